Background: an optimization exercise with open tools, aiming at small area. Do not read the settings as production practice. Where RTL was checked, it was by simulation tests only, not by an equivalence proof against the original. The runs stand in the order in which they began. Some may have run side by side, so a run need not build on the results above it, and the first need not be the original design. Some runs may be left out. An edit can pass the tests and still lose a function that they never use. No functional check of the RTL was part of runs 1 and 9.

File: run.sh
#!/bin/bash
# synth_recipe.tcl (not shown) runs the flow's synth.tcl, then flattens the netlist and writes it again
# the make line also repeats each setting of config.mk as NAME=value (left out here)
make -C /OpenROAD-flow-scripts/flow DESIGN_CONFIG=/design/flow/config.mk WORK_HOME=/design/flow/orfs CLKGATE_MAP_FILE= SYNTH_SCRIPT=/design/flow/synth_recipe.tcl finish
File: constraint.sdc
create_clock -name core_clock -period 800.0 [get_ports {clk}]
set_input_delay 160.0000 -clock core_clock [delete_from_list [all_inputs] [get_ports {clk}]]
set_output_delay 160.0000 -clock core_clock [all_outputs]
set_load 0.01 [all_outputs]
File: config.mk
export PLATFORM = sky130hd
export DESIGN_NAME = recip_top
export DESIGN_NICKNAME = recip_top
export VERILOG_FILES = /design/flow/design.v
export SDC_FILE = /design/flow/constraint.sdc
export NUM_CORES = 8
export LEC_CHECK = 0
export ABC_AREA = 1
export CAP_MARGIN = 20
export CORE_MARGIN = 2
export CORE_UTILIZATION = 45
export SLEW_MARGIN = 20
File: design.v
module FloatingAddition #(parameter XLEN=32)
                        (input [XLEN-1:0]A,
                         input [XLEN-1:0]B,
                         input clk,
                         output reg  [XLEN-1:0] result);
reg [23:0] A_Mantissa,B_Mantissa;
reg [23:0] Temp_Mantissa;
reg [22:0] Mantissa;
reg [7:0] Exponent;
reg Sign;
wire MSB;
reg [7:0] A_Exponent,B_Exponent,Temp_Exponent,diff_Exponent;
reg A_sign,B_sign,Temp_sign;
reg [32:0] Temp;
reg carry;
reg [2:0] one_hot;
reg comp;
reg [7:0] exp_adjust;
integer i;
always @(*)
begin
comp =  (A[30:23] >= B[30:23])? 1'b1 : 1'b0;
A_Mantissa = comp ? {1'b1,A[22:0]} : {1'b1,B[22:0]};
A_Exponent = comp ? A[30:23] : B[30:23];
A_sign = comp ? A[31] : B[31];
B_Mantissa = comp ? {1'b1,B[22:0]} : {1'b1,A[22:0]};
B_Exponent = comp ? B[30:23] : A[30:23];
B_sign = comp ? B[31] : A[31];
diff_Exponent = A_Exponent-B_Exponent;
B_Mantissa = (B_Mantissa >> diff_Exponent);
{carry,Temp_Mantissa} =  (A_sign ~^ B_sign)? A_Mantissa + B_Mantissa : A_Mantissa-B_Mantissa ; 
exp_adjust = A_Exponent;
if(carry)
    begin
        Temp_Mantissa = Temp_Mantissa>>1;
        exp_adjust = exp_adjust+1'b1;
    end
else
    begin
for (i = 0; i < 256; i = i + 1) begin
    if (!Temp_Mantissa[23]) begin
        Temp_Mantissa = Temp_Mantissa << 1;
        exp_adjust = exp_adjust - 1'b1;
    end else begin
        i = 256;
    end
end
    end
Sign = A_sign;
Mantissa = Temp_Mantissa[22:0];
Exponent = exp_adjust;
result = {Sign,Exponent,Mantissa};
end
endmodule
module FloatingMultiplication #(parameter XLEN=32)
                                (input [XLEN-1:0]A,
                                 input [XLEN-1:0]B,
                                 input clk,
                                 output reg  [XLEN-1:0] result);
reg [23:0] A_Mantissa,B_Mantissa;
reg [22:0] Mantissa;
reg [47:0] Temp_Mantissa;
reg [7:0] A_Exponent,B_Exponent,Temp_Exponent,diff_Exponent,Exponent;
reg A_sign,B_sign,Sign;
reg [32:0] Temp;
reg [6:0] exp_adjust;
always@(*)
begin
A_Mantissa = {1'b1,A[22:0]};
A_Exponent = A[30:23];
A_sign = A[31];
B_Mantissa = {1'b1,B[22:0]};
B_Exponent = B[30:23];
B_sign = B[31];
Temp_Exponent = A_Exponent+B_Exponent-127;
Temp_Mantissa = A_Mantissa*B_Mantissa;
Mantissa = Temp_Mantissa[47] ? Temp_Mantissa[46:24] : Temp_Mantissa[45:23];
Exponent = Temp_Mantissa[47] ? Temp_Exponent+1'b1 : Temp_Exponent;
Sign = A_sign^B_sign;
result = {Sign,Exponent,Mantissa};
end
endmodule
module FloatingReciprocal#(parameter XLEN=32)
                        (
                         input [XLEN-1:0]B,
                         input clk,
                          output [XLEN-1:0] reciprocal);
reg [23:0] A_Mantissa,B_Mantissa;
reg [22:0] Mantissa;
wire [7:0] exp;
reg [23:0] Temp_Mantissa;
reg [7:0] A_Exponent,B_Exponent,Temp_Exponent,diff_Exponent;
wire [7:0] Exponent;
reg [7:0] A_adjust,B_adjust;
reg A_sign,B_sign,Sign;
reg [32:0] Temp;
wire [31:0] temp1,temp2,temp3,temp4,temp5,temp6,temp7,debug;
wire [31:0] x0,x1,x2,x3;
reg [6:0] exp_adjust;
reg [XLEN-1:0] B_scaled; 
reg en1,en2,en3,en4,en5;
reg dummy;
FloatingMultiplication M1(.A({{1'b0,8'd126,B[22:0]}}),.B(32'h3ff0f0f1),.clk(clk),.result(temp1));  
assign debug = {1'b1,temp1[30:0]};
  FloatingAddition A1(.A(32'h4034b4b5),.B({1'b1,temp1[30:0]}),.result(x0),.clk(clk));
FloatingMultiplication M2(.A({{1'b0,8'd126,B[22:0]}}),.B(x0),.clk(clk),.result(temp2));
  FloatingAddition A2(.A(32'h40000000),.B({!temp2[31],temp2[30:0]}),.result(temp3),.clk(clk));
FloatingMultiplication M3(.A(x0),.B(temp3),.clk(clk),.result(x1));
FloatingMultiplication M4(.A({1'b0,8'd126,B[22:0]}),.B(x1),.clk(clk),.result(temp4));
  FloatingAddition A3(.A(32'h40000000),.B({!temp4[31],temp4[30:0]}),.result(temp5),.clk(clk));
FloatingMultiplication M5(.A(x1),.B(temp5),.clk(clk),.result(x2));
FloatingMultiplication M6(.A({1'b0,8'd126,B[22:0]}),.B(x2),.clk(clk),.result(temp6));
  FloatingAddition A4(.A(32'h40000000),.B({!temp6[31],temp6[30:0]}),.result(temp7),.clk(clk));
FloatingMultiplication M7(.A(x2),.B(temp7),.clk(clk),.result(x3));
assign Exponent = x3[30:23]+8'd126-B[30:23];
  assign reciprocal = (B==32'b0)?32'b0:{B[31],Exponent,x3[22:0]};
endmodule
module recip_top(
  input clk,
  input [31:0] b,
  output reg [31:0] r
);
  reg [31:0] b_q;
  wire [31:0] rw;
  FloatingReciprocal u_recip(.B(b_q), .clk(clk), .reciprocal(rw));
  always @(posedge clk) begin
    b_q <= b;
    r <= rw;
  end
endmodule
==> notes.md, run 1 <==
Route
The detailed-route wire length is 1040000 µm. In this run the remaining antenna-violating nets after routing total 0. After detailed routing, the number of vias per cell comes to 5.20. The first-iteration detailed-routing DRC count is 20600. In the final routed layout, each cell accounts on average for 17.1 µm. The DRC violations left is 0. The via count is 315000.

The first-pass detailed-route iteration total is 8.

Clock tree
The number of H-tree levels is 3. The CTS tree is yes. The maximum number of buffers from clock root to sink is 2. Clock-pin slew was measured on the worst setup and hold paths at approximately 100 ps. CTS saw 64 sinks. After clock tree synthesis, the setup repair step added 0 buffers. The root buffer selected by CTS is sky130_fd_sc_hd__clkbuf_16.

The number of buffers inserted during clock tree synthesis is 9. Buffers inserted to repair hold after CTS numbered 0. For the worst-skew pair, the clock arrives at the later sink with an insertion delay of 470 ps. The number of gates resized after cts is 0.

Worst hold path
The class of the most critical hold timing path is reg2reg. The beginning of the worst hold path is b_q[31]. The worst hold endpoint is r[31]. The number of cells on the worst hold path is 0.

STA
The count of final setup violators is 0. The clock arrives with 53.6 ps of skew. The number of max-slew violations in the final report is 0.

The tightest slew margin relative to the limit is 19.1%. In the finished design, the share of the clock period the worst path needs comes to 53.2%. Setup repair after global routing left no endpoint under its margin.

The clock period could shrink to about 430000 ps. Based on the critical path, the design can be clocked at up to 2.35 MHz. Summed over all failing endpoints, the final setup total negative slack is 0 ps. The post-layout worst setup margin is 374460 ps. The number of hold violations in the final report was 0.

Global routing
The pin count of the biggest net entering global routing is roughly 100. Global routing finished with a remaining overflow of 0. The number of global-route vias before repair was between 300k and 400k.

The first global-routing pass estimated 1660000 µm of wire. The total routing resource utilization after global routing is 27.6%. The initial antenna violation count is 34.

Synthesis
The fraction of the yosys area taken by sequential cells is 0.390%. The dominant register cell in the synthesized netlist is sky130_fd_sc_hd__dfxtp_1. The number of synthesized register bits is between 60 and 70. The count of cell types in the netlist is around 130. Synthesis produced 51700 cells. The cell area after technology mapping is approximately 330000 µm². In this run, synthesis inferred 0 flip-flops with an integrated enable. The post-synthesis average cell area is 6.36 µm². Yosys printed 3 warnings. After synthesis, the share of flip-flops with an asynchronous set or reset is 0%.

Die
The number of placement rows is 314. During I/O placement, the number of pins put on the boundary was 65. The floorplan step set the die width to 859 µm.

The area of the core is 730000 µm². The die area is 738000 µm². The chip height is roughly 860 µm.

The initial core utilization is 45.1%.

Setup path
Among cell families on the critical path, the largest total delay comes from adder cells. The launch point of the worst path is b_q[20]. The slowest cell on the critical path is sky130_fd_sc_hd__a21oi_4. The worst setup path is launched from a flop. The number of buffers and inverters on the critical path is about 170. The most numerous cell type found on the critical path is sky130_fd_sc_hd__ha_1. For this run, the slowest stage of the critical path takes around 800 ps. The path length in cells of the critical path is between 700 and 800.

Following the worst setup path forward leads to its endpoint at r[30]. The worst setup path is captured at a flop. The arrival time of the worst setup path is 425920 ps.

The critical path class is reg2reg. STA puts the critical path data required time at around 800000 ps. In this run the worst path has a maximum fanout of 32.

Layout
The number of non-filler instances in the completed layout is 60500. The area added between synthesis and finish is 1.85%. The post-route standard cell area excluding fillers is 335000 µm².

The most frequent standard cell in the layout excluding fill and tap cells is sky130_fd_sc_hd__nand2_1. At the end of the flow, the number of nets in the layout was 56100. In the final layout, the share of cells above drive strength 1 is between 10% and 20%. Leaving out fill and tap cells, the most frequent cells in the layout are 11000 x sky130_fd_sc_hd__nand2_1, 9890 x sky130_fd_sc_hd__inv_1, 5687 x sky130_fd_sc_hd__nor2_1.

Flow run
The max-capacitance violation count is 0.

Place
The number of cells after detailed placement is 60500. The quantity of I/O buffers inserted on ports is 64. The worst-case setup slack after placement is approximately 380000 ps. The wire-length estimate of the detail-placed layout is 834000 µm.

The last weighted congestion value of the routability-driven placer is approximately 0.95. The post-placement cell area is around 330000 µm².

Outcome
The run finished with no timing, DRC or antenna violations.
==> state kept, by name, summed over array words and instances (netlist names) <==
| name | count |
|---|---|
| b_q | 32 |
| r | 32 |
==> layer usage <==
layer	vias up	global-route usage (%)	share of wire [%]
met1	148000	36.8	45
met5	-	0	0.0026
met3	1582	2.80	5.6
li1	158000	-	-
met4	4	8.63	3.8
met2	7614	46.8	46
==> area by class of cell <==
type | instances | area [µm²]
clock inverter | 6 | 95.1
inverter | 10500 | 40500
antenna | 14 | 35.0
tap | 9638 | 12100
timing repair buffer | 519 | 4230
sequential | 64 | 1340
clock buffer | 10 | 250
fill | 77000 | 395000
multi-input combinational | 39800 | 276000
==> logic make-up (layout without fill, tap and decap cells) <==
logic type | count (synthesis) | after routing | synth area share (%)
muxes | 11 | 11 | 0.0346
buffers and inverters | 11900 | 11000 | 15.7
other | 2 | 18 | 0.00228
DFF | 64 | 64 | 0.390
AOI/OAI and AO/OA | 2123 | 2123 | 3.75
adders and majority gates | 5253 | 5253 | 27.0
xor gates and xnor gates | 449 | 449 | 1.28
and+or+nand+nor | 31900 | 31900 | 51.8
==> per-stage QoR <==
stage	util, %	hold slack, ps
after detailed placement	45.9	371
after global placement	45.8	368
after floorplan	-	407
final	45.9	379
after global routing	45.9	388
after CTS	45.9	380
==> synthesized netlist by cell type (529+ instances only) <==
| master | count | area, µm² |
|---|---|---|
| sky130_fd_sc_hd__inv_1 | 9905 | 37200 |
| sky130_fd_sc_hd__nand2_1 | 11000 | 41300 |
| sky130_fd_sc_hd__nand3_1 | 4947 | 24800 |
| sky130_fd_sc_hd__nand2_4 | 1044 | 11800 |
| sky130_fd_sc_hd__ha_1 | 2166 | 27100 |
| sky130_fd_sc_hd__nand3b_1 | 548 | 4110 |
| sky130_fd_sc_hd__nor2_1 | 5694 | 21400 |
| sky130_fd_sc_hd__nand2_2 | 3961 | 24800 |
| sky130_fd_sc_hd__a21oi_1 | 966 | 4830 |
| sky130_fd_sc_hd__fa_1 | 3087 | 61800 |
| sky130_fd_sc_hd__clkbuf_1 | 767 | 2880 |
| sky130_fd_sc_hd__nand3_2 | 2086 | 20900 |
| sky130_fd_sc_hd__o21ai_0 | 529 | 2650 |
| sky130_fd_sc_hd__nand4_1 | 838 | 5240 |
Power of run 1 is not shown: the default activity estimate is doubtful for this run.
## Run 2: large edit since run 1, in outline
design.v: 130 -> 7773 lines; modules unchanged: 0
  fa: new, 4 lines
  ha: new, 4 lines
  recip_core: new, 7750 lines, shown in part
  recip_top: edited, 13 -> 15 lines
  removed: FloatingAddition, FloatingMultiplication, FloatingReciprocal
==> module fa as of run 2 <==
module fa(input a, input b, input c, output s, output co);
  assign s = a ^ b ^ c;
  assign co = (a & b) | (a & c) | (b & c);
endmodule
==> module ha as of run 2 <==
module ha(input a, input b, output s, output co);
  assign s = a ^ b;
  assign co = a & b;
endmodule
==> module recip_core as of run 2, first 58 of 7750 lines <==
module recip_core(input [22:0] f, output [22:0] mant);
  wire nf1 = ~f[0];
  wire nf2 = ~f[1];
  wire nf3 = ~f[2];
  wire nf4 = ~f[3];
  wire nf5 = ~f[4];
  wire nf6 = ~f[5];
  wire nf7 = ~f[6];
  wire nf8 = ~f[7];
  wire nf9 = ~f[8];
  wire nf10 = ~f[9];
  wire nf11 = ~f[10];
  wire nf12 = ~f[11];
  wire nf13 = ~f[12];
  wire nf14 = ~f[13];
  wire nf15 = ~f[14];
  wire nf16 = ~f[15];
  wire nf17 = ~f[16];
  wire nf18 = ~f[17];
  wire nf19 = ~f[18];
  wire nf20 = ~f[19];
  wire nf21 = ~f[20];
  wire nf22 = ~f[21];
  wire nf23 = ~f[22];
  wire s24, c25;
  ha u25(.a(f[0]), .b(~f[4]), .s(s24), .co(c25));
  wire s26, c27;
  fa u27(.a(f[1]), .b(~f[5]), .c(c25), .s(s26), .co(c27));
  wire s28, c29;
  fa u29(.a(f[2]), .b(~f[6]), .c(c27), .s(s28), .co(c29));
  wire s30, c31;
  fa u31(.a(f[3]), .b(~f[7]), .c(c29), .s(s30), .co(c31));
  wire s32, c33;
  fa u33(.a(~f[0]), .b(f[4]), .c(~f[8]), .s(s32), .co(c33));
  wire s34 = ~(s32 ^ c31);
  wire c35 = s32 | c31;
  wire s36, c37;
  fa u37(.a(~f[1]), .b(f[5]), .c(~f[9]), .s(s36), .co(c37));
  wire s38, c39;
  fa u39(.a(c33), .b(s36), .c(c35), .s(s38), .co(c39));
  wire s40, c41;
  fa u41(.a(~f[2]), .b(f[6]), .c(~f[10]), .s(s40), .co(c41));
  wire s42, c43;
  fa u43(.a(c37), .b(s40), .c(c39), .s(s42), .co(c43));
  wire s44, c45;
  fa u45(.a(~f[3]), .b(f[7]), .c(~f[11]), .s(s44), .co(c45));
  wire s46, c47;
  fa u47(.a(c41), .b(s44), .c(c43), .s(s46), .co(c47));
  wire s48, c49;
  fa u49(.a(f[0]), .b(~f[4]), .c(f[8]), .s(s48), .co(c49));
  wire s50, c51;
  fa u51(.a(~f[12]), .b(c45), .c(s48), .s(s50), .co(c51));
  wire s52, c53;
  ha u53(.a(s50), .b(c47), .s(s52), .co(c53));
  wire s54, c55;
  fa u55(.a(f[1]), .b(~f[5]), .c(f[9]), .s(s54), .co(c55));
  wire s56, c57;
  fa u57(.a(~f[13]), .b(c49), .c(s54), .s(s56), .co(c57));
==> module recip_top as of run 2 <==
module recip_top(
  input clk,
  input [31:0] b,
  output reg [31:0] r
);
  reg [31:0] b_q;
  wire [22:0] mant;
  recip_core u_core(.f(b_q[22:0]), .mant(mant));
  wire [7:0] e = 8'd253 - b_q[30:23];
  wire zero = (b_q == 32'd0);
  always @(posedge clk) begin
    b_q <= b;
    r <= zero ? 32'd0 : {b_q[31], e, mant};
  end
endmodule
--- a/config.mk
+++ b/config.mk
@@ -11,2 +11,4 @@
 export CORE_UTILIZATION = 45
 export SLEW_MARGIN = 20
+export SYNTH_HIERARCHICAL = 1
+export SYNTH_MINIMUM_KEEP_SIZE = 0
==> notes.md, run 2 <==
Setup path
The end of the worst register-to-register path is r[22]. The cell family with the largest share of critical-path delay is buffers and inverters. The critical path class is reg2out.

The highest fanout seen on the critical path is 1. The largest single stage delay on the critical path is 520 ps. In this run the critical register-to-register path is launched from b_q[4]. The worst setup path is launched from a flop. The arrival time of the worst setup path is 1220 ps.

The number of cells on the worst reg-to-reg path is 318. The slowest cell on the critical path is sky130_fd_sc_hd__clkdlybuf4s50_1. The critical path goes through clkdlybuf4s50_1. The slack of the worst reg-to-reg path is 695610 ps. The number of buffers and inverters on the critical path is 1.

The data required time at the worst endpoint is between 600000 and 700000 ps. STA classifies the critical path endpoint as an output pin.

Clock tree
The number of buffers inserted during clock tree synthesis is 9. The post-CTS clock slew at the launch and capture registers of the worst setup and hold paths is around 90 ps. The clock tree synthesis step divided the H-tree into 3 levels. Buffers inserted to repair hold after CTS numbered 0. Clock tree synthesis selected as its root buffer the cell sky130_fd_sc_hd__clkbuf_16.

TritonCTS built the clock tree. The count of clock tree sinks is 64. The number of buffers added for setup after CTS is 0. The maximum number of buffers from clock root to sink is 2. Post-CTS repair changed the size of 0 cells. Clock latency on the worst-skew pair, taken at its later pin, is between 400 and 500 ps.

STA
After routing, the total negative slack on setup checks comes to 0 ps. The post-route worst hold slack is between 400 and 500 ps. The final critical path takes up 20.2% of the cycle. Setup violations remaining at the end of the flow were counted as 0. The number of hold violations in the final report is 0. Across all setup checks in the final design, the least slack found is roughly 640000 ps. The maximum clock frequency is 6.20 MHz. The number of max-slew violations in the final report is 0.

The worst path needs ~160000 ps of the cycle, external delays included. Setup repair after global routing left no endpoint under its margin. The clock arrives with roughly 37 ps of skew. The worst pin sits at a relative slew slack of a little over a third. For the pin with the worst max-slew slack, the measured transition is 976 ps.

Global routing
The residual overflow from global routing is 0. The met2 track demand over resource is 48.6%. The fraction of met1 tracks used by global routing is 39.8%. Entering global routing, the biggest net connects 64 pins.

The number of global-route vias before repair came to 52900. The total routing resource utilization after global routing is 30.3%. The first global-routing pass estimated 327000 µm of wire. The initial antenna violation count is 4. Global routing consumed, on the met3 layer, 7.56% of the routing resources.

The layer with the highest usage after global routing is met2.

Synthesis
The fraction of synthesized cell area taken by the top area cell type is 75.1%. The area share of xor/xnor cells in the synthesized design is 0.469%. The area share of fa/ha/maj cells after synthesis is around 77%.

The dominant register cell in the synthesized netlist is sky130_fd_sc_hd__dfxtp_1. Ranked by total cell area, the synthesized netlist is headed by sky130_fd_sc_hd__fa_1 75%, sky130_fd_sc_hd__nand2_1 15%, sky130_fd_sc_hd__clkbuf_1 2.4%. The most frequent cell after synthesis is sky130_fd_sc_hd__nand2_1. The post-synthesis average cell area is 10.6 µm². The number of synthesized register bits is 64. After synthesis the cells add up to between 60000 and 70000 µm². Sorting the synthesized cells by how often they occur yields 2471 x sky130_fd_sc_hd__nand2_1, 2383 x sky130_fd_sc_hd__fa_1, 408 x sky130_fd_sc_hd__clkbuf_1. After synthesis, the largest family of logic cells by area is adder cells. The compound-gate portion of the synthesized area is 0.0276%. The fraction of the yosys area taken by sequential cells is about 2%.

The number of different library cells used by synthesis comes to 32. The biggest area consumer among synthesized cells is sky130_fd_sc_hd__fa_1. The post-synthesis instance total is 5964. The warning count from the yosys run is 7. The post-synthesis mux area share is 0%. Yosys mapped a number of flops with a built-in enable equal to 0. Of the total synthesized cell area, the portion taken by AND, OR, NAND and NOR gates is 16.3%.

The fraction of synthesis flops using an asynchronous set or reset pin is 0%.

Outcome
The run finished with no timing, DRC or antenna violations.

Route
The first TritonRoute pass finished after 5 iterations. Once detail routing completed, the nets flagged for antenna violations numbered 0. The post-detailed-route via-to-cell ratio is roughly 6. After detailed routing, the average wire length per cell comes to 28.1 µm. The via count is roughly 45000.

Summed over all layers, the routed wires come to 213000 µm. The DRC violations left is 0. The first-iteration detailed-routing DRC count is roughly 4200.

Worst hold path
The number of cells on the worst hold path is 0. The worst hold endpoint is r[31]. The class of the most critical hold timing path is reg2reg. The beginning of the worst hold path is b_q[31].

Layout
The top cell types in the final layout, fill and taps aside, are 2471 x sky130_fd_sc_hd__nand2_1, 2376 x sky130_fd_sc_hd__fa_1, 174 x sky130_fd_sc_hd__buf_4. The filler cells instantiated in the layout total 12900. The sequential cell area is about 1400 µm². In the final layout, the share of cells above drive strength 1 is under 10%.

The final net count is 8182. In the final layout, the registers with the most flip-flops are b_q x32, r x32. Relative to the synthesized area, the layout overhead comes to 4.09%. The number of non-filler instances in the completed layout is 7569. Leaving out fill and tap cells, the most frequent cell in the layout is sky130_fd_sc_hd__nand2_1. The area of the multi-input gates is around 59000 µm².

Die
The die is 380 µm tall. The core region is approximately 140000 µm². The number of placement rows is 137. The initial core utilization is 45.4%. The die area is 144000 µm².

The floorplan step set the die width to roughly 380 µm. The number of top-level pins is 65.

Place
During placement, the flow inserted port buffers numbering 64. At the placement stage, the worst setup path has a slack of 639170 ps. The congestion estimate from routability-driven global placement came to 0.893. The placed wire-length estimate is around 150000 µm. In this run, placement finished with an instance count of 7550.

Flow run
The max-capacitance violation count is 0.
[run 2: changes by cell type after synthesis, sizes merged, moves of 358 or more]
| cell | previous run | this run |
|---|---|---|
| nand2 | 16039 | 2489 |
| nand3 | 7314 | 57 |
| nand3b | 599 | 3 |
| inv | 10255 | 182 |
| a21oi | 1015 | 0 |
| nor3 | 366 | 8 |
| clkbuf | 1104 | 408 |
| fa | 3087 | 2383 |
| o21ai | 699 | 2 |
| nor2 | 6297 | 87 |
| ha | 2166 | 81 |
| nand4 | 883 | 7 |
[run 2: how the worst max path moves through the flow]
stage,from,endpoint,slack [ps],cells after the start
6_report,r[6],r[6],638780,1
5_1_grt,r[29],r[29],638710,1
4_1_cts,r[6],r[6],638740,1
3_5_place_dp,r[1],r[1],639170,1
3_3_place_gp,r[9],r[9],639170,1
2_1_floorplan,r[0],r[0],639670,0
[run 2: layout make-up]
type,instances,share of cell area [%]
Clock buffer,13,0.411
Timing Repair Buffer,241,3.04
Multi-Input combinational cell,5183,89.8
Sequential cell,64,2.06
Inverter,186,1.06
Clock inverter,3,0.0360
Antenna cell,3,0.0114
Tap cell,1876,3.55
[run 2: kinds of logic after synthesis]
kind of cell | count (synthesis)
AO/OA/AOI/OAI | 3
XOR/XNOR | 34
adder cells (fa/ha/maj) | 2464
buffers and inverters | 717
flip-flops | 64
AND/OR/NAND/NOR | 2682
[run 2: per-stage QoR]
stage	area (µm²)	util (%)
6_report	66100	47.3
5_1_grt	66100	47.3
4_1_cts	66100	47.3
3_5_place_dp	65800	47.0
3_3_place_gp	65800	47.0
2_1_floorplan	63500	-
[run 2: per-layer routing]
metal / up-vias / wire [µm]
met5: - / 27
met4: 4 / 10400
met3: 654 / 24000
met2: 3156 / 100000
met1: 24700 / 78100
li1: 16800 / -
[run 2: per-module statistics from Yosys (local to each module, per instance)]
module | times used | cells | flip-flops and latches
fa | 2383 | 1 | 0
ha | 44 | 1 | 0
recip_core | 1 | 3364 | 0
recip_top | 1 | 173 | 64
Power of run 2 is not shown: default switching activity piles up to over one toggle a cycle in this logic, so the estimate is an artifact.
--- run 3: outline of the changes from run 2 ---
design.v: 7773 -> 4599 lines; modules unchanged: 3
  recip_core: edited, 7750 -> 4576 lines, shown in part
==> module recip_core as of run 3, first 48 of 4576 lines <==
module recip_core(input [22:0] f, output [22:0] mant);
  wire s1, c2;
  ha u2(.a(f[0]), .b(~f[4]), .s(s1), .co(c2));
  wire s3, c4;
  fa u4(.a(f[1]), .b(~f[5]), .c(c2), .s(s3), .co(c4));
  wire s5, c6;
  fa u6(.a(f[2]), .b(~f[6]), .c(c4), .s(s5), .co(c6));
  wire s7, c8;
  fa u8(.a(f[3]), .b(~f[7]), .c(c6), .s(s7), .co(c8));
  wire s9, c10;
  fa u10(.a(~f[0]), .b(f[4]), .c(~f[8]), .s(s9), .co(c10));
  wire s11 = ~(s9 ^ c8);
  wire c12 = s9 | c8;
  wire s13, c14;
  fa u14(.a(~f[1]), .b(f[5]), .c(~f[9]), .s(s13), .co(c14));
  wire s15, c16;
  fa u16(.a(c10), .b(s13), .c(c12), .s(s15), .co(c16));
  wire s17, c18;
  fa u18(.a(~f[2]), .b(f[6]), .c(~f[10]), .s(s17), .co(c18));
  wire s19, c20;
  fa u20(.a(c14), .b(s17), .c(c16), .s(s19), .co(c20));
  wire s21, c22;
  fa u22(.a(~f[3]), .b(f[7]), .c(~f[11]), .s(s21), .co(c22));
  wire s23, c24;
  fa u24(.a(c18), .b(s21), .c(c20), .s(s23), .co(c24));
  wire s25, c26;
  fa u26(.a(f[0]), .b(~f[4]), .c(f[8]), .s(s25), .co(c26));
  wire s27, c28;
  fa u28(.a(~f[12]), .b(c22), .c(s25), .s(s27), .co(c28));
  wire s29, c30;
  ha u30(.a(s27), .b(c24), .s(s29), .co(c30));
  wire s31, c32;
  fa u32(.a(f[1]), .b(~f[5]), .c(f[9]), .s(s31), .co(c32));
  wire s33, c34;
  fa u34(.a(~f[13]), .b(c26), .c(s31), .s(s33), .co(c34));
  wire s35, c36;
  fa u36(.a(c28), .b(s33), .c(c30), .s(s35), .co(c36));
  wire s37, c38;
  fa u38(.a(f[2]), .b(~f[6]), .c(f[10]), .s(s37), .co(c38));
  wire s39, c40;
  fa u40(.a(~f[14]), .b(c32), .c(s37), .s(s39), .co(c40));
  wire s41, c42;
  fa u42(.a(c34), .b(s39), .c(c36), .s(s41), .co(c42));
  wire s43, c44;
  fa u44(.a(f[3]), .b(~f[7]), .c(f[11]), .s(s43), .co(c44));
  wire s45, c46;
  fa u46(.a(~f[15]), .b(c38), .c(s43), .s(s45), .co(c46));
  wire s47, c48;
==> notes.md, run 3 <==
Layout
The count of cells in the finished layout, fillers not included, comes to 6809. After routing the design area is between 50000 and 60000 µm². Leaving out fill and tap cells, the most frequent cell in the layout is sky130_fd_sc_hd__fa_1. The total of fill cells in the finished design is 10600. At the end of the flow, the number of nets in the layout was 6824. The largest registers in the layout are b_q x32, r x32. The fraction of final layout cells sized beyond drive strength 1 is 7.68%. In the layout the commonest cells are 1402 x sky130_fd_sc_hd__fa_1, 1061 x sky130_fd_sc_hd__o22ai_1, 1032 x sky130_fd_sc_hd__a21oi_1.

The area growth from synthesis to layout is 5.09%.

Synthesis
By instance count, the leading cell after synthesis is sky130_fd_sc_hd__fa_1. The fraction of synthesized cell area taken by the top area cell type is between 50% and 60%. In this run, synthesis produced a sequential element count of 64. The cell area after technology mapping is 50400 µm². The post-synthesis average cell area is 9.01 µm². Of the synthesized area, sequential elements account for 2.54%. For this run, the number of Yosys warnings is 7. The commonest cells after synthesis are 1402 x sky130_fd_sc_hd__fa_1, 1061 x sky130_fd_sc_hd__o22ai_1, 1032 x sky130_fd_sc_hd__a21oi_1.

The dominant register cell in the synthesized netlist is sky130_fd_sc_hd__dfxtp_1. In this run, distinct cell masters in the synthesized netlist total 36. Yosys attributes the largest share of cell area to sky130_fd_sc_hd__fa_1 56%, sky130_fd_sc_hd__o22ai_1 13%, sky130_fd_sc_hd__a21oi_1 10%. Synthesis handed over a netlist of 5595 instances. The biggest area consumer among synthesized cells is sky130_fd_sc_hd__fa_1. Yosys mapped a number of flops with a built-in enable equal to 0. The fraction of synthesis flops using an asynchronous set or reset pin is 0%.

Global routing
The initial antenna violation count was 5. Global routing used 41.2% of the available tracks. Entering global routing, the biggest net connects 62 pins. The first-pass GRT wire length is ~350000 µm. The residual overflow from global routing is 0. The number of global-route vias before repair came to 52600.

Route
The number of routed nets with antenna violations is 0. Using the TritonRoute via totals, the vias-per-cell ratio works out to around 7.5. The first routing iteration left about 11000 violations. The DRC violations left is 0. After detailed routing, the average wire length per cell comes to around 35 µm.

The first-pass detailed-route iteration total is 9. For this block, the routed nets add up to 241000 µm of wire. The routed layout has 51300 vias.

Place
The quantity of I/O buffers inserted on ports is 64. The number of cells after detailed placement is 6784. The placed wire-length estimate is 159000 µm. At the end of routability-driven placement, the weighted congestion stood at around 1.0. Summing all placed instances gives a cell area of between 50000 and 60000 µm².

Setup path
The critical path class is reg2out. The category of the worst setup path launch point is a flop. The launch point of the worst path is r[22]. The number of buffers and inverters on the critical path is 1.

On the worst path, the slowest cell contributes a delay of roughly 560 ps. The launch instance of the worst register-to-register path is b_q[4]. STA classifies the critical path endpoint as an output pin. The highest fanout seen on the critical path is 1. The data required time at the worst endpoint is 640000 ps.

At the worst endpoint, the arrival time is between 1000 and 1500 ps. The slowest cell on the critical path is sky130_fd_sc_hd__clkdlybuf4s50_1. Traced cell by cell, the critical path runs through clkdlybuf4s50_1. The cell family with the largest share of critical-path delay is buffers and inverters.

STA
The sum of negative setup slack is 0 ps. The transition at the pin with the smallest max-transition slack is 1150 ps. The fraction of the cycle the final worst path needs is roughly 20%. The worst clock skew is 7.32 ps. The count of final setup violators is 0.

The post-route worst hold slack is roughly 360 ps. Timing would allow up to around 6.2 MHz. The routed design could run at a clock period as short as 161190 ps. The tightest slew margin relative to the limit is a little under a quarter. Setup repair after global routing left no endpoint under its margin. The number of max-slew violations in the final report is 0.

The number of hold violations in the final report is 0.

Outcome
The flow ran to the end and the layout has no timing, DRC or antenna violations.

Clock tree
For this design, the sink count on the clock tree is 64. After clock tree synthesis, the clock-pin slew on the worst setup and hold paths is 50 ps. TritonCTS created 9 clock buffers. The CTS tree is yes. In this run the post-CTS setup repair buffer count came out at 0. After clock tree synthesis, the repair step resized 0 gates. The maximum number of buffers from clock root to sink is 2. The cell sitting at the root of the clock tree is a sky130_fd_sc_hd__clkbuf_16.

CTS built an H-tree with a depth of 3. Clock latency on the worst-skew pair, taken at its later pin, is 320 ps. The hold-fix buffer count after cts is 0.

Die
The die covers 115000 µm². For this design the top-level I/O count stands at between 60 and 70. After floorplanning, the core was sized to cover approximately 110000 µm². The initial core utilization is 45.4%. The chip height is 339 µm.

The die outline width is ~340 µm. The number of placement rows is about 120.

Worst hold path
The class of the most critical hold timing path is reg2reg. In this run the most critical hold path is launched from b_q[31].

Flow run
The tool flagged a number of max-cap violations equal to 0.
run 3: cell count changes in the layout (fill, tap and decap cells not counted), moves of 38 or more:
cell                       delta
sky130_fd_sc_hd__inv_1      +214
sky130_fd_sc_hd__nand2_1   -2110
sky130_fd_sc_hd__nand3_1     +78
sky130_fd_sc_hd__a21oi_1   +1032
sky130_fd_sc_hd__fa_1       -974
sky130_fd_sc_hd__nor2_1     +100
sky130_fd_sc_hd__o22ai_1   +1061
sky130_fd_sc_hd__or2_2       +38
sky130_fd_sc_hd__clkinv_1    +40
sky130_fd_sc_hd__o221ai_1    +51
sky130_fd_sc_hd__buf_4      +103
run 3: final timing paths:
check             endpoint  slack (ps)  cells past startpoint
hold / removal       r[31]         360                      0
hold reg to reg      r[31]         360                      0
setup reg to reg     r[22]      687560                    363
setup / recovery     r[22]      638810                      1
run 3: area by class of cell:
class                           count  area [µm²]  share of cell area, %
Multi-Input combinational cell   4443       45100                   85.1
Timing Repair Buffer              341        2720                   5.13
Tap cell                         1488        1860                   3.51
Inverter                          448        1680                   3.18
Sequential cell                    64        1280                   2.42
Clock buffer                       10         239                  0.451
Clock inverter                      6        92.6                  0.175
Antenna cell                        9        22.5                 0.0425
run 3: metal layers:
layer / vias to the layer above / routed length (µm) / global-route usage, %
li1: 18800 / - / -
met1: 24900 / 80100 / 51.1
met2: 5921 / 97200 / 57.7
met3: 1651 / 43700 / 19.5
met4: 8 / 20300 / 25.4
met5: - / 85 / 0.250
run 3: kinds of logic after synthesis:
| logic type | after synthesis | share of synthesized area, % |
|---|---|---|
| XOR/XNOR | 30 | 0.521 |
| AND/OR/NAND/NOR | 766 | 6.42 |
| adder cells (fa/ha/maj) | 1484 | 57.7 |
| buffers and inverters | 1088 | 8.27 |
| AO/OA/AOI/OAI | 2163 | 24.5 |
| flip-flops | 64 | 2.54 |
run 3: per-stage QoR:
step           utilization [%]  setup slack (ps)
6_report                  47.7            638810
5_1_grt                   47.7            638780
4_1_cts                   47.7            638800
3_5_place_dp              47.4            639160
3_3_place_gp              47.4            639160
2_1_floorplan                -            639670
run 3: Yosys stat by module (local to each module, per instance):
module      cell area (µm²)  cells  times used  flip-flops and latches
fa                     20.0      1        1402                       0
ha                     12.5      1          31                       0
recip_core            20200   3989           1                       0
recip_top              1770    173           1                      64
Power of run 3 is left out for the same reason.
--- run 4: outline of the changes from run 3 ---
design.v: 4599 -> 4271 lines; modules unchanged: 2
  mj: new, 3 lines
  pp3: new, 3 lines
  recip_core: edited, 4576 -> 4242 lines, shown in part
  recip_top: edited, 15 -> 15 lines
==> module mj as of run 4 <==
module mj(input a, input b, input c, output co);
  assign co = (a & b) | (a & c) | (b & c);
endmodule
==> module pp3 as of run 4 <==
module pp3(input a1, input a2, input b1, input b2, input c1, input c2, output y);
  assign y = ~((a1 & a2) | (b1 & b2) | (c1 & c2));
endmodule
==> module recip_core as of run 4, first 49 of 4242 lines <==
module recip_core(input [22:0] f, output [22:0] nmant);
  wire s1 = ~f[0];
  wire s2 = ~(f[1] ^ f[0]);
  wire c3 = f[1] | f[0];
  wire s4 = ~(f[2] ^ c3);
  wire c5 = f[2] | c3;
  wire s6 = ~(f[3] ^ c5);
  wire c7 = f[3] | c5;
  wire s8, c9;
  fa u9(.a(~f[0]), .b(f[4]), .c(c7), .s(s8), .co(c9));
  wire s10, c11;
  fa u11(.a(~f[1]), .b(f[5]), .c(c9), .s(s10), .co(c11));
  wire s12, c13;
  fa u13(.a(~f[2]), .b(f[6]), .c(c11), .s(s12), .co(c13));
  wire s14, c15;
  fa u15(.a(~f[3]), .b(f[7]), .c(c13), .s(s14), .co(c15));
  wire s16, c17;
  fa u17(.a(~f[4]), .b(f[8]), .c(c15), .s(s16), .co(c17));
  wire s18, c19;
  fa u19(.a(~f[5]), .b(f[9]), .c(c17), .s(s18), .co(c19));
  wire s20, c21;
  fa u21(.a(~f[6]), .b(f[10]), .c(c19), .s(s20), .co(c21));
  wire s22, c23;
  fa u23(.a(~f[7]), .b(f[11]), .c(c21), .s(s22), .co(c23));
  wire s24, c25;
  fa u25(.a(~f[8]), .b(f[12]), .c(c23), .s(s24), .co(c25));
  wire s26, c27;
  fa u27(.a(~f[9]), .b(f[13]), .c(c25), .s(s26), .co(c27));
  wire s28, c29;
  fa u29(.a(~f[10]), .b(f[14]), .c(c27), .s(s28), .co(c29));
  wire s30, c31;
  fa u31(.a(~f[11]), .b(f[15]), .c(c29), .s(s30), .co(c31));
  wire s32, c33;
  fa u33(.a(~f[12]), .b(f[16]), .c(c31), .s(s32), .co(c33));
  wire s34, c35;
  fa u35(.a(~f[13]), .b(f[17]), .c(c33), .s(s34), .co(c35));
  wire s36, c37;
  fa u37(.a(~f[14]), .b(f[18]), .c(c35), .s(s36), .co(c37));
  wire s38, c39;
  fa u39(.a(~f[15]), .b(f[19]), .c(c37), .s(s38), .co(c39));
  wire s40, c41;
  fa u41(.a(~f[16]), .b(f[20]), .c(c39), .s(s40), .co(c41));
  wire s42, c43;
  fa u43(.a(~f[17]), .b(f[21]), .c(c41), .s(s42), .co(c43));
  wire s44, c45;
  fa u45(.a(~f[18]), .b(f[22]), .c(c43), .s(s44), .co(c45));
  wire s46 = ~(~f[19] ^ c45);
  wire c47 = ~f[19] | c45;
  wire s48, c49;
==> module recip_top as of run 4 <==
module recip_top(
  input clk,
  input [31:0] b,
  output reg [31:0] r
);
  reg [31:0] b_q;
  wire [22:0] nmant;    
  recip_core u_core(.f(b_q[22:0]), .nmant(nmant));
  wire [7:0] e = 8'd253 - b_q[30:23];
  wire zero = (b_q == 32'd0);
  always @(posedge clk) begin
    b_q <= b;
    r <= zero ? 32'd0 : {b_q[31], e, ~nmant};
  end
endmodule
removed: run.sh
==> flow/run.sh (new file) <==
#!/bin/bash
# Layout flow: the standard flow (its own synthesis, unchanged), with two
# changes to the layout that keep the netlist's logic as synthesized:
#  - the port buffers are the smallest buffer, sky130_fd_sc_hd__buf_1;
#  - after repair_design (3_4_place_resized), cells that have drive to spare
#    are downsized to the smallest drive strength of the same function that
#    adds no max-slew or max-capacitance violation (flow/downsize.tcl).
set -euo pipefail
W=$(pwd)
F=$W/flow
EXTRA="POST_RESIZE_TCL=$F/downsize.tcl \"BUFFER_PORTS_ARGS=-buffer_cell sky130_fd_sc_hd__buf_1\""
sed "s#\"\${@:-finish}\"#$EXTRA \"\${@:-finish}\"#" standard.sh > lay_standard.sh
if ! grep -q POST_RESIZE_TCL lay_standard.sh; then
  echo "could not add our settings: using the standard flow unchanged"
  cp standard.sh lay_standard.sh
fi
bash lay_standard.sh > layout.log 2>&1
==> flow/downsize.tcl (new file) <==
# Downsize cells that have drive to spare (the buffers repair_design inserted
# and the gates it upsized): try the smaller drive strengths of the same
# function, smallest first, and keep the first that adds no max-slew or
# max-capacitance violation, with the slew limit tightened to 80% of the
# library's for margin.
if { [catch {
  estimate_parasitics -placement
  set s0 [sta::max_slew_violation_count]
  set c0 [sta::max_capacitance_violation_count]
  puts "downsize: before, slew violations $s0, cap violations $c0"
  set_max_transition 1.2 [current_design]
  set s0 [sta::max_slew_violation_count]
  set db [ord::get_db]
  set n 0
  set tried 0
  set dont_use {}
  if { [info exists ::env(DONT_USE_CELLS)] } { set dont_use $::env(DONT_USE_CELLS) }
  foreach inst [get_cells *] {
    set m [get_property $inst ref_name]
    if { ![regexp {^(sky130_fd_sc_hd__[a-z0-9]+)_([0-9]+)$} $m -> base s] } { continue }
    if { [regexp {__(df|sdf|edf|dl|sdl|clk|tap|fill|decap|conb|dly|lpflow|probe)} $m] } { continue }
    set a0 [[$db findMaster $m] getArea]
    set cands {}
    foreach lc [get_lib_cells ${base}_*] {
      set nm [get_name $lc]
      if { ![regexp "^${base}_\[0-9\]+\$" $nm] || $nm == $m } { continue }
      if { [lsearch -exact $dont_use $nm] >= 0 } { continue }
      set mm [$db findMaster $nm]
      if { $mm == "NULL" } { continue }
      set a [$mm getArea]
      if { $a < $a0 } { lappend cands [list $a $nm] }
    }
    if { [llength $cands] == 0 } { continue }
    incr tried
    foreach c [lsort -real -index 0 $cands] {
      set nm [lindex $c 1]
      replace_cell $inst $nm
      if { [sta::max_slew_violation_count] <= $s0 && [sta::max_capacitance_violation_count] <= $c0 } {
        incr n
        break
      } else {
        replace_cell $inst $m
      }
    }
  }
  set_max_transition 1.5 [current_design]
  puts "downsize: downsized $n of $tried"
  puts "downsize: after, slew violations [sta::max_slew_violation_count], cap violations [sta::max_capacitance_violation_count]"
} err] } {
  puts "downsize: skipped ($err)"
}
==> standard.sh (new file) <==
#!/bin/bash
# synth_recipe.tcl (not shown) runs the flow's synth.tcl, then flattens the netlist and writes it again
# the make line also repeats each setting of config.mk as NAME=value (left out here)
make -C /OpenROAD-flow-scripts/flow DESIGN_CONFIG=/design/flow/config.mk WORK_HOME=/design/flow/orfs CLKGATE_MAP_FILE= SYNTH_SCRIPT=/design/flow/synth_recipe.tcl "${@:-finish}"
--- a/config.mk
+++ b/config.mk
@@ -7,8 +7,8 @@
 export LEC_CHECK = 0
 export ABC_AREA = 1
-export CAP_MARGIN = 20
+export CAP_MARGIN = 0
 export CORE_MARGIN = 2
-export CORE_UTILIZATION = 45
-export SLEW_MARGIN = 20
+export CORE_UTILIZATION = 40
+export SLEW_MARGIN = 0
 export SYNTH_HIERARCHICAL = 1
 export SYNTH_MINIMUM_KEEP_SIZE = 0
==> notes.md, run 4 <==
Outcome
The flow ran to the end, but the layout failed its checks. The layout checks failed on max-capacitance violations, max-slew violations.

STA
The sum of negative setup slack is 0 ps. The number of hold violations in the final report was 0. Setup repair after global routing left no endpoint under its margin.

The number of max-slew violations in the final report is 23. The count of final setup violators is 0. The worst path in the final design needs a cycle of 160920 ps, including I/O delays and setup. The transition at the pin with the smallest max-transition slack is 1730 ps. The maximum clock frequency is between 6 and 7 MHz. The tightest slew margin relative to the limit is -15.5%. The worst clock skew is 32.2 ps. Of the available clock period, the critical path in the final layout requires 20.1%.

Synthesis
The fraction of the yosys area taken by sequential cells is 2.70%. The largest total area in the synthesized netlist belongs to sky130_fd_sc_hd__fa_1. For this run, asynchronously set or reset flops after synthesis account for 0%.

The dominant register cell in the synthesized netlist is sky130_fd_sc_hd__dfxtp_1. The synthesized design devotes to its leading area cell type 50.9% of total area. Among all cell types in the netlist, the one instantiated most often is sky130_fd_sc_hd__fa_1. The count of flip-flops with a built-in enable after synthesis is 0. A synthesized cell averages 8.59 µm².

By area the synthesized netlist is led by sky130_fd_sc_hd__fa_1 51%, sky130_fd_sc_hd__o22ai_1 15%, sky130_fd_sc_hd__a21oi_1 12%. The number of synthesized register bits is 64. The count of cell types in the netlist is 32. The Yosys step of the flow raised 7 warnings. Counting every instance in the synthesized netlist gives 5523. Counting instances in the post-synthesis netlist gives the leading cell types as 1207 x sky130_fd_sc_hd__fa_1, 1132 x sky130_fd_sc_hd__a21oi_1, 1112 x sky130_fd_sc_hd__o22ai_1. The cell area after technology mapping is around 47000 µm².

Setup path
The category of the worst setup path launch point is a flop. The critical path endpoint category is an output pin. Broken down by cell family, the worst path's largest delay share belongs to flip-flops.

Setup slack on the worst reg-to-reg path comes out at 692710 ps. Walking the worst path, the cells encountered are buf_1. The highest fanout seen on the critical path is 1. The critical path class is reg2out. Data on the critical path is required at its endpoint by 640000 ps.

The arrival time of the worst setup path is roughly 920 ps. For this run, the slowest stage of the critical path takes between 300 and 400 ps. The path depth of the worst reg2reg path is 370.

The end of the worst register-to-register path is r[22]. For this design, the slowest cell found on the critical path is sky130_fd_sc_hd__dfxtp_1. The worst register-to-register path begins at b_q[2]. The number of buffers and inverters on the critical path is 1.

Die
For this configuration, the core starts out at a cell density of 40.2%. The die area is 121000 µm². The floorplan has 126 rows.

In this run the count of I/O pins placed on the die edge is 65. The die is 348 µm wide. The area of the core is 118000 µm². The chip height is around 350 µm.

Global routing
Entering global routing, the biggest net connects between 70 and 80 pins. Global routing consumed, over all layers together, 38.5% of the routing resources. The residual overflow from global routing is 0.

The initial antenna violation count was 13. The number of global-route vias before repair is 52100. The first-pass GRT wire length is 347000 µm.

Clock tree
The clock reaches the later pin of the worst-skew pair after 440 ps. CTS saw 64 sinks. TritonCTS built the clock tree. The number of setup buffers added after CTS is 0. The number of H-tree levels is 3. The number of buffers inserted during clock tree synthesis is 9. In this run the clock root is driven by a sky130_fd_sc_hd__clkbuf_16. The maximum number of buffers from clock root to sink is 2. After clock tree synthesis, the repair step resized 0 gates. The hold-fix buffer count after cts is 0. The post-CTS clock slew at the launch and capture registers of the worst setup and hold paths is 90 ps.

Route
The DRC violations left is 0. The via count is 51300. The first TritonRoute pass finished after 12 iterations.

The post-detailed-route wirelength per cell is 35.4 µm. The post-detailed-route via-to-cell ratio is about 7.6. The first-iteration detailed-routing DRC count is 10800.

For this block, the routed nets add up to 239000 µm of wire. The number of routed nets with antenna violations is 0.

Worst hold path
The worst hold endpoint is r[31]. The worst hold path was traced through 0 stages. The worst hold path belongs to the class reg2reg. The startpoint identified for the worst hold timing path is b_q[31].

Place
The quantity of I/O buffers inserted on ports is 64. Once detailed placement completed, the half-perimeter wirelength came to 151000 µm. The last weighted congestion value of the routability-driven placer is 1.00.

Flow run
The max-capacitance violation count is 2.

Layout
The final net count is 6525. The fraction of final layout cells sized beyond drive strength 1 is 4.66%. Leaving out fill and tap cells, the most frequent cell in the layout is sky130_fd_sc_hd__fa_1. In the layout the commonest cells are 1207 x sky130_fd_sc_hd__fa_1, 1132 x sky130_fd_sc_hd__a21oi_1, 1112 x sky130_fd_sc_hd__o22ai_1.

The area added between synthesis and finish is 2.30%. In the final layout, the registers with the most flip-flops are b_q x32, r x32.
run 4: cell count changes in the layout (fill, tap and decap cells not counted), moves of 42 or more:
cell                              previous run  this run
sky130_fd_sc_hd__nand3_1                   133        18
sky130_fd_sc_hd__buf_1                       0       136
sky130_fd_sc_hd__buf_4                     277        19
sky130_fd_sc_hd__buf_2                       0       154
sky130_fd_sc_hd__a21oi_1                  1032      1132
sky130_fd_sc_hd__o22ai_1                  1061      1112
sky130_fd_sc_hd__clkdlybuf4s50_1            64         0
sky130_fd_sc_hd__fa_1                     1402      1207
sky130_fd_sc_hd__o21ai_0                     7        77
sky130_fd_sc_hd__nor2_1                    183       141
run 4: per-stage QoR:
step,setup slack (ps),hold slack [ps],std cells,utilization [%],cell area (µm²)
after floorplan,639670,392,5523,-,47500
after global placement,639560,359,6717,41.5,49000
after detailed placement,639540,363,6717,40.9,48200
after CTS,639050,367,6733,41.1,48500
after global routing,639020,379,6733,41.1,48500
final,639080,363,6744,41.2,48500
run 4: layout make-up:
cell class	count	area (µm²)
clock inverters	7	80.1
clock buffers	9	225
repair buffers	309	1420
flip-flops and latches	64	1280
multi-input cells	4328	41800
diodes	11	27.5
fillers	11800	69400
inverters	480	1800
well taps	1536	1920
run 4: Yosys stat by module, one instance, submodules excluded:
module | cell area (µm²) | cells inside
recip_core | 21200 | 4132
ha | 12.5 | 1
fa | 20.0 | 1
recip_top | 1680 | 150
run 4: how the worst max path moves through the flow:
stage	endpoint	startpoint	cells past startpoint	slack [ps]
6_report	r[20]	r[20]	1	639080
2_1_floorplan	r[0]	r[0]	0	639670
3_3_place_gp	r[30]	r[30]	1	639560
5_1_grt	r[20]	r[20]	1	639020
4_1_cts	r[20]	r[20]	1	639050
3_5_place_dp	r[23]	r[23]	1	639540
run 4: kinds of logic after synthesis:
kind of cell,after synthesis,share of synthesized area (%)
AND/OR/NAND/NOR,561,4.71
AO/OA/AOI/OAI,2427,29.3
XOR/XNOR,40,0.738
buffers and inverters,1131,9.24
flip-flops,64,2.70
adder cells (fa/ha/maj),1300,53.4
run 4: layer usage:
layer  GRT usage (%)  share of wire (%)  vias to the layer above
met5            3.12               0.22                        -
met1            46.7                 33                    24700
met3            20.1                 19                     1836
li1                -                  -                    18800
met4            24.7                8.8                       18
met2            52.9                 39                     5940
Power of run 4 is left out for the same reason.
==> run 5: changes to the inputs <==
==> run.sh (new file) <==
#!/bin/bash
# synth_recipe.tcl (not shown) runs the flow's synth.tcl, then flattens the netlist and writes it again
# the make line also repeats each setting of config.mk as NAME=value (left out here)
make -C /OpenROAD-flow-scripts/flow DESIGN_CONFIG=/design/flow/config.mk WORK_HOME=/design/flow/orfs CLKGATE_MAP_FILE= SYNTH_SCRIPT=/design/flow/synth_recipe.tcl finish
--- a/config.mk
+++ b/config.mk
@@ -7,8 +7,8 @@
 export LEC_CHECK = 0
 export ABC_AREA = 1
-export CAP_MARGIN = 0
+export CAP_MARGIN = 10
 export CORE_MARGIN = 2
 export CORE_UTILIZATION = 40
-export SLEW_MARGIN = 0
+export SLEW_MARGIN = 10
 export SYNTH_HIERARCHICAL = 1
 export SYNTH_MINIMUM_KEEP_SIZE = 0
removed: flow/run.sh
removed: flow/downsize.tcl
removed: standard.sh
==> notes.md, run 5 <==
Outcome
The run finished with no timing, DRC or antenna violations.

Layout
Of the cells placed in the final design, the portion with a size suffix greater than 1 is roughly 6.7%. The area of the multi-input gates is between 40000 and 50000 µm². The library cells used most frequently in the layout, excluding fill and tap cells, are 1206 x sky130_fd_sc_hd__fa_1, 1132 x sky130_fd_sc_hd__a21oi_1, 1112 x sky130_fd_sc_hd__o22ai_1.

The final net count is 6528. The most frequent standard cell in the layout excluding fill and tap cells is sky130_fd_sc_hd__fa_1. Fill cells in the final layout number 11600. The area added between synthesis and finish is 4.81%. The largest registers in the layout are b_q x32, r x32. The post-route standard cell area excluding fillers is slightly below 50000 µm². Across the whole layout, storage elements account for between 1000 and 1500 µm².

Synthesis
The post-synthesis average cell area is 8.59 µm². In this run, synthesis produced a sequential element count of 64. Ranked by total cell area, the synthesized netlist is headed by sky130_fd_sc_hd__fa_1 51%, sky130_fd_sc_hd__o22ai_1 15%, sky130_fd_sc_hd__a21oi_1 12%.

The cell area after technology mapping is 47500 µm². The share of synthesized area in the top cell type comes to 50.9%. The fraction of the yosys area taken by sequential cells is 2.70%.

After synthesis, the netlist uses 32 different library cells. The post-synthesis instance total is 5523. The synthesized design contains 0 enable-type register cells. The biggest area consumer among synthesized cells is sky130_fd_sc_hd__fa_1. The warning count from the yosys run is 7.

After synthesis, the most frequently instantiated cells are 1207 x sky130_fd_sc_hd__fa_1, 1132 x sky130_fd_sc_hd__a21oi_1, 1112 x sky130_fd_sc_hd__o22ai_1. The most used flip-flop cell after synthesis is sky130_fd_sc_hd__dfxtp_1. Of all flip-flops after synthesis, the portion carrying an async set or reset was 0%. The most common cell in the synthesized netlist is sky130_fd_sc_hd__fa_1.

Worst hold path
The class of the most critical hold timing path is reg2reg. The beginning of the worst hold path is b_q[31].

Clock tree
The number of buffers inserted during clock tree synthesis is 9. The number of H-tree levels is 3. Buffers inserted to repair hold after CTS numbered 0. The clock insertion delay at the later pin of the skew report is 440 ps. Clock tree synthesis found a total of 64 sinks. The longest clock path from root to sink contains 2 buffers.

The number of buffers added for setup after CTS is 0. TritonCTS built the clock tree. Clock tree synthesis selected as its root buffer the cell sky130_fd_sc_hd__clkbuf_16.

The post-CTS clock slew at the launch and capture registers of the worst setup and hold paths is 90 ps. Once the clock tree was built, the resizer swapped 0 gates to a different size.

Setup path
Grouping stages by cell kind, the critical path spends the most delay in buffers and inverters. In this run the worst path has a maximum fanout of 1. In this run the critical register-to-register path is launched from b_q[2]. The setup path with the least slack is of type reg2out. Traced cell by cell, the critical path runs through clkdlybuf4s50_1. STA classifies the critical path endpoint as an output pin. The launch point of the worst path is r[13]. The slowest cell on the critical path is sky130_fd_sc_hd__clkdlybuf4s50_1. Together, buffers and inverters on the worst path number 1. The maximum single-stage delay on the critical path is 540 ps. STA classifies the critical path startpoint as a flop.

The arrival time of the worst setup path is 1310 ps. Data on the critical path is required at its endpoint by 640000 ps.

Route
The first routing iteration left 10400 violations. In the final routed layout, each cell accounts on average for 34.7 µm. The pre-antenna-repair detailed-routing pass consisted of 14 iterations. The detailed-route wire length is roughly 230000 µm. In this run the remaining antenna-violating nets after routing total 0.

The post-detailed-route via-to-cell ratio is between 7 and 8. For this run, design rule violations remaining after detail routing come to 0. The via count is 50600.

Flow run
Max-cap violations in this run came to 0.

Global routing
After global routing the overflow that remains totals 0. The initial antenna violation count came to 6. The first-pass GRT wire length is 345000 µm.

Entering global routing, the biggest net connects 69 pins. For this run, the total global-route usage over all layers was measured as 38.1%. The number of global-route vias before repair came to 52100.

STA
After layout, the worst path uses approximately 20% of the clock period. The transition at the pin with the smallest max-transition slack is between 1000 and 1500 ps. The maximum clock frequency is just over 6 MHz. The clock period minus worst slack is 161310 ps. For the final database, setup skew stands at 37.6 ps. The worst path meets setup with ~640000 ps of slack. The number of hold violations in the final report is 0. Setup repair after global routing left no endpoint under its margin. The number of max-slew violations in the final report is 0.

Setup violations remaining at the end of the flow were counted as 0. Adding up every negative setup slack in the final design gives 0 ps. In this run the tightest slew margin relative to its limit is around 15%.

Die
Pin placement for this block handled 65 I/O pins. The die is 348 µm tall. The initial core utilization is 40.2%. The number of placement rows is 126.

In this run the horizontal extent of the chip is 348 µm. The area of the core is 118000 µm². The die area is 121000 µm².

Place
Detailed placement finished with a half-perimeter wire length of 152000 µm. At the end of routability-driven placement, the weighted congestion stood at 0.995. The quantity of I/O buffers inserted on ports is 64. The worst-case setup slack after placement is about 640000 ps. The post-placement cell area is 49400 µm².
-- run 5: cell counts after synthesis --
Identical to the previous run, type by type.
-- run 5: kinds of logic (layout without fill, tap and decap cells) --
kind of cell | count (synthesis) | after routing | share of synthesized area (%)
AOI/OAI and AO/OA | 2427 | 2427 | 29.3
adders and majority gates | 1300 | 1300 | 53.4
xor gates and xnor gates | 40 | 40 | 0.738
buffers and inverters | 1131 | 807 | 9.24
and+or+nand+nor | 561 | 561 | 4.71
DFF | 64 | 64 | 2.70
other | 0 | 10 | 0
-- run 5: Yosys stat by module (local to each module, per instance) --
module	flops+latches	area (µm²)	cells
ha	0	12.5	1
recip_core	0	21200	4132
recip_top	64	1680	150
fa	0	20.0	1
-- run 5: cell type report --
class | count | area share [%]
Multi-Input combinational cell | 4328 | 84.3
Inverter | 480 | 3.62
Antenna cell | 10 | 0.0503
Clock buffer | 11 | 0.488
Timing Repair Buffer | 312 | 5.03
Clock inverter | 4 | 0.108
Tap cell | 1536 | 3.86
Sequential cell | 64 | 2.58
-- run 5: worst reg2reg max path: cells and delay by family, from the launching register on --
kind	cells	cell delay, ps
AOI/OAI and AO/OA	23	4260
DFF	1	610
adders and majority gates	236	84730
buffers and inverters	60	7560
and+or+nand+nor	40	3970
xor gates and xnor gates	9	2340
-- run 5: path summary, 6_finish.rpt --
check,to,slack (ps),depth (start not counted)
min reg2reg,r[31],370,0
max,r[13],638690,1
max reg2reg,r[22],696280,368
min,r[31],370,0
-- run 5: stage by stage --
step / instances / util (%) / hold WS (ps)
after floorplan: 5523 / - / 392
after global placement: 6720 / 41.9 / 363
after detailed placement: 6720 / 41.9 / 363
after CTS: 6735 / 42.2 / 371
after global routing: 6735 / 42.2 / 371
final: 6745 / 42.2 / 368
-- run 5: routing by layer --
metal | global-route usage [%] | vias up | wire [µm] | share of wire [%]
met1 | 47.2 | 24500 | 79600 | 34
met2 | 52.8 | 5730 | 92900 | 40
met3 | 18.8 | 1608 | 41800 | 18
met4 | 23.3 | 8 | 19500 | 8.3
li1 | - | 18800 | - | -
met5 | 1.56 | - | 251 | 0.11
Power of run 5 is left out for the same reason.
==> run 6: too many edits to list; what changed since run 5 <==
design.v: 4271 -> 4271 lines; modules unchanged: 5
  recip_core: edited, 4242 -> 4242 lines, shown in part
==> module recip_core, changes in run 6, first 37 of 1532 lines <==
@@ -53,196 +53,196 @@
   wire s52, c53;
   ha u53(.a(~f[22]), .b(c51), .s(s52), .co(c53));
-  wire c54 = ~f[4] | s1;
-  wire c55 = (~f[5] & s2) | (~f[5] & c54) | (s2 & c54);
-  wire c56 = (~f[6] & s4) | (~f[6] & c55) | (s4 & c55);
-  wire c57 = (~f[7] & s6) | (~f[7] & c56) | (s6 & c56);
-  wire c58 = (~f[8] & s8) | (~f[8] & c57) | (s8 & c57);
-  wire c59 = (~f[9] & s10) | (~f[9] & c58) | (s10 & c58);
-  wire c60 = (~f[10] & s12) | (~f[10] & c59) | (s12 & c59);
-  wire c61 = (~f[11] & s14) | (~f[11] & c60) | (s14 & c60);
+  wire c54 = f[4] & ~s1;
+  wire c55 = (f[5] & ~s2) | (f[5] & c54) | (~s2 & c54);
+  wire c56 = (f[6] & ~s4) | (f[6] & c55) | (~s4 & c55);
+  wire c57 = (f[7] & ~s6) | (f[7] & c56) | (~s6 & c56);
+  wire c58 = (f[8] & ~s8) | (f[8] & c57) | (~s8 & c57);
+  wire c59 = (f[9] & ~s10) | (f[9] & c58) | (~s10 & c58);
+  wire c60 = (f[10] & ~s12) | (f[10] & c59) | (~s12 & c59);
+  wire c61 = (f[11] & ~s14) | (f[11] & c60) | (~s14 & c60);
   wire s62, c63;
-  fa u63(.a(~f[12]), .b(s16), .c(s1), .s(s62), .co(c63));
-  wire c64 = s62 | c61;
+  fa u63(.a(f[12]), .b(~s16), .c(~s1), .s(s62), .co(c63));
+  wire c64 = s62 & c61;
   wire s65, c66;
-  fa u66(.a(~f[13]), .b(s18), .c(s2), .s(s65), .co(c66));
+  fa u66(.a(f[13]), .b(~s18), .c(~s2), .s(s65), .co(c66));
   wire c67 = (c63 & s65) | (c63 & c64) | (s65 & c64);
   wire s68, c69;
-  fa u69(.a(~f[14]), .b(s20), .c(s4), .s(s68), .co(c69));
+  fa u69(.a(f[14]), .b(~s20), .c(~s4), .s(s68), .co(c69));
   wire c70 = (c66 & s68) | (c66 & c67) | (s68 & c67);
   wire s71, c72;
-  fa u72(.a(~f[15]), .b(s22), .c(s6), .s(s71), .co(c72));
+  fa u72(.a(f[15]), .b(~s22), .c(~s6), .s(s71), .co(c72));
   wire c73 = (c69 & s71) | (c69 & c70) | (s71 & c70);
   wire s74, c75;
--- a/config.mk
+++ b/config.mk
@@ -9,5 +9,6 @@
 export CAP_MARGIN = 10
 export CORE_MARGIN = 2
-export CORE_UTILIZATION = 40
+export CORE_UTILIZATION = 50
+export PLACE_DENSITY = 0.72
 export SLEW_MARGIN = 10
 export SYNTH_HIERARCHICAL = 1
==> notes.md, run 6 <==
Outcome
The flow ran to the end and the layout has no timing, DRC or antenna violations.

Synthesis
Ranked by instance count, the synthesized netlist is headed by 1207 x sky130_fd_sc_hd__fa_1, 1132 x sky130_fd_sc_hd__a21oi_1, 1112 x sky130_fd_sc_hd__o22ai_1. The count of flip-flops with a built-in enable after synthesis is 0. Of all flip-flops after synthesis, the portion carrying an async set or reset was 0%. The synthesized netlist occupies a cell area of 47700 µm². Yosys mapped the design onto 38 distinct sky130hd cell types. The most used flip-flop cell after synthesis is sky130_fd_sc_hd__dfxtp_1. By area the synthesized netlist is led by sky130_fd_sc_hd__fa_1 51%, sky130_fd_sc_hd__o22ai_1 15%, sky130_fd_sc_hd__a21oi_1 12%. The biggest area contributor in the post-synthesis netlist is sky130_fd_sc_hd__fa_1. The most common cell in the synthesized netlist is sky130_fd_sc_hd__fa_1. The synthesized design devotes to its leading area cell type 50.7% of total area. The number of synthesized register bits is 64.

The post-synthesis instance total is about 5600. The post-synthesis average cell area is between 8 and 9 µm². The fraction of the yosys area taken by sequential cells is 2.69%. During synthesis, Yosys emitted a total of 7 warnings.

Place
The number of placed instances, taps included, is 6464. The placed wire-length estimate is approximately 150000 µm. The post-placement cell area is around 49000 µm². The last weighted congestion value of the routability-driven placer is 1.04. In this run the tool buffered the top-level ports with 64 buffer cells.

Global routing
The number of global-route vias before repair is 52000. The first global-routing pass estimated between 300000 and 400000 µm of wire. The residual overflow from global routing is 0. Entering global routing, the biggest net connects 66 pins. The initial antenna violation count is 11. The total routing resource utilization after global routing is 45.3%.

Setup path
Together, buffers and inverters on the worst path number 1. The slowest cell on the critical path is sky130_fd_sc_hd__clkdlybuf4s50_1. The arrival time of the worst setup path is 1220 ps. The critical path endpoint category is an output pin. In this design, the stage delay of the slowest critical-path cell is 570 ps. The critical path goes through clkdlybuf4s50_1.

The highest fanout seen on the critical path is 1. The category of the worst setup path launch point is a flop. The critical path class is reg2out. The cell family with the largest share of critical-path delay is buffers and inverters. At the worst endpoint, the required time is 640000 ps.

Clock tree
The number of buffers added for setup after CTS is 0. Clock-pin slew was measured on the worst setup and hold paths at 60 ps. The later pin in the worst-skew pair is clocked with a latency of roughly 320 ps.

The root buffer selected by CTS is sky130_fd_sc_hd__clkbuf_16. The maximum number of buffers from clock root to sink is 2. The number of buffers inserted during clock tree synthesis is 9. TritonCTS built the clock tree. Gates resized during post-CTS repair numbered 0. In this run the number of H-tree levels came out at 3. Clock tree synthesis found a total of 64 sinks. The number of hold buffers added after CTS was 0.

STA
The post-route worst hold slack is 381 ps. The maximum clock frequency is 6.20 MHz. The number of max-slew violations in the final report is 0. For the final database, setup skew stands at 5.77 ps. The sum of negative setup slack is 0 ps. The worst path uses 20.2% of the clock period. For the pin with the worst max-slew slack, the measured transition is 1260 ps. The count of final setup violators is 0. The tightest slew margin relative to the limit is 16.2%.

For the finished layout, the period the worst path requires is approximately 160000 ps. The number of hold violations in the final report was 0. Setup repair after global routing left no endpoint under its margin.

Layout
Leaving out fill and tap cells, the most frequent cells in the layout are 1207 x sky130_fd_sc_hd__fa_1, 1132 x sky130_fd_sc_hd__a21oi_1, 1112 x sky130_fd_sc_hd__o22ai_1. The area growth from synthesis to layout is 3.57%. The fraction of final layout cells sized beyond drive strength 1 is under 10%.

In the final layout, the registers with the most flip-flops are b_q x32, r x32. The layout has about 9000 filler cells. The post-route standard cell area excluding fillers is around 50000 µm². Excluding fillers, the count of instances in the completed layout stands at between 6000 and 7000. The final net count is between 6000 and 7000.

The library cell used most frequently in the layout, excluding fill and tap cells, is sky130_fd_sc_hd__fa_1.

Die
The initial core utilization is between 50% and 60%. The chip height is between 300 and 400 µm. The number of top-level pins is 65.

The initialized floorplan defines approximately 110 standard-cell rows. The floorplan step defined a die boundary enclosing 97800 µm². The area of the core is 94700 µm². The die is 313 µm wide.

Route
The routed design uses about 44000 µm of met3 wire. In this run the remaining antenna-violating nets after routing total 0. The first-iteration detailed-routing DRC count is 11000. The post-detailed-route wirelength per cell is 34.7 µm. The DRC violations left is 0.

The wire length the detailed router placed on met1 is ~74000 µm. The pre-antenna-repair detailed-routing pass consisted of 13 iterations. Using the TritonRoute via totals, the vias-per-cell ratio works out to ~7.9. The top layer used by detailed routing is met5. The routed design has 225000 µm of wire. After detailed routing, the met2 layer carries ~87000 µm of wire.

The via count is 51100.

Worst hold path
The worst hold path belongs to the class reg2reg.

Flow run
Max-cap violations in this run came to 0.
run 6: changes by cell type after synthesis, moves of 3 or more:
cell | previous run | this run
sky130_fd_sc_hd__buf_1 | 109 | 112
sky130_fd_sc_hd__inv_1 | 406 | 420
sky130_fd_sc_hd__o21ai_1 | 5 | 16
sky130_fd_sc_hd__xnor2_1 | 25 | 20
sky130_fd_sc_hd__buf_2 | 8 | 12
sky130_fd_sc_hd__nand2_1 | 369 | 373
sky130_fd_sc_hd__nor2_1 | 134 | 140
sky130_fd_sc_hd__nor2_4 | 1 | 4
sky130_fd_sc_hd__clkbuf_1 | 503 | 499
sky130_fd_sc_hd__inv_2 | 16 | 31
sky130_fd_sc_hd__xor2_1 | 15 | 19
sky130_fd_sc_hd__o21ai_0 | 77 | 61
run 6: final cells by class:
| cell class | count | area [µm²] | area share, % |
|---|---|---|---|
| clock buffer | 10 | 239 | 0.484 |
| tap | 1265 | 1580 | 3.21 |
| inverter | 510 | 1920 | 3.88 |
| sequential | 64 | 1280 | 2.60 |
| timing repair buffer | 289 | 2330 | 4.72 |
| multi-input combinational | 4336 | 42000 | 85.0 |
| clock inverter | 6 | 43.8 | 0.0887 |
| antenna | 4 | 10.0 | 0.0203 |
run 6: per-stage QoR:
step / worst slack [ps] / util [%]
floorplan: 639670 / -
global placement: 639160 / 51.8
detailed placement: 639150 / 51.8
CTS: 638770 / 52.1
global route: 638740 / 52.1
finish: 638780 / 52.1
run 6: worst paths after layout:
kind	cells after the start	end	startpoint	slack, ps
hold reg to reg	0	r[31]	b_q[31]	380
hold / removal	0	r[31]	b_q[31]	380
setup / recovery	1	r[12]	r[12]	638780
setup reg to reg	372	r[22]	b_q[0]	696570
run 6: cells by family after synthesis:
logic type	count (synthesis)	synth area share (%)
AO/OA/AOI/OAI	2423	29.1
XOR/XNOR	39	0.717
adder cells (fa/ha/maj)	1300	53.2
buffers and inverters	1165	9.50
flip-flops	64	2.69
AND/OR/NAND/NOR	574	4.85
run 6: layer usage:
metal	up-vias	global-route usage (%)
li1	18800	-
met1	24100	55.9
met2	6281	61.3
met3	1889	24.6
met4	16	28.6
met5	-	0.0967
run 6: Yosys stat by module (local to each module, per instance):
module,cells,area [µm²]
recip_core,4174,21400
recip_top,150,1680
fa,1,20.0
ha,1,12.5
Power of run 6 is left out for the same reason.
==> run 7: changes to the inputs <==
==> flow/run.sh (new file) <==
#!/bin/bash
# Layout flow: the standard flow (its own synthesis, unchanged), with two
# changes to the layout that keep the netlist's logic as synthesized:
#  - the port buffers are the smallest buffer, sky130_fd_sc_hd__buf_1;
#  - after repair_design (3_4_place_resized), cells that have drive to spare
#    are downsized to the smallest drive strength of the same function that
#    adds no max-slew or max-capacitance violation, then repair_design
#    with 20% margins (flow/downsize.tcl).
set -euo pipefail
W=$(pwd)
F=$W/flow
EXTRA="POST_RESIZE_TCL=$F/downsize.tcl \"BUFFER_PORTS_ARGS=-buffer_cell sky130_fd_sc_hd__buf_1\""
sed "s#\"\${@:-finish}\"#$EXTRA \"\${@:-finish}\"#" standard.sh > lay_standard.sh
if ! grep -q POST_RESIZE_TCL lay_standard.sh; then
  echo "could not add our settings: using the standard flow unchanged"
  cp standard.sh lay_standard.sh
fi
bash lay_standard.sh > layout.log 2>&1
==> flow/downsize.tcl (new file) <==
# Downsize cells that have drive to spare (the buffers repair_design inserted
# and the gates it upsized): try the smaller drive strengths of the same
# function, smallest first, and keep the first that adds no max-slew or
# max-capacitance violation, with the slew limit tightened to 80% of the
# library's for margin; then repair_design with 20% margins gives drive back
# to any net that came too close to a limit.
if { [catch {
  estimate_parasitics -placement
  set s0 [sta::max_slew_violation_count]
  set c0 [sta::max_capacitance_violation_count]
  puts "downsize: before, slew violations $s0, cap violations $c0"
  set_max_transition 1.2 [current_design]
  set s0 [sta::max_slew_violation_count]
  set db [ord::get_db]
  set n 0
  set tried 0
  set dont_use {}
  if { [info exists ::env(DONT_USE_CELLS)] } { set dont_use $::env(DONT_USE_CELLS) }
  foreach inst [get_cells *] {
    set m [get_property $inst ref_name]
    if { ![regexp {^(sky130_fd_sc_hd__[a-z0-9]+)_([0-9]+)$} $m -> base s] } { continue }
    if { [regexp {__(df|sdf|edf|dl|sdl|clk|tap|fill|decap|conb|dly|lpflow|probe)} $m] } { continue }
    set a0 [[$db findMaster $m] getArea]
    set cands {}
    foreach lc [get_lib_cells ${base}_*] {
      set nm [get_name $lc]
      if { ![regexp "^${base}_\[0-9\]+\$" $nm] || $nm == $m } { continue }
      if { [lsearch -exact $dont_use $nm] >= 0 } { continue }
      set mm [$db findMaster $nm]
      if { $mm == "NULL" } { continue }
      set a [$mm getArea]
      if { $a < $a0 } { lappend cands [list $a $nm] }
    }
    if { [llength $cands] == 0 } { continue }
    incr tried
    foreach c [lsort -real -index 0 $cands] {
      set nm [lindex $c 1]
      replace_cell $inst $nm
      if { [sta::max_slew_violation_count] <= $s0 && [sta::max_capacitance_violation_count] <= $c0 } {
        incr n
        break
      } else {
        replace_cell $inst $m
      }
    }
  }
  set_max_transition 1.5 [current_design]
  puts "downsize: downsized $n of $tried"
  # give back drive where a net has come within 20% of a limit
  estimate_parasitics -placement
  repair_design -slew_margin 20 -cap_margin 20
  puts "downsize: after, slew violations [sta::max_slew_violation_count], cap violations [sta::max_capacitance_violation_count]"
} err] } {
  puts "downsize: skipped ($err)"
}
==> standard.sh (new file) <==
#!/bin/bash
# synth_recipe.tcl (not shown) runs the flow's synth.tcl, then flattens the netlist and writes it again
# the make line also repeats each setting of config.mk as NAME=value (left out here)
make -C /OpenROAD-flow-scripts/flow DESIGN_CONFIG=/design/flow/config.mk WORK_HOME=/design/flow/orfs CLKGATE_MAP_FILE= SYNTH_SCRIPT=/design/flow/synth_recipe.tcl "${@:-finish}"
--- a/config.mk
+++ b/config.mk
@@ -9,6 +9,5 @@
 export CAP_MARGIN = 10
 export CORE_MARGIN = 2
-export CORE_UTILIZATION = 50
-export PLACE_DENSITY = 0.72
+export CORE_UTILIZATION = 40
 export SLEW_MARGIN = 10
 export SYNTH_HIERARCHICAL = 1
removed: run.sh
==> notes.md, run 7 <==
Setup path
Data on the critical path is required at its endpoint by 640000 ps. Traced cell by cell, the critical path runs through buf_1. Grouping stages by cell kind, the critical path spends the most delay in flip-flops.

The worst setup path is captured at an output pin. The category of the worst setup path launch point is a flop. The number of buffers and inverters on the critical path is 1. The slowest cell on the critical path is sky130_fd_sc_hd__dfxtp_1.

The worst setup path is of the reg2out kind. The maximum single-stage delay on the critical path is 320 ps. Along the worst path, the maximum fanout reaches 1.

At the worst endpoint, the arrival time is 810 ps.

Layout
In the final layout, the registers with the most flip-flops are b_q x32, r x32. The area added between synthesis and finish is 2.15%. In the layout the commonest cells are 1207 x sky130_fd_sc_hd__fa_1, 1132 x sky130_fd_sc_hd__a21oi_1, 1112 x sky130_fd_sc_hd__o22ai_1. The number of non-filler instances in the completed layout is 6777. The post-route standard cell area excluding fillers is between 40000 and 50000 µm².

After the last flow step, the layout net total stands at between 6000 and 7000. Leaving out fill and tap cells, the most frequent cell in the layout is sky130_fd_sc_hd__fa_1. Cells with a size suffix above 1 make up 4.70% of the layout. The filler cells instantiated in the layout total 11900.

STA
The transition at the pin with the smallest max-transition slack is 1430 ps. The number of max-slew violations in the final report came to 0. For the finished layout, the period the worst path requires is around 160000 ps. Across all hold checks on the routed design, the worst slack comes to 374 ps. In the finished design, the share of the clock period the worst path needs comes to 20.1%.

Setup repair after global routing left no endpoint under its margin. Timing would allow up to 6.22 MHz. The worst clock skew is 8.29 ps. The count of final setup violators is 0. After routing, the total negative slack on setup checks comes to 0 ps. In this run the tightest slew margin relative to its limit is 4.78%. The number of hold violations in the final report was 0.

Route
The via count is about 50000. The detailed-route wire length is 235000 µm. The first-iteration detailed-routing DRC count is 9344. The DRC violations left is 0.

The number of routed nets with antenna violations is 0. Dividing the detail-routed wire length by the instance count gives 34.7 µm. The post-detailed-route via-to-cell ratio is approximately 7.5. The first detailed-routing pass ran for 22 iterations.

Die
The area of the core is 118000 µm². The die outline width is approximately 350 µm. The die area is between 100000 and 150000 µm². Once the floorplan was initialized, standard cells occupied between 40% and 50% of the core. The floorplan has 126 rows. The chip height is 349 µm. The number of top-level pins is 65.

Synthesis
The fraction of the yosys area taken by sequential cells is 2.69%. The fraction of synthesized cell area taken by the top area cell type is around half. Summing every instance area after synthesis gives 47700 µm². In the post-synthesis netlist, the biggest area contributors are sky130_fd_sc_hd__fa_1 51%, sky130_fd_sc_hd__o22ai_1 15%, sky130_fd_sc_hd__a21oi_1 12%. By count the netlist is led by 1207 x sky130_fd_sc_hd__fa_1, 1132 x sky130_fd_sc_hd__a21oi_1, 1112 x sky130_fd_sc_hd__o22ai_1. The synthesized design contains 64 register bits. The post-synthesis instance total is 5565. Among all flip-flop cells after synthesis, the most frequent one is sky130_fd_sc_hd__dfxtp_1. The count of cell types in the netlist is 38. The post-synthesis average cell area is roughly 8.6 µm². The biggest area consumer among synthesized cells is sky130_fd_sc_hd__fa_1. The fraction of synthesis flops using an asynchronous set or reset pin is 0%. The most frequent cell after synthesis is sky130_fd_sc_hd__fa_1. The Yosys step of the flow raised 7 warnings. The count of flip-flops with a built-in enable after synthesis is 0.

Clock tree
The clock reaches the later pin of the worst-skew pair after 330 ps. TritonCTS built the clock tree. Clock-pin slew was measured on the worst setup and hold paths at 50 ps. After clock tree synthesis, the flow added hold-fix buffers numbering 0. The number of clock buffers added by TritonCTS is 9. Once the clock tree was built, the setup fixing pass inserted 0 buffers. The root buffer cell chosen for the clock tree is sky130_fd_sc_hd__clkbuf_16. The number of gates resized after cts is 0. The maximum number of buffers from clock root to sink is 2. The number of H-tree levels is 3.

The count of clock tree sinks is 64.

Global routing
Across every metal layer, demand over resource in global routing totals 37.7%. The number of global-route vias before repair is 51700. The initial antenna violation count is 7. The pin count of the biggest net entering global routing is between 60 and 70. The first global-routing pass estimated 344000 µm of wire. After global routing the overflow that remains totals 0.

Outcome
The flow ran to the end and the layout has no timing, DRC or antenna violations.

Place
The congestion estimate from routability-driven global placement came to roughly 1.0. The post-placement cell area is 48300 µm². The number of cells after detailed placement is between 6000 and 7000. The quantity of I/O buffers inserted on ports is 64. Once detailed placement completed, the half-perimeter wirelength came to 155000 µm.

Flow run
The max-capacitance violation count is 0.

Worst hold path
The class of the most critical hold timing path is reg2reg.
==> run 7: cell counts after synthesis <==
Identical to the previous run, type by type.
==> run 7: modules after synthesis (local to each module, per instance) <==
module | cell area (µm²) | copies in the design
recip_core | 21400 | 1
ha | 12.5 | 34
recip_top | 1680 | 1
fa | 20.0 | 1207
==> run 7: cell families (layout without fill, tap and decap cells) <==
kind of cell	Yosys count	after routing	synth area share, %
compound gates	2423	2423	29.1
xor+xnor	39	39	0.717
fa+ha+maj	1300	1300	53.2
buf+inv	1165	838	9.50
flops	64	64	2.69
other cells	0	3	0
simple gates	574	574	4.85
==> run 7: layer usage <==
metal,wire [µm],GRT usage (%),part of all wire (%)
met3,43200,18.5,18
met2,92900,52.0,39
met4,17800,21.7,7.5
met1,81600,47.7,35
met5,32,0.240,0.014
==> run 7: path summary, 6_finish.rpt <==
check / from / end / slack (ps) / depth (start not counted)
min reg2reg: b_q[31] / r[31] / 370 / 0
max reg2reg: b_q[2] / r[22] / 694590 / 370
min: b_q[31] / r[31] / 370 / 0
max: r[22] / r[22] / 639190 / 1
==> run 7: stage by stage <==
step           utilization, %  worst slack [ps]
2_1_floorplan               -            639670
3_3_place_gp             41.6            639540
3_5_place_dp             40.9            639530
4_1_cts                  41.2            639180
5_1_grt                  41.2            639150
6_report                 41.2            639190
==> run 7: final cells by class <==
type / instances / area [µm²] / area share, %
inverter: 510 / 1910 / 3.93
sequential: 64 / 1280 / 2.63
clock inverter: 6 / 91.3 / 0.188
clock buffer: 10 / 239 / 0.491
multi-input combinational: 4336 / 41800 / 85.9
timing repair buffer: 312 / 1410 / 2.90
tap: 1536 / 1920 / 3.95
antenna: 3 / 7.51 / 0.0154
Power of run 7 is left out for the same reason.
==> run 8: changes to the inputs <==
--- a/flow/run.sh
+++ b/flow/run.sh
@@ -3,8 +3,8 @@
 # changes to the layout that keep the netlist's logic as synthesized:
 #  - the port buffers are the smallest buffer, sky130_fd_sc_hd__buf_1;
-#  - after repair_design (3_4_place_resized), cells that have drive to spare
-#    are downsized to the smallest drive strength of the same function that
-#    adds no max-slew or max-capacitance violation, then repair_design
-#    with 20% margins (flow/downsize.tcl).
+#  - after repair_design (3_4_place_resized), buffers and inverters that
+#    have drive to spare are downsized, keeping 30% margin on capacitance and
+#    20% on slew, then repair_design runs again with 20% margins
+#    (flow/downsize.tcl).
 set -euo pipefail
 W=$(pwd)
==> flow/downsize.tcl (replaced) <==
# Downsize the buffers and inverters that have drive to spare (most of them
# were inserted by repair_design): try the smaller drive strengths of the
# same cell, smallest first, and keep the first whose output net's
# capacitance stays within 70% of the cell's max_capacitance and that adds
# no max-slew or max-capacitance violation with the slew limit tightened to
# 80% of the library's.  Then repair_design with 20% margins gives drive
# back to any net that came too close to a limit.
set ds_limit {
  buf_1 0.130015 buf_2 0.315867 buf_4 0.561228 buf_6 0.785532
  inv_1 0.181284 inv_2 0.331431 inv_4 0.563059 inv_6 0.782786
  clkinv_1 0.19044 clkinv_2 0.395518 clkinv_4 0.782786
}
if { [catch {
  estimate_parasitics -placement
  set s0 [sta::max_slew_violation_count]
  set c0 [sta::max_capacitance_violation_count]
  puts "downsize: before, slew violations $s0, cap violations $c0"
  set_max_transition 1.2 [current_design]
  set s0 [sta::max_slew_violation_count]
  set scene [sta::cmd_scene]
  set n 0
  set tried 0
  foreach inst [get_cells *] {
    set m [get_property $inst ref_name]
    if { ![regexp {^sky130_fd_sc_hd__((buf|inv|clkinv)_([0-9]+))$} $m -> short k s] } { continue }
    if { ![dict exists $ds_limit $short] } { continue }
    set opin [expr { $k eq "buf" ? "X" : "Y" }]
    set pin [get_pins [get_name $inst]/$opin]
    set net [get_nets -of_objects $pin]
    if { $net eq "" } { continue }
    set cap [sta::Net_capacitance $net $scene max]
    incr tried
    foreach t {1 2 4 6} {
      if { $t >= $s } { break }
      set cand ${k}_$t
      if { ![dict exists $ds_limit $cand] } { continue }
      if { $cap > 0.7e-12 * [dict get $ds_limit $cand] } { continue }
      replace_cell $inst sky130_fd_sc_hd__$cand
      if { [sta::max_slew_violation_count] <= $s0 && [sta::max_capacitance_violation_count] <= $c0 } {
        incr n
        break
      } else {
        replace_cell $inst $m
      }
    }
  }
  set_max_transition 1.5 [current_design]
  puts "downsize: downsized $n of $tried"
  estimate_parasitics -placement
  repair_design -slew_margin 20 -cap_margin 20
  puts "downsize: after, slew violations [sta::max_slew_violation_count], cap violations [sta::max_capacitance_violation_count]"
} err] } {
  puts "downsize: stopped ($err)"
}
--- a/config.mk
+++ b/config.mk
@@ -7,8 +7,9 @@
 export LEC_CHECK = 0
 export ABC_AREA = 1
-export CAP_MARGIN = 10
+export CAP_MARGIN = 20
 export CORE_MARGIN = 2
 export CORE_UTILIZATION = 40
-export SLEW_MARGIN = 10
+export CTS_BUF_LIST = sky130_fd_sc_hd__clkbuf_8
+export SLEW_MARGIN = 20
 export SYNTH_HIERARCHICAL = 1
 export SYNTH_MINIMUM_KEEP_SIZE = 0
==> notes.md, run 8 <==
STA
The worst path needs between 150000 and 200000 ps of the cycle, external delays included. The tightest slew margin relative to the limit is 15.5%. The worst clock skew is 8.50 ps. Setup repair after global routing left no endpoint under its margin.

Setup violations remaining at the end of the flow were counted as 0. The number of max-slew violations in the final report is 0. Summed over all failing endpoints, the final setup total negative slack is 0 ps. The fraction of the cycle the final worst path needs is 20.1%. The post-route worst hold slack is 363 ps. At the pin with the least slew margin, the transition time is 1270 ps.

The number of hold violations in the final report is 0. Static timing analysis puts the maximum clock frequency at about 6.2 MHz.

Synthesis
The warning count from the yosys run is 7. Summed over its instances, the top area cell type makes up just over 50% of the synthesized netlist area. The count of flip-flops with a built-in enable after synthesis is 0. For this run, asynchronously set or reset flops after synthesis account for 0%. The cell area after technology mapping is 47700 µm². Counting flops and latches in the post-synthesis netlist gives 64. By area the synthesized netlist is led by sky130_fd_sc_hd__fa_1 51%, sky130_fd_sc_hd__o22ai_1 15%, sky130_fd_sc_hd__a21oi_1 12%. Synthesis produced a netlist whose cell count is 5565. For this run, the register share of the synthesized area comes to under 10%. The count of cell types in the netlist is 38.

The biggest area consumer among synthesized cells is sky130_fd_sc_hd__fa_1. The most used flip-flop cell after synthesis is sky130_fd_sc_hd__dfxtp_1. By instance count, the leading cell after synthesis is sky130_fd_sc_hd__fa_1. The post-synthesis average cell area is approximately 8.6 µm². The commonest cells after synthesis are 1207 x sky130_fd_sc_hd__fa_1, 1132 x sky130_fd_sc_hd__a21oi_1, 1112 x sky130_fd_sc_hd__o22ai_1.

Route
The final route contains ~50000 vias. After the first detailed-routing iteration, the DRC count stood at 9690. After detailed routing, the number of remaining DRC violations is 0. The post-detailed-route wirelength per cell is ~35 µm. The first-pass detailed-route iteration total is 10.

The number of routed nets with antenna violations is 0. The detailed-route wire length is ~240000 µm. Using the TritonRoute via totals, the vias-per-cell ratio works out to 7.50.

Clock tree
The number of buffers added for setup after CTS is 0. The number of H-tree levels is 3. The clock passes through at most 2 buffers. The number of buffers inserted during clock tree synthesis is 9. The hold-fix buffer count after cts is 0. The root buffer selected by CTS is sky130_fd_sc_hd__clkbuf_8.

In this run, post-CTS repair resized a total of 0 instances. The clock net in this run drives a total of 64 sinks. The CTS tree is yes. At the later pin of the worst-skew pair, clock insertion delay measures 340 ps.

The post-CTS clock slew at the launch and capture registers of the worst setup and hold paths is 70 ps.

Setup path
The end of the worst register-to-register path is r[22]. The number of buffers and inverters on the critical path is 1. The largest single stage delay on the critical path is around 320 ps. Of all nets on the critical path, the largest fanout is 1. Walking the worst path, the cells encountered are buf_1. STA classifies the critical path startpoint as a flop. The launch instance of the worst register-to-register path is b_q[2]. The worst register-to-register path has a depth of ~370. The critical path class is reg2out.

For flop-to-flop paths, the worst setup slack is roughly 690000 ps. The critical path endpoint category is an output pin. The cell family with the largest share of critical-path delay is flip-flops.

Among all stages on the critical path, the largest delay is contributed by sky130_fd_sc_hd__dfxtp_1. Data on the critical path is required at its endpoint by 640000 ps. The arrival time of the worst setup path is between 800 and 900 ps. In this run the number of cells on the critical path is 1.

Die
During I/O placement, the number of pins put on the boundary was 65. The floorplan step set the die width to 349 µm. Once the floorplan was initialized, standard cells occupied 40.4% of the core. The chip height is approximately 350 µm. The floorplan step defined a die boundary enclosing 122000 µm². The area of the core is 118000 µm².

The number of placement rows is 126.

Global routing
The initial antenna violation count is 5. The first-pass GRT wire length is 344000 µm. The total routing resource utilization after global routing is between 30% and 40%.

Entering global routing, the biggest net connects 65 pins. For this run the aggregate overflow at the end of global routing stands at 0. The number of global-route vias before repair is around 52000.

Flow run
Across the run, the number of max-cap violations was 0.

Place
Detailed placement finished with a half-perimeter wire length of between 150000 and 200000 µm. During placement, the flow inserted port buffers numbering 64. The last weighted congestion value of the routability-driven placer is 1.01.

Layout
The largest registers in the layout are b_q x32, r x32. The final design utilization is 41.3%. The final layout contains 6567 nets. The area added between synthesis and finish is 2.35%. Leaving out fill and tap cells, the most frequent cells in the layout are 1207 x sky130_fd_sc_hd__fa_1, 1132 x sky130_fd_sc_hd__a21oi_1, 1112 x sky130_fd_sc_hd__o22ai_1. The most frequent standard cell in the layout excluding fill and tap cells is sky130_fd_sc_hd__fa_1.

The fraction of final layout cells sized beyond drive strength 1 is approximately 5.2%.

Outcome
The run finished with no timing, DRC or antenna violations.

Worst hold path
The path with the worst hold slack has its endpoint at r[31]. The number of cells on the worst hold path is 0. The class of the most critical hold timing path is reg2reg.

The worst hold path begins at b_q[31].
run 8: per-stage QoR:
step	setup WS [ps]	cells	area [µm²]
finish	639180	6783	48800
global route	639110	6776	48800
CTS	639160	6774	48700
detailed placement	639540	6758	48500
global placement	639540	6757	49200
floorplan	639670	5565	47700
run 8: per-module statistics from Yosys, one instance, submodules excluded:
module | cells inside | flip-flops and latches | times used | area (µm²)
fa | 1 | 0 | 1207 | 20.0
ha | 1 | 0 | 34 | 12.5
recip_top | 150 | 64 | 1 | 1680
recip_core | 4174 | 0 | 1 | 21400
run 8: layout make-up:
class | count | area (µm²)
fillers | 11900 | 69300
multi-input cells | 4336 | 42000
well taps | 1536 | 1920
inverters | 510 | 1910
repair buffers | 313 | 1490
flip-flops and latches | 64 | 1280
clock buffers | 10 | 138
clock inverters | 6 | 43.8
diodes | 8 | 20.0
run 8: routing by layer:
metal  vias to the layer above  wire length, µm  part of all wire (%)  track usage, %
li1                      18900                -                     -               -
met1                     24600            81500                    35            47.6
met2                      5893            92900                    40            51.9
met3                      1570            42700                    18            18.9
met4                        12            17900                   7.6            21.5
met5                         -              132                 0.056           0.240
run 8: cells by family (layout without fill, tap and decap cells):
family          count (synthesis)  count (layout)  share of synthesized area [%]
fa+ha+maj                    1300            1300                           53.2
flops                          64              64                           2.69
compound gates               2423            2423                           29.1
buf+inv                      1165             839                           9.50
other cells                     0               8                              0
xor+xnor                       39              39                          0.717
simple gates                  574             574                           4.85
run 8: worst max path at each step:
| stage | startpoint | end | slack, ps |
|---|---|---|---|
| final | r[13] | r[13] | 639180 |
| after detailed placement | r[19] | r[19] | 639540 |
| after floorplan | r[0] | r[0] | 639670 |
| after global routing | r[12] | r[12] | 639110 |
| after CTS | r[19] | r[19] | 639160 |
| after global placement | r[22] | r[22] | 639540 |
Power of run 8 is left out for the same reason.
## Run 9: large edit since run 8, in outline
design.v: 4271 -> 4275 lines; modules unchanged: 5
  fac: new, 4 lines
  recip_core: edited, 4242 -> 4242 lines, shown in part
==> module fac as of run 9 <==
module fac(input a, input b, output s, output co);
  assign s = ~(a ^ b);
  assign co = a | b;
endmodule
==> module recip_core, changes in run 9, first 52 of 3222 lines <==
@@ -1,10 +1,10 @@
 module recip_core(input [22:0] f, output [22:0] nmant);
   wire s1 = ~f[0];
-  wire s2 = ~(f[1] ^ f[0]);
-  wire c3 = f[1] | f[0];
-  wire s4 = ~(f[2] ^ c3);
-  wire c5 = f[2] | c3;
-  wire s6 = ~(f[3] ^ c5);
-  wire c7 = f[3] | c5;
+  wire s2, c3;
+  fa u3(.a(f[1]), .b(f[0]), .c(1'b1), .s(s2), .co(c3));
+  wire s4, c5;
+  fa u5(.a(f[2]), .b(c3), .c(1'b1), .s(s4), .co(c5));
+  wire s6, c7;
+  fa u7(.a(f[3]), .b(c5), .c(1'b1), .s(s6), .co(c7));
   wire s8, c9;
   fa u9(.a(~f[0]), .b(f[4]), .c(c7), .s(s8), .co(c9));
@@ -45,6 +45,6 @@
   wire s44, c45;
   fa u45(.a(~f[18]), .b(f[22]), .c(c43), .s(s44), .co(c45));
-  wire s46 = ~(~f[19] ^ c45);
-  wire c47 = ~f[19] | c45;
+  wire s46, c47;
+  fa u47(.a(~f[19]), .b(c45), .c(1'b1), .s(s46), .co(c47));
   wire s48, c49;
   ha u49(.a(~f[20]), .b(c47), .s(s48), .co(c49));
@@ -120,6 +120,6 @@
   wire s119, c120;
   fa u120(.a(c112), .b(s117), .c(c114), .s(s119), .co(c120));
-  wire s121 = ~(s119 ^ c116);
-  wire c122 = s119 | c116;
+  wire s121, c122;
+  fa u122(.a(s119), .b(c116), .c(1'b1), .s(s121), .co(c122));
   wire s123, c124;
   fa u124(.a(~s46), .b(~s30), .c(~s14), .s(s123), .co(c124));
@@ -132,6 +132,6 @@
   wire s131, c132;
   fa u132(.a(c124), .b(s129), .c(c126), .s(s131), .co(c132));
-  wire s133 = ~(s131 ^ c128);
-  wire c134 = s131 | c128;
+  wire s133, c134;
+  fa u134(.a(s131), .b(c128), .c(1'b1), .s(s133), .co(c134));
   wire s135, c136;
   fa u136(.a(~s50), .b(~s34), .c(~s18), .s(s135), .co(c136));
@@ -150,6 +150,6 @@
   wire s149, c150;
   fa u150(.a(c142), .b(s147), .c(c144), .s(s149), .co(c150));
-  wire s151 = ~(s149 ^ c146);
-  wire c152 = s149 | c146;
+  wire s151, c152;
+  fa u152(.a(s149), .b(c146), .c(1'b1), .s(s151), .co(c152));
   wire s153, c154;
==> notes.md, run 9 <==
STA
Across all hold checks on the routed design, the worst slack comes to 416 ps. The number of max-slew violations in the final report is 0. The fraction of the cycle the final worst path needs is 20.1%. Setup repair after global routing left no endpoint under its margin. The clock period minus worst slack is 160850 ps.

The transition at the pin with the smallest max-transition slack is 1350 ps. Based on the critical path, the design can be clocked at up to 6.22 MHz. The count of final setup violators is 0.

The worst clock skew is around 22 ps. The post-layout worst setup margin is 639150 ps. The number of hold violations in the final report is 0. In this run the tightest slew margin relative to its limit is under 10%. After routing, the total negative slack on setup checks comes to 0 ps.

Route
The post-detailed-route wirelength per cell is 35.8 µm. In this run the top signal layer used is met5. The routed wire length on met3 is 45400 µm. The routed length on met2 is 93900 µm. The detailed-route wire length is between 200000 and 250000 µm.

After detailed routing, the wire length on met1 is 78300 µm. After detailed routing, the number of vias per cell comes to 7.61. The first-pass detailed-route iteration total is 12. In this run the remaining antenna-violating nets after routing total 0. After detailed routing, the number of remaining DRC violations is 0. In this run, the number of DRC markers left after iteration 0 of detailed routing was 10100.

The detailed router placed around 50000 vias in this run.

Die
In this run the horizontal extent of the chip is 349 µm. The number of placement rows is 126. The die covers 122000 µm². The area of the core is 118000 µm². For this configuration, the core starts out at a cell density of 40.3%. 65 I/O pins were placed. The chip height is 349 µm.

Worst hold path
The worst hold path begins at b_q[31]. The class of the most critical hold timing path is reg2reg.

Synthesis
Ranked by total cell area, the synthesized netlist is headed by sky130_fd_sc_hd__fa_1 53%, sky130_fd_sc_hd__o22ai_1 15%, sky130_fd_sc_hd__a21oi_1 12%. In the synthesized netlist the async set-or-reset flop fraction comes to 0%. The most frequent cell after synthesis is sky130_fd_sc_hd__fa_1.

The count of flip-flops with a built-in enable after synthesis is 0. By count the netlist is led by 1267 x sky130_fd_sc_hd__fa_1, 1127 x sky130_fd_sc_hd__a21oi_1, 1125 x sky130_fd_sc_hd__o22ai_1. Of all cell types, the one taking the most synthesized area is sky130_fd_sc_hd__fa_1. Of the post-synthesis cell area, the dominant cell type holds a little over half. The cell area after technology mapping is 47600 µm². The warning count from the yosys run is 7. The dominant register cell in the synthesized netlist is sky130_fd_sc_hd__dfxtp_1. The synthesized design contains 64 register bits. Synthesis handed over a netlist of ~5400 instances. Summing the sequential cell areas from Yosys gives 2.69% of the chip area. The count of cell types in the netlist is a little over 40. A synthesized cell averages 8.76 µm².

Clock tree
The number of buffers added for setup after CTS is 0. The clock insertion delay at the later pin of the skew report is 380 ps. In this run the deepest clock path goes through 2 buffers. Clock tree synthesis selected as its root buffer the cell sky130_fd_sc_hd__clkbuf_8. The post-CTS clock slew at the launch and capture registers of the worst setup and hold paths is 80 ps.

In this run, post-CTS repair resized a total of 0 instances. The H-tree was split into 3 levels. The CTS tree is yes. The number of buffers inserted during clock tree synthesis is 9. The hold-fix buffer count after cts is 0. Counting every sink on the clock net gives 64.

Setup path
The cell family with the largest share of critical-path delay is flip-flops. The launch instance of the worst register-to-register path is b_q[0]. STA classifies the critical path startpoint as a flop. The critical path class is reg2out.

The highest fanout seen on the critical path is 1. The launch point of the worst path is r[23]. The number of buffers and inverters on the critical path is 1.

The data required time at the worst endpoint is between 600000 and 700000 ps. On the critical path, the stage with the largest delay is an instance of sky130_fd_sc_hd__dfxtp_1. The critical path endpoint category is an output pin. The arrival time of the worst setup path is 850 ps.

Traced cell by cell, the critical path runs through buf_1. In this design, the stage delay of the slowest critical-path cell is 320 ps.

Layout
Leaving out fill and tap cells, the most frequent cells in the layout are 1266 x sky130_fd_sc_hd__fa_1, 1127 x sky130_fd_sc_hd__a21oi_1, 1125 x sky130_fd_sc_hd__o22ai_1. The final design utilization is 41.4%. The area growth from synthesis to layout is 2.72%. The largest registers in the layout are b_q x32, r x32. For this run, the post-layout net count is about 6500. The fraction of final layout cells sized beyond drive strength 1 is roughly 6%.

The most frequent standard cell in the layout excluding fill and tap cells is sky130_fd_sc_hd__fa_1.

Place
Routability-driven placement finished with a final weighted congestion of between 1 and 1.5. Detailed placement finished with a half-perimeter wire length of 154000 µm. Buffers placed on the I/O ports in this run total 64. Prior to clock tree synthesis, the placed netlist has a worst setup slack of 639540 ps.

Flow run
The tool flagged a number of max-cap violations equal to 0.

Global routing
The initial antenna violation count is 6. Global routing finished with a remaining overflow of 0. Entering global routing, the biggest net connects 53 pins. The total routing resource utilization after global routing is 38.5%.

The number of global-route vias before repair was 52300. The first global-routing pass estimated 348000 µm of wire.

Outcome
The flow ran to the end and the layout has no timing, DRC or antenna violations.
run 9: cell count changes after synthesis, sizes merged, moves of 13 or more:
cell    before   now
inv        451   317
ha          93    30
fa        1207  1267
clkbuf     499   547
clkinv      59    32
nand2      377   357
a31oi        1    18
o221ai      58    44
buf        156   143
o22ai     1112  1125
run 9: kinds of logic after synthesis:
logic type / count (synthesis) / synth area share (%)
fa+ha+maj: 1297 / 54.1
simple gates: 555 / 4.69
other cells: 1 / 0.00788
compound gates: 2436 / 29.3
flops: 64 / 2.69
xor+xnor: 40 / 0.752
buf+inv: 1039 / 8.52
run 9: per-stage QoR:
step / std cells / area, µm²
after global placement: 6660 / 49300
after CTS: 6677 / 48900
after detailed placement: 6662 / 48700
final: 6680 / 48900
after floorplan: 5491 / 47800
after global routing: 6677 / 48900
run 9: path summary, 6_finish.rpt:
check	to	slack, ps	cells past startpoint
worst max-delay path	r[23]	639150	1
worst min register to register	r[31]	420	0
worst max register to register	r[22]	682020	322
worst min-delay path	r[31]	420	0
run 9: per-module statistics from Yosys (local to each module, per instance):
module      cells inside  area, µm²  flops+latches
recip_core          3987      20200              0
recip_top            150       1680             64
fa                     1       20.0              0
ha                     1       12.5              0
run 9: metal layers:
| layer | global-route usage [%] | vias to the layer above |
|---|---|---|
| met5 | 0 | - |
| met4 | 24.8 | 6 |
| met3 | 19.4 | 1838 |
| met2 | 53.2 | 5973 |
| met1 | 47.2 | 24500 |
| li1 | - | 18500 |
run 9: final cells by class:
cell class	count	area (µm²)
Antenna cell	3	7.51
Clock buffer	10	138
Clock inverter	5	81.3
Fill cell	11700	69200
Inverter	349	1310
Multi-Input combinational cell	4388	42600
Sequential cell	64	1280
Tap cell	1536	1920
Timing Repair Buffer	325	1550
Power of run 9 is left out for the same reason.
==> run 10: changes to the inputs <==
==> design.v: back to that of run 6 <==
--- a/config.mk
+++ b/config.mk
@@ -7,9 +7,9 @@
 export LEC_CHECK = 0
 export ABC_AREA = 1
-export CAP_MARGIN = 20
+export CAP_MARGIN = 10
 export CORE_MARGIN = 2
 export CORE_UTILIZATION = 40
 export CTS_BUF_LIST = sky130_fd_sc_hd__clkbuf_8
-export SLEW_MARGIN = 20
+export SLEW_MARGIN = 10
 export SYNTH_HIERARCHICAL = 1
 export SYNTH_MINIMUM_KEEP_SIZE = 0
==> notes.md, run 10 <==
Outcome
The flow ran to the end and the layout has no timing, DRC or antenna violations.

Setup path
The slack of the worst reg-to-reg path is 694320 ps. STA classifies the critical path startpoint as a flop. The arrival time of the worst setup path is 820 ps.

On the worst path, the slowest cell contributes a delay of 320 ps. Walking the worst path, the cells encountered are buf_1. Along the worst path, the maximum fanout reaches 1. The path depth of the worst reg2reg path is 373. The launch instance of the worst register-to-register path is b_q[2]. The worst setup path is captured at an output pin. The cell family with the largest share of critical-path delay is flip-flops. At the worst endpoint, the required time is roughly 640000 ps. For this design, the slowest cell found on the critical path is sky130_fd_sc_hd__dfxtp_1. The path length in cells of the critical path is 1. The critical path is of the reg2out type. Together, buffers and inverters on the worst path number 1. The worst register-to-register path ends at r[22].

Global routing
The residual overflow from global routing is 0. Global routing consumed, over all layers together, between 30 and 40% of the routing resources. The first global-routing pass estimated 344000 µm of wire.

The initial antenna violation count is 5. The number of global-route vias before repair is 51900. Entering global routing, the biggest net connects 65 pins.

Die
For this configuration, the core starts out at a cell density of between 40% and 50%. 65 I/O pins were placed. The die is 349 µm wide.

The chip height is 349 µm. The floorplan has 126 rows. The die area is 122000 µm². The area of the core is approximately 120000 µm².

Clock tree
The number of gates resized after CTS was 0. The tree is rooted in a sky130_fd_sc_hd__clkbuf_8. The clock insertion delay at the later pin of the skew report is ~340 ps. The number of buffers inserted during clock tree synthesis is 9. CTS built an H-tree with a depth of 3. The number of setup buffers added after CTS is 0. The maximum number of buffers from clock root to sink is 2.

The post-CTS clock slew at the launch and capture registers of the worst setup and hold paths is 70 ps. The CTS tree is yes. The count of clock tree sinks is 64.

The hold-fix buffer count after cts is 0.

Synthesis
The warning count from the yosys run is 7. The count of flip-flops with a built-in enable after synthesis is 0. The dominant register cell in the synthesized netlist is sky130_fd_sc_hd__dfxtp_1. Summed over its instances, the top area cell type makes up 50.7% of the synthesized netlist area.

Counting flops with an async set or reset pin after synthesis yields a share of 0%. The count of cell types in the netlist is 38. The post-synthesis instance total is 5565.

The post-synthesis average cell area is approximately 8.6 µm². The most frequent cell after synthesis is sky130_fd_sc_hd__fa_1. Counting flops and latches in the post-synthesis netlist gives 64.

Sorting the synthesized cells by area gives the leading types as sky130_fd_sc_hd__fa_1 51%, sky130_fd_sc_hd__o22ai_1 15%, sky130_fd_sc_hd__a21oi_1 12%. Of all cell types, the one taking the most synthesized area is sky130_fd_sc_hd__fa_1. By count the netlist is led by 1207 x sky130_fd_sc_hd__fa_1, 1132 x sky130_fd_sc_hd__a21oi_1, 1112 x sky130_fd_sc_hd__o22ai_1. In this run the cell area of the synthesized design comes to 47700 µm². After synthesis, flip-flops and latches occupy 2.69% of the total area.

STA
The maximum clock frequency is between 6 and 7 MHz. The number of hold violations in the final report is 0. The number of max-slew violations in the final report was 0. The sum of negative setup slack is 0 ps. The post-layout worst setup margin is 639180 ps. Setup repair after global routing left no endpoint under its margin. The transition at the pin with the smallest max-transition slack is about 1300 ps. The clock period minus worst slack is between 150000 and 200000 ps. The worst clock skew is approximately 8.5 ps.

Setup violations remaining at the end of the flow were counted as 0. The tightest slew margin relative to the limit is 13.4%. The worst path uses between 20% and 30% of the clock period.

Place
The worst-case setup slack after placement is roughly 640000 ps. The wire-length estimate of the detail-placed layout is 156000 µm. The last weighted congestion value of the routability-driven placer is 1.01. The post-placement cell area is 48500 µm². The quantity of I/O buffers inserted on ports is 64. The number of placed instances, taps included, is 6758.

Worst hold path
The worst hold path belongs to the class reg2reg. For hold timing, the worst endpoint is r[31]. The beginning of the worst hold path is b_q[31]. The number of cells on the worst hold path is 0.

Layout
Leaving out fill and tap cells, the most frequent cell in the layout is sky130_fd_sc_hd__fa_1. The post-route standard cell area excluding fillers is 48700 µm². The count of cells in the finished layout, fillers not included, comes to 6781. In the final layout, the registers with the most flip-flops are b_q x32, r x32.

The top cell types in the final layout, fill and taps aside, are 1207 x sky130_fd_sc_hd__fa_1, 1132 x sky130_fd_sc_hd__a21oi_1, 1112 x sky130_fd_sc_hd__o22ai_1. The fraction of final layout cells sized beyond drive strength 1 is 5.19%. The area added between synthesis and finish is 2.29%.

For this run, the post-layout net count is 6566.

Route
For this block, the initial DRC count from the detailed router was between 10000 and 15000. Summing over every cut layer, the via total after detailed routing is 50800. After detailed routing, the total wire length is roughly 240000 µm.

The DRC violations left is 0. The post-detailed-route wirelength per cell is 34.7 µm. The number of routed nets with antenna violations is 0.

In the routed layout, each cell is associated on average with a via count of 7.49. The first detailed-routing pass ran for 9 iterations.

Flow run
Across the run, the number of max-cap violations was 0.
[run 10: cell types whose count changed after synthesis, moves of 11 or more]
| cell | previous run | this run |
|---|---|---|
| sky130_fd_sc_hd__a22oi_1 | 33 | 22 |
| sky130_fd_sc_hd__a31oi_1 | 18 | 1 |
| sky130_fd_sc_hd__inv_1 | 299 | 420 |
| sky130_fd_sc_hd__clkbuf_1 | 547 | 499 |
| sky130_fd_sc_hd__fa_1 | 1267 | 1207 |
| sky130_fd_sc_hd__nand2_1 | 354 | 373 |
| sky130_fd_sc_hd__o22ai_1 | 1125 | 1112 |
| sky130_fd_sc_hd__o21ai_1 | 0 | 16 |
| sky130_fd_sc_hd__o221ai_1 | 43 | 58 |
| sky130_fd_sc_hd__clkinv_1 | 31 | 59 |
| sky130_fd_sc_hd__buf_1 | 101 | 112 |
| sky130_fd_sc_hd__ha_1 | 30 | 93 |
| sky130_fd_sc_hd__inv_2 | 18 | 31 |
[run 10: worst max-delay path by stage]
stage | end | start | slack, ps
6_report | r[13] | r[13] | 639180
3_3_place_gp | r[22] | r[22] | 639540
4_1_cts | r[19] | r[19] | 639160
3_5_place_dp | r[19] | r[19] | 639540
5_1_grt | r[12] | r[12] | 639110
2_1_floorplan | r[0] | r[0] | 639670
[run 10: stage by stage]
| step | utilization, % | hold WS (ps) |
|---|---|---|
| after detailed placement | 41.1 | 371 |
| after global placement | 41.6 | 366 |
| after global routing | 41.3 | 372 |
| final | 41.3 | 364 |
| after floorplan | - | 392 |
| after CTS | 41.3 | 373 |
[run 10: cell families (layout without fill, tap and decap cells)]
group	count (synthesis)	after routing	synth area share, %
and+or+nand+nor	574	574	4.85
adders and majority gates	1300	1300	53.2
DFF	64	64	2.69
xor gates and xnor gates	39	39	0.717
other	0	7	0
buffers and inverters	1165	838	9.50
AOI/OAI and AO/OA	2423	2423	29.1
[run 10: Yosys stat by module (local to each module, per instance)]
module | cell area (µm²) | flip-flops and latches
recip_top | 1680 | 64
fa | 20.0 | 0
recip_core | 21400 | 0
ha | 12.5 | 0
[run 10: worst reg2reg max path: cells and delay by family, from the launching register on]
family	cells	cell delay, ps
XOR/XNOR	10	2080
AND/OR/NAND/NOR	42	3440
AO/OA/AOI/OAI	22	3910
buffers and inverters	64	10290
flip-flops	1	600
adder cells (fa/ha/maj)	235	85180
[run 10: area by class of cell]
cell class,instances,area (µm²)
inverters,510,1910
diodes,7,17.5
flip-flops and latches,64,1280
clock inverters,6,43.8
repair buffers,312,1470
fillers,11900,69300
well taps,1536,1920
multi-input cells,4336,42000
clock buffers,10,138
[run 10: metal layers]
layer / vias to the layer above / global-route usage (%) / wire (µm)
met2: 5824 / 51.9 / 92700
met1: 24600 / 47.6 / 81100
met3: 1568 / 18.9 / 43300
li1: 18800 / - / -
met4: 8 / 21.5 / 17900
met5: - / 0.240 / 85
Power of run 10 is left out for the same reason.
==> run 11: changes to the inputs <==
--- a/design.v
+++ b/design.v
@@ -3,15 +3,16 @@
   assign co = (a & b) | (a & c) | (b & c);
 endmodule
-module mj(input a, input b, input c, output co);
-  assign co = (a & b) | (a & c) | (b & c);
-endmodule
-module pp3(input a1, input a2, input b1, input b2, input c1, input c2, output y);
-  assign y = ~((a1 & a2) | (b1 & b2) | (c1 & c2));
-endmodule
 module ha(input a, input b, output s, output co);
   assign s = a ^ b;
   assign co = a & b;
 endmodule
-module recip_core(input [22:0] f, output [22:0] nmant);
+module recip_top(
+  input clk,
+  input [31:0] b,
+  output reg [31:0] r
+);
+  reg [31:0] b_q;
+  wire [22:0] f = b_q[22:0];    
+  wire [22:0] nmant;            
   wire s1 = ~f[0];
   wire s2 = ~(f[1] ^ f[0]);
@@ -4254,13 +4255,4 @@
   wire s4239 = ~(s3313 ^ c4238);
   assign nmant = {s4239, s4237, s4235, s4233, s4231, s4229, s4227, s4225, s4223, s4221, s4219, s4217, s4215, s4213, s4211, s4209, s4205, s4201, s4195, s4189, s4183, s4177, s4171};
-endmodule
-module recip_top(
-  input clk,
-  input [31:0] b,
-  output reg [31:0] r
-);
-  reg [31:0] b_q;
-  wire [22:0] nmant;    
-  recip_core u_core(.f(b_q[22:0]), .nmant(nmant));
   wire [7:0] e = 8'd253 - b_q[30:23];
   wire zero = (b_q == 32'd0);
--- a/config.mk
+++ b/config.mk
@@ -7,9 +7,9 @@
 export LEC_CHECK = 0
 export ABC_AREA = 1
-export CAP_MARGIN = 10
+export CAP_MARGIN = 20
 export CORE_MARGIN = 2
 export CORE_UTILIZATION = 40
 export CTS_BUF_LIST = sky130_fd_sc_hd__clkbuf_8
-export SLEW_MARGIN = 10
+export SLEW_MARGIN = 20
 export SYNTH_HIERARCHICAL = 1
 export SYNTH_MINIMUM_KEEP_SIZE = 0
==> notes.md, run 11 <==
Worst hold path
The beginning of the worst hold path is b_q[31]. The worst hold endpoint is r[31]. The worst hold path passes through 0 cells.

The class of the most critical hold timing path is reg2reg.

Global routing
The first-pass GRT wire length is 339000 µm. The number of global-route vias before repair came to between 50000 and 60000. The initial antenna violation count is 9. The pin count of the biggest net entering global routing is 54. The total routing resource utilization after global routing is 37.2%.

The total overflow left after global routing is 0.

Synthesis
The most frequent cell after synthesis is sky130_fd_sc_hd__fa_1. The post-synthesis average cell area is approximately 8.6 µm². In this run, synthesis inferred 0 flip-flops with an integrated enable.

By count the netlist is led by 1207 x sky130_fd_sc_hd__fa_1, 1135 x sky130_fd_sc_hd__a21oi_1, 1113 x sky130_fd_sc_hd__o22ai_1. During synthesis, Yosys emitted a total of 7 warnings. The count of cell types in the netlist is 45. In the synthesized netlist the async set-or-reset flop fraction comes to 0%.

Sorting the synthesized cells by area gives the leading types as sky130_fd_sc_hd__fa_1 51%, sky130_fd_sc_hd__o22ai_1 15%, sky130_fd_sc_hd__a21oi_1 12%. Sequential cells were found to cover roughly 2.7% of the synthesized design area. The post-synthesis instance total is 5548. The biggest area consumer among synthesized cells is sky130_fd_sc_hd__fa_1. In the synthesized netlist the dominant register cell turns out to be sky130_fd_sc_hd__dfxtp_1. The cell area after technology mapping is 47500 µm². Counting flops and latches in the post-synthesis netlist gives 64.

The fraction of synthesized cell area taken by the top area cell type is between 50 and 60%.

Setup path
Traced cell by cell, the critical path runs through buf_1. The largest single stage delay on the critical path is roughly 320 ps. Along the worst path, the maximum fanout reaches 1.

The path depth of the worst reg2reg path is 370. The slack of the worst reg-to-reg path is 694380 ps. Counting both buffers and inverters, the worst setup path holds a total of 1. The critical path class is reg2out.

For the worst setup path, the data arrival time is 850 ps. The category of the worst setup path launch point is a flop. The worst register-to-register path begins at b_q[0]. The cell family with the largest share of critical-path delay is flip-flops. The worst register-to-register path ends at r[22]. The slowest cell on the critical path is sky130_fd_sc_hd__dfxtp_1. STA puts the critical path data required time at 640000 ps. The critical path endpoint category is an output pin.

Layout
The area added between synthesis and finish is 2.56%. Counting the fill cells in the layout gives 11900. The library cells used most frequently in the layout, excluding fill and tap cells, are 1207 x sky130_fd_sc_hd__fa_1, 1135 x sky130_fd_sc_hd__a21oi_1, 1113 x sky130_fd_sc_hd__o22ai_1. The largest registers in the layout are b_q x32, r x32.

The fraction of final layout cells sized beyond drive strength 1 is 5.40%. The library cell used most frequently in the layout, excluding fill and tap cells, is sky130_fd_sc_hd__fa_1. The final net count is about 6500.

STA
The post-route worst hold slack is 376 ps. In the post-route analysis, the smallest setup slack over all paths is about 640000 ps. The worst pin sits at a relative slew slack of between 10% and 20%. Across the routed clock network, the largest skew measured is around 13 ps. Setup violations remaining at the end of the flow were counted as 0. Of the available clock period, the critical path in the final layout requires around a fifth.

At the pin with the least slew margin, the transition time is 1280 ps. The number of max-slew violations in the final report is 0. After routing, the total negative slack on setup checks comes to 0 ps. The number of hold violations in the final report came to 0. The clock period minus worst slack is 160850 ps. Setup repair after global routing left no endpoint under its margin. The maximum clock frequency is 6.22 MHz.

Route
The first-pass detailed-route iteration total is 9. After detailed routing, the average wire length per cell comes to 34.3 µm. The detailed-route wire length is roughly 230000 µm.

The detail route stage leaves a number of antenna-violating nets equal to 0. The via count is ~50000. After the first detailed-routing iteration, the DRC count stood at 8868. Using the TritonRoute via totals, the vias-per-cell ratio works out to 7.36. The DRC violations left is 0.

Outcome
The flow ran to the end and the layout has no timing, DRC or antenna violations.

Die
65 I/O pins were placed. The die outline width is 349 µm. The initial core utilization is between 40% and 50%.

After floorplanning, the core was sized to cover roughly 120000 µm². The floorplan step defined a die boundary enclosing 121000 µm². The chip height is 349 µm. The floorplan has 126 rows.

Flow run
The max-capacitance violation count is 0.

Clock tree
The hold-fix buffer count after cts is 0. The clock insertion delay at the later pin of the skew report is 360 ps. The root buffer selected by CTS is sky130_fd_sc_hd__clkbuf_8. TritonCTS built the clock tree. The number of buffers inserted during clock tree synthesis is 9. Once the clock tree was built, the resizer swapped 0 gates to a different size. The post-CTS clock slew at the launch and capture registers of the worst setup and hold paths is 80 ps. Post-CTS timing repair inserted 0 buffers for setup.

Counting every sink on the clock net gives 64. The number of H-tree levels is 3. The clock passes through at most 2 buffers.

Place
The worst-case setup slack after placement is 639530 ps. The placed wire-length estimate is 154000 µm. The quantity of I/O buffers inserted on ports is 64. The last weighted congestion value of the routability-driven placer is 1.02.
==> run 11: per-stage QoR <==
stage               std cells  utilization (%)  area (µm²)
floorplan                5548                -       47500
global placement         6724             41.6       49000
detailed placement       6726             41.1       48500
CTS                      6742             41.3       48700
global route             6742             41.3       48700
finish                   6749             41.3       48700
==> run 11: per-module statistics from Yosys (local to each module, per instance) <==
module	cell area (µm²)	cells
fa	20.0	1
ha	12.5	1
recip_top	22900	4307
==> run 11: worst max-delay path by stage <==
| stage | startpoint | end | slack, ps | depth (start not counted) |
|---|---|---|---|---|
| after floorplan | r[0] | r[0] | 639670 | 0 |
| after global placement | r[19] | r[19] | 639540 | 1 |
| after detailed placement | r[20] | r[20] | 639530 | 1 |
| after CTS | r[13] | r[13] | 639130 | 1 |
| after global routing | r[19] | r[19] | 639100 | 1 |
| final | r[13] | r[13] | 639150 | 1 |
==> run 11: routing by layer <==
layer	vias to the layer above	share of wire, %	GRT usage, %
li1	18700	-	-
met1	24200	35	46.8
met2	5320	41	53.2
met3	1401	17	16.2
met4	13	7.4	21.6
met5	-	0.12	0.0800
==> run 11: layout make-up <==
cell class,instances,area [µm²],area share (%)
Multi-Input combinational cell,4321,41900,86.1
Tap cell,1536,1920,3.95
Inverter,506,1900,3.90
Timing Repair Buffer,299,1440,2.96
Sequential cell,64,1280,2.63
Clock buffer,9,124,0.254
Clock inverter,7,101,0.208
Antenna cell,7,17.5,0.0360
==> run 11: logic make-up (layout without fill, tap and decap cells) <==
logic type	Yosys count	after routing	share of synthesized area [%]
AO/OA/AOI/OAI	2423	2423	29.2
adder cells (fa/ha/maj)	1300	1300	53.3
buffers and inverters	1163	821	9.29
AND/OR/NAND/NOR	559	559	4.76
flip-flops	64	64	2.70
XOR/XNOR	39	39	0.735
other	0	7	0
Power of run 11 is left out for the same reason.
==> run 12: changes to the inputs <==
--- a/config.mk
+++ b/config.mk
@@ -11,4 +11,5 @@
 export CORE_UTILIZATION = 40
 export CTS_BUF_LIST = sky130_fd_sc_hd__clkbuf_8
+export GPL_TIMING_DRIVEN = 0
 export SLEW_MARGIN = 20
 export SYNTH_HIERARCHICAL = 1
==> notes.md, run 12 <==
Synthesis
The fraction of synthesized cell area taken by the top area cell type is 50.9%. In the post-synthesis netlist, the biggest area contributors are sky130_fd_sc_hd__fa_1 51%, sky130_fd_sc_hd__o22ai_1 15%, sky130_fd_sc_hd__a21oi_1 12%. The post-synthesis average cell area is about 8.6 µm².

The biggest area consumer among synthesized cells is sky130_fd_sc_hd__fa_1. The fraction of the yosys area taken by sequential cells is about 2.7%. Synthesis produced a netlist whose cell count is 5548. The number of synthesized register bits is 64. The compound-gate portion of the synthesized area is 29.2%.

In this run, synthesis inferred 0 flip-flops with an integrated enable. The synthesized netlist occupies a cell area of 47500 µm². The warning count from the yosys run is 7.

The area share of fa/ha/maj cells after synthesis is 53.3%. By count the netlist is led by 1207 x sky130_fd_sc_hd__fa_1, 1135 x sky130_fd_sc_hd__a21oi_1, 1113 x sky130_fd_sc_hd__o22ai_1. The most frequent cell after synthesis is sky130_fd_sc_hd__fa_1.

By area, the combinational part of the netlist is dominated by adder cells. Counting flops with an async set or reset pin after synthesis yields a share of 0%. Of the post-synthesis cell area, the part taken by muxes is 0%. Counting distinct cell types in the post-synthesis netlist gives 45. For this run, the leading register cell type out of synthesis is sky130_fd_sc_hd__dfxtp_1.

The area share of xor/xnor cells in the synthesized design is less than 1%. The synthesized netlist devotes approximately 4.8% of its cell area to simple gates.

Clock tree
The count of clock tree sinks is 64. In this run, post-CTS hold repair placed 0 buffers. The number of buffers added for setup after CTS is 0. The H-tree was split into 3 levels.

The clock insertion delay at the later pin of the skew report is 370 ps. TritonCTS created 9 clock buffers. The root buffer selected by CTS is sky130_fd_sc_hd__clkbuf_8. The clock passes through at most 2 buffers.

After clock tree synthesis, the clock-pin slew on the worst setup and hold paths is 90 ps. Post-CTS repair changed the size of 0 cells. The CTS tree is yes.

Worst hold path
The class of the most critical hold timing path is reg2reg.

Setup path
The slack of the worst reg-to-reg path is approximately 700000 ps. The category of the worst setup path launch point is a flop. Of all nets on the critical path, the largest fanout is 1. STA puts the critical path data required time at between 600000 and 700000 ps. The critical path class is reg2out. The critical path endpoint category is an output pin. The largest individual stage delay along the critical path comes from the cell sky130_fd_sc_hd__dfxtp_1. The maximum single-stage delay on the critical path is between 300 and 400 ps.

Traced cell by cell, the critical path runs through buf_1. The cell family with the largest share of critical-path delay is flip-flops. Counting both buffers and inverters, the worst setup path holds a total of 1. Data arrives at the worst endpoint at 880 ps.

STA
The transition at the pin with the smallest max-transition slack is 1320 ps. The final critical path takes up roughly a fifth of the cycle. Headroom to the max-slew limit came out at 12.0%. The number of max-slew violations in the final report was 0. The count of final setup violators is 0.

The clock period minus worst slack is 160880 ps. The number of hold violations in the final report was 0. The maximum clock frequency is 6.22 MHz.

Setup repair after global routing left no endpoint under its margin. Setup total negative slack on the finished layout was measured at 0 ps. The post-route worst hold slack is 430 ps. The worst clock skew is around 11 ps.

Layout
Summing all non-filler instances in the final layout gives an area of 50000 µm². At the end of the flow the core is filled with cells to 42.4%. In the layout the commonest cells are 1207 x sky130_fd_sc_hd__fa_1, 1135 x sky130_fd_sc_hd__a21oi_1, 1113 x sky130_fd_sc_hd__o22ai_1.

The area added between synthesis and finish is 5.28%. The layout has between 10000 and 15000 filler cells. For this run, the post-layout net count is 6962.

The fraction of final layout cells sized beyond drive strength 1 is 1.56%. The most frequent standard cell in the layout excluding fill and tap cells is sky130_fd_sc_hd__fa_1. The largest registers in the layout are b_q x32, r x32.

Place
The placed wire-length estimate is 236000 µm. The post-placement cell area is 49600 µm². The quantity of I/O buffers inserted on ports is 64.

The last weighted congestion value of the routability-driven placer is 1.08.

Die
In this run the standard cell core region covers approximately 120000 µm². The number of top-level pins is 65. The number of placement rows is 126.

The die is 349 µm tall. The die outline width is 349 µm. The die area is 121000 µm². The initial utilization of the core area, before any placement, comes to 40.3%.

Route
The detailed-route wire length is 296000 µm. The routed design uses 44200 µm of met3 wire. The routed length on met2 is between 100000 and 150000 µm. The first-iteration detailed-routing DRC count is slightly above 9000. The post-detailed-route via-to-cell ratio is approximately 7.3.

After detailed routing, the number of remaining DRC violations is 0. The top layer used by detailed routing is met5. For this run, the detailed router's first-pass iteration total came to 10. The wire length the detailed router placed on met1 is 104000 µm. The via count is between 50000 and 60000. The post-detailed-route wirelength per cell is 41.1 µm. Once detail routing completed, the nets flagged for antenna violations numbered 0.

Global routing
Entering global routing, the biggest net connects 14 pins. The number of global-route vias before repair is roughly 52000. The residual overflow from global routing is 0.

The first-pass GRT wire length is 409000 µm. The total routing resource utilization after global routing is a little under half. The initial antenna violation count is 16.

Outcome
The flow ran to the end and the layout has no timing, DRC or antenna violations.

Flow run
The max-capacitance violation count is 0.
## run 12: changes by cell type in the layout (fill, tap and decap cells not counted), moves of 7 or more
| cell | before | now |
|---|---|---|
| sky130_fd_sc_hd__buf_4 | 17 | 0 |
| sky130_fd_sc_hd__nand2_2 | 15 | 4 |
| sky130_fd_sc_hd__clkbuf_1 | 0 | 533 |
| sky130_fd_sc_hd__clkbuf_2 | 7 | 14 |
| sky130_fd_sc_hd__nor2_4 | 11 | 2 |
| sky130_fd_sc_hd__buf_2 | 166 | 4 |
| sky130_fd_sc_hd__buf_1 | 107 | 173 |
| sky130_fd_sc_hd__nand2_1 | 363 | 375 |
| sky130_fd_sc_hd__nor2_2 | 6 | 14 |
## run 12: logic make-up after synthesis
logic type | count (synthesis)
XOR/XNOR | 39
AND/OR/NAND/NOR | 559
buffers and inverters | 1163
adder cells (fa/ha/maj) | 1300
flip-flops | 64
AO/OA/AOI/OAI | 2423
## run 12: through the flow
| stage | setup slack [ps] | cells |
|---|---|---|
| 6_report | 639120 | 7182 |
| 5_1_grt | 639070 | 7171 |
| 4_1_cts | 639100 | 7167 |
| 3_5_place_dp | 639510 | 7151 |
| 3_3_place_gp | 639530 | 7148 |
| 2_1_floorplan | 639670 | 5548 |
## run 12: layer usage
layer | GRT usage, % | up-vias
met5 | 1.16 | -
met4 | 33.0 | 22
met3 | 19.9 | 1335
met2 | 68.1 | 5260
met1 | 58.7 | 26100
li1 | - | 19700
## run 12: worst paths after layout
| check | start | endpoint | cells past startpoint |
|---|---|---|---|
| max | r[1] | r[1] | 1 |
| max reg2reg | b_q[2] | r[22] | 374 |
| min | b_q[23] | r[23] | 1 |
| min reg2reg | b_q[23] | r[23] | 1 |
## run 12: Yosys stat by module, one instance, submodules excluded
module	cell area, µm²	cells inside
fa	20.0	1
ha	12.5	1
recip_top	22900	4307
## run 12: layout make-up
type | instances | area [µm²] | share of cell area [%]
clock inverter | 7 | 125 | 0.250
multi-input combinational | 4321 | 41800 | 83.6
timing repair buffer | 70 | 309 | 0.618
tap | 1536 | 1920 | 3.84
buffer | 657 | 2490 | 4.98
antenna | 12 | 30.0 | 0.0601
inverter | 506 | 1900 | 3.80
sequential | 64 | 1280 | 2.56
clock buffer | 9 | 124 | 0.248
Power of run 12 is left out for the same reason.
==> run 13: too many edits to list; what changed since run 12 <==
design.v: 4263 -> 4263 lines; modules unchanged: 2
  recip_top: edited, 4255 -> 4255 lines, shown in part
==> module recip_top, changes in run 13, first 38 of 2863 lines <==
@@ -206,50 +206,50 @@
   ha u198(.a(~s52), .b(c196), .s(s197), .co(c198));
   wire s199 = ~(~c53 ^ c198);
-  wire s200, c201;
-  ha u201(.a(~s121), .b(~s115), .s(s200), .co(c201));
+  wire s200 = ~(s121 ^ s115);
+  wire c201 = s121 | s115;
   wire s202, c203;
-  fa u203(.a(~s127), .b(~s121), .c(c201), .s(s202), .co(c203));
+  fa u203(.a(s127), .b(s121), .c(c201), .s(s202), .co(c203));
   wire s204, c205;
-  fa u205(.a(~s133), .b(~s127), .c(c203), .s(s204), .co(c205));
+  fa u205(.a(s133), .b(s127), .c(c203), .s(s204), .co(c205));
   wire s206, c207;
-  fa u207(.a(~s139), .b(~s133), .c(c205), .s(s206), .co(c207));
+  fa u207(.a(s139), .b(s133), .c(c205), .s(s206), .co(c207));
   wire s208, c209;
-  fa u209(.a(~s145), .b(~s139), .c(c207), .s(s208), .co(c209));
+  fa u209(.a(s145), .b(s139), .c(c207), .s(s208), .co(c209));
   wire s210, c211;
-  fa u211(.a(~s151), .b(~s145), .c(c209), .s(s210), .co(c211));
+  fa u211(.a(s151), .b(s145), .c(c209), .s(s210), .co(c211));
   wire s212, c213;
-  fa u213(.a(~s155), .b(~s151), .c(c211), .s(s212), .co(c213));
+  fa u213(.a(s155), .b(s151), .c(c211), .s(s212), .co(c213));
   wire s214, c215;
-  fa u215(.a(~s159), .b(~s155), .c(c213), .s(s214), .co(c215));
+  fa u215(.a(s159), .b(s155), .c(c213), .s(s214), .co(c215));
   wire s216, c217;
-  fa u217(.a(~s163), .b(~s159), .c(c215), .s(s216), .co(c217));
+  fa u217(.a(s163), .b(s159), .c(c215), .s(s216), .co(c217));
   wire s218, c219;
-  fa u219(.a(~s167), .b(~s163), .c(c217), .s(s218), .co(c219));
+  fa u219(.a(s167), .b(s163), .c(c217), .s(s218), .co(c219));
   wire s220, c221;
-  fa u221(.a(~s171), .b(~s167), .c(c219), .s(s220), .co(c221));
+  fa u221(.a(s171), .b(s167), .c(c219), .s(s220), .co(c221));
   wire s222, c223;
--- a/config.mk
+++ b/config.mk
@@ -11,5 +11,4 @@
 export CORE_UTILIZATION = 40
 export CTS_BUF_LIST = sky130_fd_sc_hd__clkbuf_8
-export GPL_TIMING_DRIVEN = 0
 export SLEW_MARGIN = 20
 export SYNTH_HIERARCHICAL = 1
==> notes.md, run 13 <==
Outcome
The run finished with no timing, DRC or antenna violations.

STA
Setup violations remaining at the end of the flow were counted as 0. The fraction of the cycle the final worst path needs is 20.1%. The transition at the pin with the smallest max-transition slack is 1300 ps.

The worst clock skew is 42.3 ps. The maximum clock frequency is 6.22 MHz. The clock period minus worst slack is 160860 ps. The worst path meets setup with 639140 ps of slack.

The sum of negative setup slack is 0 ps. Setup repair after global routing left no endpoint under its margin. The number of max-slew violations in the final report is 0. The worst pin sits at a relative slew slack of about an eighth.

The number of hold violations in the final report is 0.

Place
The worst-case setup slack after placement is 639530 ps. In this run the tool buffered the top-level ports with 64 buffer cells. The last weighted congestion value of the routability-driven placer is 1.02. The placed wire-length estimate is 152000 µm.

Worst hold path
The class of the most critical hold timing path is reg2reg. The worst hold path begins at b_q[31]. For hold timing, the worst endpoint is r[31]. Along the worst hold path, the cell count comes to 0.

Layout
The final design utilization is between 40% and 50%. The most frequent standard cell in the layout excluding fill and tap cells is sky130_fd_sc_hd__fa_1. In the layout the commonest cells are 1207 x sky130_fd_sc_hd__fa_1, 1112 x sky130_fd_sc_hd__o22ai_1, 1098 x sky130_fd_sc_hd__a21oi_1. The fraction of final layout cells sized beyond drive strength 1 is 6.21%. The final net count is 6512.

In the final layout, the registers with the most flip-flops are b_q x32, r x32. The area added between synthesis and finish is 2.49%.

Setup path
For the worst flop-to-flop path, the logic depth is 367. The worst setup path is launched from a flop. The signal on the critical path passes through buf_1. The critical path endpoint category is an output pin.

The worst register-to-register path begins at b_q[2]. The end of the worst register-to-register path is r[22]. The worst setup path is of the reg2out kind. The data required time at the worst endpoint is 640000 ps.

The slack of the worst reg-to-reg path is a little under 700000 ps. The number of buffers and inverters on the critical path is 1. In this run the worst path has a maximum fanout of 1. The slowest cell on the critical path is sky130_fd_sc_hd__dfxtp_1.

In this run the number of cells on the critical path is 1. The kind of cell with the highest combined delay along the critical path is flip-flops. At the worst endpoint, the arrival time is between 800 and 900 ps. In this design, the stage delay of the slowest critical-path cell is 320 ps.

Synthesis
For this run, asynchronously set or reset flops after synthesis account for 0%. The most frequent cell after synthesis is sky130_fd_sc_hd__fa_1. The count of flip-flops with a built-in enable after synthesis is 0.

The most used flip-flop cell after synthesis is sky130_fd_sc_hd__dfxtp_1. The count of cell types in the netlist is slightly below 50. In this run the cell area of the synthesized design comes to around 48000 µm².

The biggest area consumer among synthesized cells is sky130_fd_sc_hd__fa_1. For this run, the number of Yosys warnings is 7. For this run, the register share of the synthesized area comes to under 10%. The post-synthesis instance total is 5534. By area the synthesized netlist is led by sky130_fd_sc_hd__fa_1 51%, sky130_fd_sc_hd__o22ai_1 15%, sky130_fd_sc_hd__a21oi_1 12%. In this run the mean area of a mapped cell was 8.61 µm². In the synthesized netlist, the cells that appear most often are 1207 x sky130_fd_sc_hd__fa_1, 1112 x sky130_fd_sc_hd__o22ai_1, 1098 x sky130_fd_sc_hd__a21oi_1. The number of synthesized register bits is between 60 and 70.

The fraction of synthesized cell area taken by the top area cell type is 50.7%.

Route
For this run, design rule violations remaining after detail routing come to 0. The detailed-route wire length is 235000 µm. The via count is roughly 51000. The first TritonRoute pass finished after 14 iterations. The first-iteration detailed-routing DRC count is 10400. After detailed routing, the average wire length per cell comes to roughly 35 µm. Dividing the detail-routed via count by the number of cells gives around 7.6. In this run the remaining antenna-violating nets after routing total 0.

Clock tree
The hold-fix buffer count after cts is 0. The maximum number of buffers from clock root to sink is 2. The number of H-tree levels is 3. The clock net in this run drives a total of 64 sinks. Clock latency on the worst-skew pair, taken at its later pin, is 410 ps.

Gates resized during post-CTS repair numbered 0. The CTS tree is yes. The number of buffers added for setup after CTS is 0.

After clock tree synthesis, the clock-pin slew on the worst setup and hold paths is about 70 ps. Clock tree synthesis selected as its root buffer the cell sky130_fd_sc_hd__clkbuf_8. The number of clock buffers added by TritonCTS is 9.

Global routing
Summed over all layers, the global routing overflow is 0. For met1 alone, demand over resource in global routing was a little under half. The initial antenna violation count is 10. The layer with the highest usage after global routing is met2. The number of global-route vias before repair came to 51900.

The met3 routing resource usage after global routing is 19.6%. Global routing used 37.8% of the available tracks across all layers. The first global-routing pass estimated 343000 µm of wire. The pin count of the biggest net entering global routing is 66. For this run, global-route usage on met2 was measured as 51.1%.

Die
The die outline width is 349 µm. The number of top-level pins is 65. The die covers approximately 120000 µm². The number of placement rows is 126. The chip height is 349 µm. The core region is 118000 µm². The initial core utilization is about two fifths.

Flow run
The max-capacitance violation count is 0.
[run 13: changes by cell type in the layout (fill, tap and decap cells not counted), sizes merged, moves of 9 or more]
| cell | previous run | this run |
|---|---|---|
| clkbuf | 556 | 21 |
| buf | 180 | 296 |
| inv | 483 | 432 |
| a21oi | 1135 | 1118 |
| a31oi | 1 | 18 |
| clkinv | 27 | 40 |
| o221ai | 56 | 44 |
| o22ai | 1113 | 1122 |
[run 13: kinds of logic (layout without fill, tap and decap cells)]
logic type | Yosys count | in the layout | share of synthesized area [%]
DFF | 64 | 64 | 2.69
adders and majority gates | 1299 | 1299 | 53.2
buffers and inverters | 1142 | 792 | 9.15
other | 0 | 5 | 0
and+or+nand+nor | 567 | 567 | 4.90
xor gates and xnor gates | 37 | 37 | 0.680
AOI/OAI and AO/OA | 2425 | 2425 | 29.4
[run 13: routing by layer]
metal / vias to the layer above / share of wire, %
met5: - / 0.11
met4: 17 / 9.1
met3: 1872 / 19
met2: 5952 / 38
met1: 24300 / 34
li1: 18800 / -
[run 13: worst max-delay path by stage]
stage	end	startpoint	slack [ps]
after CTS	r[28]	r[28]	639100
after floorplan	r[0]	r[0]	639670
final	r[26]	r[26]	639140
after global placement	r[28]	r[28]	639530
after detailed placement	r[28]	r[28]	639530
after global routing	r[20]	r[20]	639090
[run 13: cell type report]
type                       instances  area (µm²)
sequential                        64        1280
clock inverter                     5        81.3
tap                             1536        1920
clock buffer                      10         138
fill                           11800       69300
antenna                            5        12.5
inverter                         470        1760
timing repair buffer             307        1510
multi-input combinational       4328       42100
[run 13: modules after synthesis, one instance, submodules excluded]
| module | flops+latches | area (µm²) | cells inside |
|---|---|---|---|
| fa | 0 | 20.0 | 1 |
| ha | 0 | 12.5 | 1 |
| recip_top | 64 | 23100 | 4299 |
[run 13: per-stage QoR]
step	instances	hold slack [ps]	area, µm²
floorplan	5534	393	47600
global placement	6703	371	49100
detailed placement	6705	375	48600
CTS	6720	385	48800
global route	6721	392	48800
finish	6725	384	48800
Power of run 13 is left out for the same reason.

==> separate check: timing with driven ports <==
How much do the figures lean on ideal ports? The routed layouts below were timed once more, with nothing changed but the port constraints. Step 1 assumes that a clkbuf_16 drives the clock port and a buf_2 every other input. Step 2, shift: input delay + t, output delay - t, t = (earliest + latest rising clock arrival at the registers) / 2. This alone moves slack from input paths to output paths. Slacks: no drivers / after step 1 / after step 2; pairs: no drivers / after step 1.
run | t (ns) | setup slack, ns | worst register clock-pin slew, ns
run 1 | 0.520 | 374.455 / 374.455 / 374.455 | 0.12 / 0.12
run 2 | 0.432 | 638.780 / 638.735 / 639.167 | 0.09 / 0.09
run 3 | 0.344 | 638.814 / 638.789 / 639.133 | 0.05 / 0.05
run 4 | 0.492 | 639.078 / 639.011 / 639.503 | 0.09 / 0.09
run 5 | 0.480 | 638.694 / 638.635 / 639.115 | 0.09 / 0.09
run 6 | 0.366 | 638.782 / 638.737 / 639.103 | 0.06 / 0.06
run 7 | 0.346 | 639.186 / 639.161 / 639.507 | 0.06 / 0.06
run 8 | 0.358 | 639.175 / 639.156 / 639.515 | 0.07 / 0.07
run 9 | 0.409 | 639.151 / 639.111 / 639.520 | 0.09 / 0.09
run 10 | 0.355 | 639.178 / 639.159 / 639.515 | 0.07 / 0.07
run 11 | 0.374 | 639.153 / 639.132 / 639.507 | 0.08 / 0.08
run 12 | 0.380 | 639.117 / 639.098 / 639.478 | 0.09 / 0.09
run 13 | 0.442 | 639.139 / 639.084 / 639.525 | 0.11 / 0.11
